What follows belongs to an exercise in optimizing a design on an open flow for small area; a production flow would make more cautious choices.
At most, simulation tests tie the RTL to the original design; equivalence was not proved.
Order is by start time. A run may have started before the one above it ended, and the first run may already hold edits.
The series may have gaps, and a smaller design here may also do less where the tests do not look.
The RTL of run 5 was laid out without a check of its function.
Power is estimated from default activity; no workload was simulated.

[design/flow/config.mk]
export PLATFORM = sky130hd
export DESIGN_NAME = top
export DESIGN_NICKNAME = top
export VERILOG_FILES = /design/flow/design.v
export SDC_FILE = /design/flow/constraint.sdc
export NUM_CORES = 4
export LEC_CHECK = 0
export CAP_MARGIN = 20
export CORE_MARGIN = 2
export CORE_UTILIZATION = 40
export PLACE_DENSITY = 0.6
export SLEW_MARGIN = 20
[design/flow/constraint.sdc]
create_clock -name core_clock -period 10.0 [get_ports {clk}]
set_input_delay 2.0000 -clock core_clock [delete_from_list [all_inputs] [get_ports {clk}]]
set_output_delay 2.0000 -clock core_clock [all_outputs]
set_load 0.01 [all_outputs]
[design/flow/run.sh]
#!/bin/bash
# synth_recipe.tcl (not shown) runs the flow's synth.tcl, then flattens the netlist and writes it again
# the make line also repeats each setting of config.mk as NAME=value (left out here)
make -C /OpenROAD-flow-scripts/flow DESIGN_CONFIG=/design/flow/config.mk WORK_HOME=/design/flow/orfs CLKGATE_MAP_FILE= SYNTH_SCRIPT=/design/flow/synth_recipe.tcl finish
[design/flow/design.v]
module signal_generator #(parameter DELAY = 2,
						  parameter TIMER_SIZE = 63
						  )(input  clk,
							input  rst,
							output reg out);
   reg [TIMER_SIZE:0] counter;
   always @(posedge clk) begin
	  if (rst) begin
		 counter <= 0;
		 out <= 0;
	  end else begin
		 if (counter == DELAY - 1) begin
			out <= 1;
			counter <= 0;
		 end else begin
			out <= 0;
			counter = counter + 1;
		 end
	  end
   end
endmodule
module switch(input  clk,
			  input  rst,
			  input  trigger,
			  output out);
   reg 				 out_reg;
   assign out = out_reg;
   always @(posedge clk)
	 if (rst)
	   out_reg <= 0;
	 else if (trigger)
	   out_reg <= ~out_reg;
endmodule
module interval_switch #(parameter DELAY = 2,
						 parameter TIMER_SIZE = 63
						  )(input  clk,
							input  rst,
							output out);
   wire 						   trigger;
   switch switch(clk, rst, trigger, out);
   signal_generator #(.DELAY(DELAY)) signal_generator(clk, rst, trigger);
endmodule
module edge_detector #(parameter FALL = 1,
					   parameter RISE = 1
					   )(input clk,
						 input rst,
						 input signal,
						 output reg out);
   reg 								prev_signal;
   always @(posedge clk) begin
	  if (rst) begin
		 out <= 0;
	  end else if (RISE && signal && !prev_signal) begin
		 out <= 1;
	  end else if (FALL && !signal && prev_signal) begin
		 out <= 1;
	  end else begin
		 out <= 0;
	  end
	  prev_signal <= signal;
   end
endmodule
module counter(input             clk,
			   input 			 rst,
			   input 			 increment,
			   input 			 trigger,
			   output reg [63:0] out);
   reg [63:0] 					 counter;
   always @(posedge clk) begin
	  if (rst) begin
		 out <= 0;
		 counter <= 0;
	  end else if (trigger) begin
		 out <= counter;
		 counter <= 0;
	  end else if (increment) begin
		 counter = counter + 1;
	  end
   end
endmodule
module pulse_recognizer (input     [14:0] in,
						 output reg [4:0] out);
   always @(*) begin
	  if      (in < 40)                                             out <= 9;
      else if (in > 60       && in < 72)      out <= 1;
      else if (in > 71       && in < 82)      out <= 2;
      else if (in > 81       && in < 92)      out <= 3;
      else if (in > 91       && in < 102)      out <= 4;
      else if (in > 101  && in < 114) out <= 5;
      else if (in > 113  && in < 124) out <= 6;
      else if (in > 123  && in < 135) out <= 7;
      else if (in > 134  && in < 148) out <= 8;
      else                                                                             out <= 0;
   end
endmodule
module pulse_buffer(input                          clk,
					input 						   rst,
					input 						   next,
					input [14:0] pulse,
					output 						   completed,
					output reg [63:0] 			   out);
   reg [4:0] 					   buffer [15:0];
   reg [7:0] 									   index;
   wire 										   last_index = index == 15;
   wire [4:0] 				   recognized_pulse;
   assign completed = last_index;
   integer 							 i;
   pulse_recognizer pulse_recognizer(pulse, recognized_pulse);
   always @(posedge clk) begin
	  if (rst) begin
		 for (i = 0; i < 16; i++) begin
			buffer[i] <= 0;
		 end
		 index <= 0;
		 out <= 0;
	  end else if (next) begin
		 if (index < 16)
		   buffer[index[3:0]] <= recognized_pulse;
		 index <= index + 1;
	  end else if (last_index) begin
		 for (i = 0; i < 16; i++) begin
			out[4*i+:4] <= buffer[i];
		 end
		 index <= 0;
	  end
   end
endmodule
module serial_transmitter(input       clk,
						  input 	  rst,
						  input 	  transmission_clock, 
						  input 	  send,
						  input [7:0] in_data,
						  output 	  transmission,
						  output 	  out_data);
   reg [7:0] 						  index;
   reg [7:0]						  data_buffer;
   reg 								  sending;
   wire 							  current_bit = data_buffer[index];
   wire 							  last_index = index == 7;
   assign transmission = sending;
   assign out_data = current_bit;
   always @(posedge clk) begin
	  if (rst) begin
		 index <= 0;
		 data_buffer <= 0;
		 sending <= 0;
	  end if (send) begin
		 data_buffer <= in_data;
		 sending <= 1;
		 index <= 0;
	  end else if (last_index && transmission_clock) begin
		 index <= 0;
		 sending <= 0;
	  end else if (sending && transmission_clock) begin
		 index <= index + 1;
	  end
   end
endmodule
module data_transmitter(input        clk,
						input 		 rst,
						input 		 send,
						input [63:0] data,
						output 		 busy,
						output 		 transmission,
						output 		 clock,
						output 		 out_data);
   reg [7:0] 						 data_buffer [7:0];
   reg [7:0] 						 index;
   reg 								 state;
   reg 								 new_byte;
   wire [7:0] 						 current_byte = data_buffer[index];
   wire 							 serial_transmitter_busy;
   wire 							 last_index = index == 7;
   wire 							 serial_clk;
   interval_switch #(.DELAY(10)) transmitter_out_clock_generator(clk, rst, clock);
   signal_generator #(.DELAY(10)) serial_generator(clk, rst, serial_clk);
   assign transmission = serial_transmitter_busy;
   assign busy = state == 1 || serial_transmitter_busy;
   integer 							 i;
   always @(posedge clk) begin
	 if (rst) begin
		 index <= -1;
		 new_byte <= 0;
		 state <= 0;
	 end else if (state == 0 && !busy) begin
		 if (send) begin
			state <= 1;
			for (i = 0; i < 8; i++) begin
		 	   data_buffer[i] <= data[8*i+:8];
			end	
		 end
	 end 
	 else if (state == 1) begin
		if (!new_byte && !last_index && serial_clk && !serial_transmitter_busy) begin
		   new_byte <= 1;
		   index <= index + 1;
		end else if (last_index) begin
		   state <= 0;
		   index <= -1;
		   new_byte <=0;
		end else begin
		   new_byte <= 0;
		end
	 end
   end
   serial_transmitter serial_transmitter(.clk(clk),
										 .rst(rst),
										 .transmission_clock(serial_clk),
										 .send(new_byte),
										 .in_data(current_byte),
										 .transmission(serial_transmitter_busy),
										 .out_data(out_data));   
endmodule
module top(input        clk,
		   input 		rst,  
		   input 		btn1, 
		   input 		vive_sensor,
		   output [2:0] led,
		   output 		transmission,
		   output 		clock,
		   output 		data);
   wire 				edge_detected;
   wire 				transmitter_busy;
   wire 				transmitter_clk;
   wire 				transmitter_data;
   wire 				transmission_active; 				   
   wire [63:0] 			counter_wire;
   wire 				every_us;
   signal_generator #(.DELAY(100)) every_us_generator(clk, rst, every_us);
   counter counter(clk, rst, every_us, edge_detected, counter_wire);
   wire [14:0] pulse_duration = counter_wire[14:0];
   wire 						 buffer_ready_wire;
   wire [63:0] 					 pulse_buffer_wire;
   pulse_buffer pulse_buffer(.clk(clk), .rst(rst),
							 .next(edge_detected),
							 .pulse(pulse_duration),
							 .completed(buffer_ready_wire),
							 .out(pulse_buffer_wire));
   data_transmitter data_transmitter(.clk(clk), .rst(rst),
									 .send(buffer_ready_wire),
									 .data(pulse_buffer_wire),
   									 .busy(transmitter_busy),
   									 .transmission(transmission_active),
   									 .out_data(transmitter_data),
   									 .clock(transmitter_clk));
   assign clock        = transmitter_clk;
   assign data         = transmitter_data;
   assign transmission = transmission_active; 				   
   wire 				every_second_switch;
   interval_switch #(.DELAY(1000000)) every_second_switch_generator(clk, rst, every_second_switch);
   edge_detector edge_detector(clk, rst, vive_sensor, edge_detected);
   assign led[0] = transmitter_busy;  
   assign led[1] = every_second_switch;  
   assign led[2] = rst;   
 endmodule
==> insert_results.sql, run 1 <==
INSERT INTO impl_metrics (metric_group, metric, value, unit) VALUES
('status', 'run_status', 'complete, no violations', ''),
('synthesis', 'synth_edf_count', '136', ''),
('critical_path', 'path_cells', 'buf_4 -> clkdlybuf4s50_1', ''),
('cts', 'cts_inserted_buffers', '55', ''),
('synthesis', 'post_synth_xor_area_fraction', '0.05620', ''),
('grt', 'grt_use_total', '0.1678', ''),
('drt', 'wire_per_inst', '15.46', 'µm'),
('synthesis', 'synth-warning-count', '11', ''),
('final_layout', 'final_common_cell', 'sky130_fd_sc_hd__dfxtp_1', ''),
('cts', 'worstSkewPairLatency', '0.61', 'ns'),
('synthesis', 'synth_top_family_by_area', 'simple AND/OR/NAND/NOR gates', ''),
('floorplan', 'core-area', '56280', 'µm²'),
('grt', 'grt_pass1_vias', '16879', ''),
('synthesis', 'synthFlopType', 'sky130_fd_sc_hd__dfxtp_1', ''),
('drt', 'route.detailed.vias_per_inst', '5.541', ''),
('critical_path', 'cp_top_family', 'buffers and inverters', ''),
('final_layout', 'filler_cells_inserted', '5346', ''),
('cts', 'cts_h_tree_depth', '2', ''),
('timing', 'timing.setup.tns', '0', 'ns'),
('drt', 'final_antenna_net_count', '0', ''),
('cts', 'tritoncts', 'done', ''),
('drt', 'drtIter0Drc', '1083', ''),
('drt', 'drtPass1Iterations', '5', ''),
('synthesis', 'synth_cells', '2477', ''),
('critical_path', 'cp_num_buf_inv', '2', ''),
('drt', 'drc', '0', ''),
('grt', 'grt_antenna_before_repair', '0', ''),
('critical_path', 'r2r_setup_slack', '6.81', 'ns'),
('final_layout', 'final_cell_mix', 'sky130_fd_sc_hd__dfxtp_1, sky130_fd_sc_hd__nor2_1, sky130_fd_sc_hd__nand2_1', ''),
('placed_design', 'cell_area_after_placement', '23470', 'µm²'),
('drt', 'num_vias', '18004', ''),
('hold_path', 'hold_path.class', 'flop to flop', ''),
('synthesis', 'synth_nets', '2499', ''),
('synthesis', 'yosys.cell_types.count', '71', ''),
('timing', 'worst_pin_slew', '1.008', 'ns'),
('critical_path', 'worstPathRequired', '8.00', 'ns'),
('run', 'maxCapViolations', '0', ''),
('power', 'leakage', '7.970', 'nW'),
('timing', 'slew_viols_final', '0', ''),
('timing', 'period_utilization_post_route', '0.5086', ''),
('critical_path', 'setup.worst_path.end', 'led[2]', ''),
('power', 'worst_ir_drop_vdd', '0.0001331', 'V'),
('timing', 'report.final.hold_viol_count', '0', ''),
('final_layout', 'area.growth.synth_to_final', '11.30', '%'),
('placed_design', 'hpwl_after_detailed_placement', '32.61', 'mm'),
('timing', 'tightest_slew_margin_relative_to_the_limit', '0.3218', ''),
('cts', 'path_clk_slew', '0.06', 'ns'),
('critical_path', 'timing.setup.critical_path_class', 'input pin to primary output', ''),
('synthesis', 'syn_area_per_cell', '9.186', 'µm²'),
('timing', 'holdWs', '0.4219', 'ns'),
('floorplan', 'start_util', '0.4043', ''),
('floorplan', 'boundaryPins', '10', ''),
('floorplan', 'fp.dieH', '242.5', 'µm'),
('cts', 'hold_buffer_count_at_cts', '0', ''),
('final_layout', 'antenna_cells_inserted', '0', ''),
('critical_path', 'timing.critical_path.from_type', 'input pin', ''),
('synthesis', 'synthAdderAreaFrac', '0.009898', ''),
('synthesis', 'synthSimpleGateAreaFrac', '0.2703', ''),
('critical_path', 'crit-reg2reg-launch', 'data_transmitter.serial_generator.counter[3]', ''),
('grt', 'grt_overflow', '0', ''),
('timing', 'setup_repair_after_global_routing_missed_its_margin', 'no', ''),
('timing', 'clock-skew-final', '0.02178', 'ns'),
('cts', 'post_cts_repair_timing_setup_buffer_count', '0', ''),
('final_layout', 'layout.core_utilization', '0.4500', ''),
('grt', 'grt_first_pass_wirelength', '84.08', 'mm'),
('floorplan', 'die_width', '242.5', 'µm'),
('synthesis', 'synth.ff_latch_count', '521', ''),
('synthesis', 'synth-async-reset-ratio', '0', ''),
('critical_path', 'regToRegEndpoint', 'data_transmitter.serial_generator.counter[57]', ''),
('placed_design', 'gpl.final_weighted_congestion', '0.8154', ''),
('power', 'power_density', '168.9', 'nW/µm²');
-- synthesized netlist by cell type, types with 4 or more instances --
master,n,share of area
sky130_fd_sc_hd__dfxtp_1,385,0.34
sky130_fd_sc_hd__nor2_1,287,0.047
sky130_fd_sc_hd__nand2_1,272,0.045
sky130_fd_sc_hd__a21oi_1,212,0.047
sky130_fd_sc_hd__edfxtp_1,136,0.18
sky130_fd_sc_hd__nand3_1,123,0.027
sky130_fd_sc_hd__nand4_1,117,0.032
sky130_fd_sc_hd__nor4_1,101,0.028
sky130_fd_sc_hd__clkbuf_1,97,0.016
sky130_fd_sc_hd__o21ai_0,88,0.019
sky130_fd_sc_hd__or3_1,83,0.023
sky130_fd_sc_hd__xor2_1,77,0.030
sky130_fd_sc_hd__xnor2_1,69,0.027
sky130_fd_sc_hd__or4_1,58,0.019
sky130_fd_sc_hd__o31ai_1,49,0.016
sky130_fd_sc_hd__inv_1,48,0.0079
sky130_fd_sc_hd__nor3_1,39,0.0086
sky130_fd_sc_hd__and3_1,29,0.0080
sky130_fd_sc_hd__and4_1,22,0.0085
sky130_fd_sc_hd__ha_1,18,0.0099
sky130_fd_sc_hd__mux2i_1,17,0.0075
sky130_fd_sc_hd__and2_1,16,0.0044
sky130_fd_sc_hd__a221o_1,14,0.0062
sky130_fd_sc_hd__or2_2,14,0.0038
sky130_fd_sc_hd__mux2_2,9,0.0045
sky130_fd_sc_hd__a222oi_1,8,0.0035
sky130_fd_sc_hd__buf_1,6,0.00099
sky130_fd_sc_hd__nand3b_1,6,0.0020
sky130_fd_sc_hd__nor2b_1,6,0.0016
sky130_fd_sc_hd__o41ai_1,5,0.0019
sky130_fd_sc_hd__a31o_2,4,0.0015
sky130_fd_sc_hd__nor4b_1,4,0.0015
-- per-layer routing --
layer	up-vias	wire length, µm	track usage
met5	-	0	0
met4	0	908	0.04375
met3	74	2175	0.02880
met2	308	23550	0.2799
met1	8609	23610	0.2251
li1	9013	-	-
-- how the worst min path moves through the flow --
stage,startpoint,to,slack [ns],cells past startpoint
after floorplan,pulse_buffer.out[0],data_transmitter.data_buffer[0][0],0.41,0
after global placement,pulse_buffer.out[7],data_transmitter.data_buffer[0][7],0.41,0
after detailed placement,pulse_buffer.out[27],data_transmitter.data_buffer[3][3],0.41,0
after CTS,pulse_buffer.out[3],data_transmitter.data_buffer[0][3],0.43,0
after global routing,pulse_buffer.out[45],data_transmitter.data_buffer[5][5],0.44,0
final,pulse_buffer.out[3],data_transmitter.data_buffer[0][3],0.42,0
-- where the power goes --
| part | internal (mW) | switching [mW] |
|---|---|---|
| combinational | 0.0161 | 0.0483 |
| clock | 1.18 | 0.850 |
| sequential | 2.17 | 0.00931 |
| total | 3.37 | 0.908 |
-- area by class of cell --
cell class | count | area, µm² | share of cell area
clock buffer | 83 | 1664 | 0.06571
tap | 756 | 945.9 | 0.03735
sequential | 521 | 11790 | 0.4656
clock inverter | 20 | 178.9 | 0.007065
timing repair buffer | 24 | 201.4 | 0.007954
inverter | 50 | 187.7 | 0.007411
multi-input combinational | 1795 | 10360 | 0.4089
-- cell families after synthesis --
family                     after synthesis
and+or+nand+nor                       1203
adders and majority gates               18
AOI/OAI and AO/OA                      400
muxes                                   28
buffers and inverters                  161
DFF                                    521
xor gates and xnor gates               146
-- metrics by stage --
stage               setup WS, ns  cells
floorplan                  2.665   2477
detailed placement         4.899   3145
finish                     4.914   3249
CTS                        4.895   3248
global route               4.842   3249
global placement           4.895   3145
==> run 2: changes to the inputs <==
==> design/flow/design.v (replaced) <==
module top(input        clk,
           input        rst,
           input        btn1,
           input        vive_sensor,
           output [2:0] led,
           output       transmission,
           output       clock,
           output       data);
   reg [3:0]  c10;
   reg        tick;
   reg        clk_out;
   reg [3:0]  c100;
   reg [13:0] cs;
   reg        blink;
   wire c10_end = c10 == 4'd9;
   wire us_tick = tick & (c100 == 4'd9);
   wire s_tick  = us_tick & (cs == 14'd9999);
   always @(posedge clk) begin
      if (rst) begin
         c10 <= 0; tick <= 0; clk_out <= 0; c100 <= 0; cs <= 0; blink <= 0;
      end else begin
         c10  <= c10_end ? 4'd0 : c10 + 4'd1;
         tick <= c10_end;
         if (tick) begin
            clk_out <= ~clk_out;
            c100    <= (c100 == 4'd9) ? 4'd0 : c100 + 4'd1;
         end
         if (us_tick) cs <= (cs == 14'd9999) ? 14'd0 : cs + 14'd1;
         if (s_tick) blink <= ~blink;
      end
   end
   reg prev_sensor, edge_r;
   always @(posedge clk) begin
      prev_sensor <= vive_sensor;
      edge_r      <= !rst && (vive_sensor ^ prev_sensor);
   end
   reg [14:0] cnt;
   reg [3:0]  cls;
   function [3:0] classify(input [14:0] d);
      if      (d < 40)             classify = 4'd9;
      else if (d > 60  && d < 72)  classify = 4'd1;
      else if (d > 71  && d < 82)  classify = 4'd2;
      else if (d > 81  && d < 92)  classify = 4'd3;
      else if (d > 91  && d < 102) classify = 4'd4;
      else if (d > 101 && d < 114) classify = 4'd5;
      else if (d > 113 && d < 124) classify = 4'd6;
      else if (d > 123 && d < 135) classify = 4'd7;
      else if (d > 134 && d < 148) classify = 4'd8;
      else                         classify = 4'd0;
   endfunction
   always @(posedge clk) begin
      if (rst) begin
         cnt <= 0; cls <= 4'd9;
      end else if (edge_r) begin
         cls <= classify(cnt);
         cnt <= 0;
      end else if (us_tick) begin
         cnt <= cnt + 15'd1;
      end
   end
   reg [7:0]  index;
   reg [63:0] pbuf;
   reg [63:0] frame;
   reg        frame_zero;
   wire       complete = index == 8'd15;
   always @(posedge clk) begin
      if (rst) begin
         index <= 0; pbuf[63:60] <= 0; frame_zero <= 1;
      end else if (edge_r) begin
         if (index[7:4] == 0) pbuf[index[3:0]*4 +: 4] <= cls;
         index <= index + 8'd1;
      end else if (complete) begin
         frame <= pbuf; frame_zero <= 0; index <= 0;
      end
   end
   reg        state;      
   reg        nb;         
   reg [2:0]  p;          
   reg        sending;
   reg [2:0]  sidx;
   reg [63:0] txbuf;
   reg        tx_zero;
   reg        hold;
   wire dbit = state && p == 3'd7 ? hold : (txbuf[{p, sidx}] & !tx_zero);
   always @(posedge clk) begin
      if (rst) begin
         state <= 0; nb <= 0; p <= 3'd7; sending <= 0; sidx <= 0; tx_zero <= 1;
      end else begin
         nb <= state & tick & !sending;
         if (!state && !sending && complete) begin
            state   <= 1;
            txbuf   <= frame;
            tx_zero <= frame_zero;
            hold    <= dbit;
         end
         if (nb) begin
            p       <= p + 3'd1;
            sending <= 1;
            if (p == 3'd6) state <= 0;
         end else if (tick && sending) begin
            sidx    <= sidx + 3'd1;
            sending <= sidx != 3'd7;
         end
      end
   end
   assign data         = dbit;
   assign transmission = sending;
   assign clock        = clk_out;
   assign led[0]       = state | sending;
   assign led[1]       = blink;
   assign led[2]       = rst;
endmodule
==> run 2 against run 1 <==
Critical path type is now flop to primary output. Synthesized cell count fell by 70%. Critical path depth rose by 6. Largest cell class unchanged. Clock-buffer cell count fell by 53. Power fell by 49%. Sequential share of layout area rose by 14 points. Maximum frequency fell by 1.5%. Clock power fell by 52%. Critical endpoint is now data. Synthesized area fell by 54%. Still clean.
==> insert_results.sql, run 2 <==
INSERT INTO impl_metrics (metric_group, metric, value, unit) VALUES
('status', 'run_status', 'complete, no violations', ''),
('timing', 'slew_viols_final', '0', ''),
('hold_path', 'worstHoldPathCells', '0', ''),
('synthesis', 'synth_nets', '763', ''),
('cts', 'hold_buffer_count_at_cts', '0', ''),
('power', 'totalPowerFinal', '2.171', 'mW'),
('synthesis', 'yosys.cell_types.count', '55', ''),
('critical_path', 'timing.setup.critical_path_class', 'flop to primary output', ''),
('critical_path', 'cp_num_buf_inv', '2', ''),
('placed_design', 'numPlacedInstances', '1060', ''),
('timing', 'period_utilization_post_route', '0.5165', ''),
('power', 'worst_ir_drop_vdd', '0.0001250', 'V'),
('cts', 'clock_tree.buffer_depth', '3', ''),
('grt', 'grt_first_pass_wirelength', '29.18', 'mm'),
('hold_path', 'hold_path.class', 'flop to flop', ''),
('critical_path', 'worstPathRequired', '8.00', 'ns'),
('critical_path', 'path_cells', 'buf_4 -> mux4_2 -> nor2b_1 -> a211oi_1 -> a21oi_1 -> a21oi_1 -> o21ai_1 -> clkdlybuf4s50_1', ''),
('critical_path', 'setup.worst_path.end_class', 'primary output', ''),
('final_layout', 'drive_gt1_frac', '0.1630', ''),
('timing', 'max_clock_freq', '0.1936', 'GHz'),
('synthesis', 'synthAdderAreaFrac', '0.01563', ''),
('grt', 'largest_net_degree_at_the_start_of_global_routing', '65', ''),
('floorplan', 'boundaryPins', '10', ''),
('timing', 'fin_crit', '5.165', 'ns'),
('power', 'share_seq_of_total_power', '0.535', ''),
('synthesis', 'syn_area_per_cell', '13.95', 'µm²'),
('cts', 'cts-resized-gates', '0', ''),
('run', 'maxCapViolations', '0', ''),
('drt', 'drtIter0Drc', '396', ''),
('timing', 'timing.setup.tns', '0', 'ns'),
('drt', 'wl', '18.11', 'mm'),
('cts', 'cts_root_buffer', 'sky130_fd_sc_hd__clkbuf_16', ''),
('synthesis', 'post-synth-top-count-cell', 'sky130_fd_sc_hd__edfxtp_1', ''),
('timing', 'setup_repair_after_global_routing_missed_its_margin', 'no', ''),
('placed_design', 'hpwl_after_detailed_placement', '10.84', 'mm'),
('timing', 'clock-skew-final', '0.01224', 'ns'),
('final_layout', 'final_common_cell', 'sky130_fd_sc_hd__edfxtp_1', ''),
('cts', 'path_clk_slew', '0.06', 'ns'),
('final_layout', 'filler_cells_inserted', '2288', ''),
('critical_path', 'r2r_setup_slack', '7.30', 'ns'),
('synthesis', 'synth.area.mux_share', '0.09799', ''),
('synthesis', 'syn_area', '10410', 'µm²'),
('cts', 'tritoncts', 'done', ''),
('floorplan', 'start_util', '0.4039', ''),
('synthesis', 'most_used_standard_cells_in_the_synthesized_netlist', 'sky130_fd_sc_hd__edfxtp_1, sky130_fd_sc_hd__nor2_1, sky130_fd_sc_hd__dfxtp_1', ''),
('synthesis', 'synthFlopType', 'sky130_fd_sc_hd__edfxtp_1', ''),
('critical_path', 'crit_path_frequent_cell', 'sky130_fd_sc_hd__a21oi_1', ''),
('critical_path', 'delay_of_the_slowest_cell_on_the_worst_path', '0.54', 'ns'),
('drt', 'drtPass1Iterations', '4', ''),
('drt', 'drc', '0', ''),
('placed_design', 'gpl.final_weighted_congestion', '0.7518', ''),
('cts', 'cts.sink_count', '258', ''),
('timing', 'setup_slack', '4.835', 'ns'),
('drt', 'final_antenna_net_count', '0', ''),
('cts', 'cts_inserted_buffers', '26', ''),
('critical_path', 'cp_top_family', 'buffers and inverters', ''),
('final_layout', 'post-route-cell-area', '11670', 'µm²'),
('power', 'power_report.internal_total', '1.738', 'mW'),
('placed_design', 'placement.io_buffers', '8', ''),
('synthesis', 'synth-async-reset-ratio', '0', ''),
('final_layout', 'antenna_cells_inserted', '0', ''),
('critical_path', 'regToRegEndpoint', 'frame[10]', ''),
('synthesis', 'synth-warning-count', '1', ''),
('final_layout', 'layout.core_utilization', '0.4531', ''),
('floorplan', 'fp-row-count', '59', ''),
('power', 'net_sw_power', '0.4335', 'mW'),
('power', 'switching_share', '0.1997', ''),
('cts', 'cts_h_tree_depth', '1', ''),
('final_layout', 'layout_top_registers', 'frame x64, pbuf x64, txbuf x64', ''),
('hold_path', 'min_to', 'txbuf[5]', ''),
('drt', 'num_vias', '5717', ''),
('grt', 'grt_antenna_before_repair', '0', ''),
('grt', 'grt_use_total', '0.1359', ''),
('placed_design', 'place_worst_setup_slack', '4.994', 'ns'),
('synthesis', 'synth-seq-area-share', '0.6781', ''),
('timing', 'holdWs', '0.4166', 'ns'),
('power', 'power_density', '186.0', 'nW/µm²'),
('critical_path', 'critical_path_peak_fanout', '19', ''),
('final_layout', 'area.growth.synth_to_final', '12.17', '%'),
('placed_design', 'cell_area_after_placement', '10820', 'µm²'),
('synthesis', 'synth_edf_count', '189', ''),
('synthesis', 'synth_cells', '746', ''),
('cts', 'post_cts_repair_timing_setup_buffer_count', '0', ''),
('power', 'leakage', '3.868', 'nW'),
('power', 'p_comb_frac', '0.018', ''),
('floorplan', 'core-area', '25760', 'µm²'),
('critical_path', 'reg2reg_depth', '4', ''),
('timing', 'setup_viol', '0', ''),
('grt', 'grt_pass1_vias', '5407', ''),
('final_layout', 'fin_nets', '770', ''),
('synthesis', 'synth_top_family_by_area', 'simple AND/OR/NAND/NOR gates', ''),
('critical_path', 'timing.critical_path.slowest_stage_cell', 'sky130_fd_sc_hd__mux4_2', ''),
('grt', 'grt_overflow', '0', ''),
('timing', 'report.final.hold_viol_count', '0', ''),
('final_layout', 'final_cell_mix', 'sky130_fd_sc_hd__edfxtp_1, sky130_fd_sc_hd__nor2_1, sky130_fd_sc_hd__dfxtp_1', ''),
('synthesis', 'synth.ff_latch_count', '258', ''),
('critical_path', 'timing.critical_path.from_type', 'flop', ''),
('synthesis', 'synthTopCellsByArea', 'sky130_fd_sc_hd__edfxtp_1, sky130_fd_sc_hd__dfxtp_1, sky130_fd_sc_hd__mux2_2', ''),
('timing', 'tightest_slew_margin_relative_to_the_limit', '0.3938', ''),
('floorplan', 'die_width', '165.3', 'µm'),
('cts', 'worstSkewPairLatency', '0.52', 'ns'),
('drt', 'route.detailed.vias_per_inst', '5.160', ''),
('timing', 'worst_pin_slew', '0.9080', 'ns'),
('synthesis', 'synthSimpleGateAreaFrac', '0.1112', ''),
('synthesis', 'compound_gate_portion_of_the_synthesized_area', '0.04617', ''),
('synthesis', 'synth_largest_type_area_fraction', '0.5454', ''),
('synthesis', 'yosysTopAreaCell', 'sky130_fd_sc_hd__edfxtp_1', ''),
('floorplan', 'fp.dieArea', '27320', 'µm²'),
('critical_path', 'crit_arrival', '3.16', 'ns'),
('floorplan', 'fp.dieH', '165.3', 'µm'),
('drt', 'wire_per_inst', '16.34', 'µm'),
('power', 'share_clk_of_total_power', '0.447', ''),
('final_layout', 'finalNonFillerCells', '1108', ''),
('critical_path', 'crit-reg2reg-launch', 'index[4]', ''),
('hold_path', 'holdCritStartpoint', 'frame[5]', ''),
('synthesis', 'post_synth_xor_area_fraction', '0.03114', '');
run 2: layer usage:
metal  vias up  GRT usage  routed length [µm]
met4         0    0.03997                 403
met1      2820     0.1853                8361
met5         -          0                   0
met2        92     0.2259                8577
met3        26    0.02098                 763
li1       2779          -                   -
run 2: worst max path at each step:
stage	cells after the start	startpoint	slack, ns	to
3_5_place_dp	2	rst	4.99	led[2]
5_1_grt	8	sidx[0]	4.63	data
2_1_floorplan	2	rst	2.77	hold
6_report	8	sidx[0]	4.84	data
4_1_cts	8	sidx[0]	4.78	data
3_3_place_gp	2	rst	5.00	led[2]
run 2: kinds of logic after synthesis:
logic type | after synthesis
flip-flops | 258
adder cells (fa/ha/maj) | 13
buffers and inverters | 49
XOR/XNOR | 37
multiplexers | 78
AO/OA/AOI/OAI | 78
AND/OR/NAND/NOR | 233
run 2: power by group through the flow:
stage               clock, mW  combinational [mW]  sequential [mW]
detailed placement          0              0.0394             1.18
global placement            0              0.0382             1.18
finish                  0.971              0.0387             1.16
floorplan                   0              0.0311             1.18
global route             1.04              0.0445             1.16
CTS                     0.998              0.0395             1.16
run 2: worst reg2reg max path, delay by kind of cell, from the launching register on:
family / cells / cell delay, ns
AND/OR/NAND/NOR: 3 / 1.26
flip-flops: 1 / 0.33
buffers and inverters: 1 / 0.66
run 2: area by class of cell:
type,count,area [µm²],area share
Clock buffer,30,686.9,0.05885
Clock inverter,18,170.2,0.01458
Inverter,13,48.80,0.004181
Multi-Input combinational cell,439,3158,0.2706
Sequential cell,258,7057,0.6046
Tap cell,335,419.2,0.03591
Timing Repair Buffer,15,132.6,0.01136
==> run 3: changes to the inputs <==
--- a/design/flow/design.v
+++ b/design/flow/design.v
@@ -59,19 +59,45 @@
       end
    end
+   function [6:0] pack(input [3:0] a, input [3:0] b);
+      pack = {b[2], (b[3] & !a[3]) ? a[2] : b[1], b[0],
+              !a[3] & (b[3] | a[2]), a[3] ? b[3] : a[1], a[0]};
+      pack[6] = a[3] | b[3];
+   endfunction
+   function [7:0] unpack(input [6:0] c);
+      reg bsmall;
+      begin
+         bsmall = !c[6] | (!c[2] & !c[1]);
+         unpack = {c[6] & (c[2] | c[1]), c[5] & bsmall, c[4] & bsmall, c[3],
+                   c[6] & !c[2], c[2] & (!c[6] | c[4]), c[1] & (!c[6] | c[2]), c[0]};
+      end
+   endfunction
    reg [7:0]  index;
-   reg [63:0] pbuf;
-   reg [63:0] frame;
+   reg [3:0]  even_slot;
+   reg [48:0] pairs;      
+   reg [3:0]  slot15;
+   reg [55:0] frame;      
    reg        frame_zero;
    wire       complete = index == 8'd15;
    always @(posedge clk) begin
       if (rst) begin
-         index <= 0; pbuf[63:60] <= 0; frame_zero <= 1;
+         index <= 0; frame_zero <= 1;
       end else if (edge_r) begin
-         if (index[7:4] == 0) pbuf[index[3:0]*4 +: 4] <= cls;
          index <= index + 8'd1;
       end else if (complete) begin
-         frame <= pbuf; frame_zero <= 0; index <= 0;
+         frame <= {pack(even_slot, slot15), pairs}; frame_zero <= 0; index <= 0;
       end
    end
+   always @(posedge clk)
+     if (edge_r && index[7:4] == 0 && !index[0]) even_slot <= cls;
+   always @(posedge clk)
+     if (rst) slot15 <= 0;
+     else if (edge_r && index == 8'd15) slot15 <= cls;
+   genvar gi;
+   generate
+      for (gi = 0; gi < 7; gi = gi + 1) begin : pair
+         always @(posedge clk)
+           if (edge_r && index == 2*gi+1) pairs[gi*7 +: 7] <= pack(even_slot, cls);
+      end
+   endgenerate
    reg        state;      
    reg        nb;         
@@ -79,8 +105,9 @@
    reg        sending;
    reg [2:0]  sidx;
-   reg [63:0] txbuf;
+   reg [55:0] txbuf;
    reg        tx_zero;
    reg        hold;
-   wire dbit = state && p == 3'd7 ? hold : (txbuf[{p, sidx}] & !tx_zero);
+   wire [7:0] cur_byte = unpack(txbuf[p*7 +: 7]);
+   wire dbit = state && p == 3'd7 ? hold : (cur_byte[sidx] & !tx_zero);
    always @(posedge clk) begin
       if (rst) begin
==> run 3 against run 2 <==
Still clean on timing, DRC and antenna. Final cell count fell by 13%. Routed wire length shrank 16%. Hold slack worse by 0.0094 ns. Clock-buffer cell count is 2 higher. Cell area shrank 13%. Clock skew is 0.013 ns higher. Highest routed layer unchanged.
==> insert_results.sql, run 3 <==
INSERT INTO impl_metrics (metric_group, metric, value, unit) VALUES
('timing', 'period_utilization_post_route', '0.5509', ''),
('critical_path', 'timing.critical_path.slowest_stage_cell', 'sky130_fd_sc_hd__clkdlybuf4s50_1', ''),
('critical_path', 'cp_top_family', 'buffers and inverters', ''),
('critical_path', 'timing.setup.critical_path_class', 'input pin to primary output', ''),
('critical_path', 'crit_path_frequent_cell', 'sky130_fd_sc_hd__clkdlybuf4s50_1', ''),
('floorplan', 'boundaryPins', '10', ''),
('final_layout', 'final_common_cell', 'sky130_fd_sc_hd__edfxtp_1', ''),
('power', 'power_report.internal_total', '1.494', 'mW'),
('cts', 'cts_root_buffer', 'sky130_fd_sc_hd__clkbuf_16', ''),
('power', 'leakage', '3.348', 'nW'),
('grt', 'grt_overflow', '0', ''),
('cts', 'clock_tree.buffer_depth', '3', ''),
('synthesis', 'synth_largest_type_area_fraction', '0.5511', ''),
('floorplan', 'fp.dieArea', '23830', 'µm²'),
('hold_path', 'holdCritStartpoint', 'frame[39]', ''),
('synthesis', 'yosysTopAreaCell', 'sky130_fd_sc_hd__edfxtp_1', ''),
('final_layout', 'area.growth.synth_to_final', '11.66', '%'),
('power', 'power_density', '182.8', 'nW/µm²'),
('timing', 'tightest_slew_margin_relative_to_the_limit', '0.3783', ''),
('power', 'p_comb_frac', '0.010', ''),
('power', 'totalPowerFinal', '1.846', 'mW'),
('floorplan', 'die_width', '154.4', 'µm'),
('drt', 'wire_per_inst', '15.83', 'µm'),
('grt', 'grt_antenna_before_repair', '0', ''),
('timing', 'slew_viols_final', '0', ''),
('synthesis', 'yosys.cell_types.count', '61', ''),
('floorplan', 'core-area', '22430', 'µm²'),
('timing', 'timing.setup.tns', '0', 'ns'),
('synthesis', 'synthTopCellsByArea', 'sky130_fd_sc_hd__edfxtp_1, sky130_fd_sc_hd__dfxtp_1, sky130_fd_sc_hd__nor2_1', ''),
('final_layout', 'filler_cells_inserted', '1972', ''),
('critical_path', 'worstPathRequired', '8.00', 'ns'),
('drt', 'route.detailed.vias_per_inst', '5.174', ''),
('grt', 'grt_first_pass_wirelength', '25.27', 'mm'),
('run', 'maxCapViolations', '0', ''),
('placed_design', 'placement.io_buffers', '8', ''),
('synthesis', 'synth-async-reset-ratio', '0', ''),
('cts', 'cts_h_tree_depth', '1', ''),
('timing', 'setup_viol', '0', ''),
('critical_path', 'crit_arrival', '3.51', 'ns'),
('cts', 'worstSkewPairLatency', '0.51', 'ns'),
('final_layout', 'layout_top_registers', 'frame x56, txbuf x56, pairs x49', ''),
('synthesis', 'syn_area', '9045', 'µm²'),
('grt', 'grt_pass1_vias', '5008', ''),
('power', 'switching_share', '0.1907', ''),
('cts', 'tritoncts', 'done', ''),
('final_layout', 'drive_gt1_frac', '0.1024', ''),
('critical_path', 'setup.worst_path.end_class', 'primary output', ''),
('power', 'share_seq_of_total_power', '0.563', ''),
('power', 'worst_ir_drop_vdd', '0.0001054', 'V'),
('critical_path', 'reg2reg_depth', '4', ''),
('power', 'share_clk_of_total_power', '0.426', ''),
('final_layout', 'final_cell_mix', 'sky130_fd_sc_hd__edfxtp_1, sky130_fd_sc_hd__nor2_1, sky130_fd_sc_hd__dfxtp_1', ''),
('final_layout', 'antenna_cells_inserted', '0', ''),
('cts', 'cts_inserted_buffers', '23', ''),
('cts', 'post_cts_repair_timing_setup_buffer_count', '0', ''),
('drt', 'drc', '0', ''),
('floorplan', 'fp-row-count', '55', ''),
('timing', 'clock-skew-final', '0.02519', 'ns'),
('drt', 'num_vias', '4962', ''),
('placed_design', 'numPlacedInstances', '917', ''),
('timing', 'worst_pin_slew', '0.9291', 'ns'),
('drt', 'final_antenna_net_count', '0', ''),
('cts', 'path_clk_slew', '0.06', 'ns'),
('grt', 'grt_use_total', '0.1318', ''),
('placed_design', 'gpl.final_weighted_congestion', '0.8510', ''),
('timing', 'report.final.hold_viol_count', '0', ''),
('critical_path', 'cp_num_buf_inv', '3', ''),
('critical_path', 'regToRegEndpoint', 'txbuf[29]', ''),
('cts', 'cts-resized-gates', '0', ''),
('synthesis', 'synth_cells', '646', ''),
('critical_path', 'delay_of_the_slowest_cell_on_the_worst_path', '0.63', 'ns'),
('grt', 'largest_net_degree_at_the_start_of_global_routing', '58', ''),
('critical_path', 'crit-reg2reg-launch', 'index[4]', ''),
('synthesis', 'post-synth-top-count-cell', 'sky130_fd_sc_hd__edfxtp_1', ''),
('timing', 'fin_crit', '5.509', 'ns'),
('critical_path', 'r2r_setup_slack', '7.23', 'ns'),
('critical_path', 'timing.critical_path.from_type', 'input pin', ''),
('hold_path', 'min_to', 'txbuf[39]', ''),
('final_layout', 'finalNonFillerCells', '959', ''),
('final_layout', 'seq_area', '6366', 'µm²'),
('drt', 'wl', '15.18', 'mm'),
('synthesis', 'most_used_standard_cells_in_the_synthesized_netlist', 'sky130_fd_sc_hd__edfxtp_1, sky130_fd_sc_hd__nor2_1, sky130_fd_sc_hd__dfxtp_1', ''),
('synthesis', 'synth.ff_latch_count', '235', ''),
('synthesis', 'syn_area_per_cell', '14.00', 'µm²'),
('cts', 'cts.sink_count', '235', ''),
('final_layout', 'fin_nets', '673', ''),
('synthesis', 'synth_edf_count', '166', ''),
('critical_path', 'path_cells', 'clkdlybuf4s50_1 -> buf_4 -> clkdlybuf4s50_1', ''),
('critical_path', 'critical_path_peak_fanout', '44', ''),
('synthesis', 'synthFlopType', 'sky130_fd_sc_hd__edfxtp_1', ''),
('synthesis', 'synth-seq-area-share', '0.7038', ''),
('hold_path', 'hold_path.class', 'flop to flop', ''),
('synthesis', 'synth_nets', '662', ''),
('synthesis', 'synth-warning-count', '1', ''),
('floorplan', 'fp.dieH', '154.4', 'µm'),
('final_layout', 'multiInputGateArea', '2539', 'µm²'),
('drt', 'drtPass1Iterations', '4', ''),
('placed_design', 'hpwl_after_detailed_placement', '9.820', 'mm'),
('cts', 'hold_buffer_count_at_cts', '0', ''),
('timing', 'setup_repair_after_global_routing_missed_its_margin', 'no', ''),
('status', 'run_status', 'complete, no violations', ''),
('critical_path', 'worstSetupPathDepth', '3', ''),
('timing', 'max_clock_freq', '0.1815', 'GHz'),
('power', 'net_sw_power', '0.3521', 'mW'),
('floorplan', 'start_util', '0.4032', ''),
('drt', 'drtIter0Drc', '324', ''),
('hold_path', 'worstHoldPathCells', '0', '');
[run 3: kinds of logic after synthesis]
group	after synthesis	synth area share
DFF	235	0.7038
and+or+nand+nor	224	0.1227
AOI/OAI and AO/OA	71	0.05229
xor gates and xnor gates	36	0.03486
buffers and inverters	35	0.01743
muxes	33	0.05229
adders and majority gates	12	0.01660
[run 3: worst max-delay path by stage]
stage          start     end  slack [ns]
3_5_place_dp     rst  led[2]        4.48
4_1_cts          rst  led[2]        4.48
2_1_floorplan    rst    hold        3.35
5_1_grt          rst  led[2]        4.42
3_3_place_gp     rst  led[2]        4.50
6_report         rst  led[2]        4.49
[run 3: power groups by stage]
stage	sequential, mW	clock, mW	combinational (mW)
global placement	1.06	0	0.0184
finish	1.04	0.787	0.0191
floorplan	1.06	0	0.0145
detailed placement	1.06	0	0.0196
CTS	1.04	0.809	0.0196
global route	1.04	0.854	0.0218
[run 3: per-layer routing]
layer	vias up	share of wire	GRT usage
met5	-	0	0
met4	0	0.019	0.04233
met3	22	0.040	0.02073
met2	77	0.51	0.2323
met1	2461	0.43	0.1675
li1	2402	-	-
[run 3: area by class of cell]
class,instances,share of cell area
flip-flops and latches,235,0.6303
multi-input cells,376,0.2514
clock buffers,32,0.06033
well taps,285,0.03531
repair buffers,14,0.01239
clock inverters,10,0.007681
inverters,7,0.002602
[run 3: worst reg2reg max path, stage by stage, from the launching register on]
cell and delay [ns]:
sky130_fd_sc_hd__dfxtp_1 0.34, sky130_fd_sc_hd__nor4_1 0.54, sky130_fd_sc_hd__nand4_1 0.56, sky130_fd_sc_hd__nor3_2 0.30
sky130_fd_sc_hd__buf_4 0.61
[run 3: stage by stage]
| stage | cell area [µm²] | hold slack, ns | setup WS [ns] | utilization |
|---|---|---|---|---|
| final | 10100 | 0.4072 | 4.491 | 0.4502 |
| after global routing | 10100 | 0.4235 | 4.423 | 0.4502 |
| after CTS | 10100 | 0.4053 | 4.484 | 0.4502 |
| after detailed placement | 9413 | 0.4045 | 4.484 | 0.4196 |
| after global placement | 9413 | 0.4018 | 4.495 | 0.4196 |
| after floorplan | 9045 | 0.4003 | 3.353 | - |
==> run 4: changes to the inputs <==
--- a/design/flow/config.mk
+++ b/design/flow/config.mk
@@ -9,4 +9,5 @@
 export CORE_MARGIN = 2
 export CORE_UTILIZATION = 40
+export CTS_BUF_LIST = sky130_fd_sc_hd__clkbuf_4
 export PLACE_DENSITY = 0.6
 export SLEW_MARGIN = 20
==> run 4 against run 3 <==
Still clean on timing, DRC and antenna. Clock skew rose by 0.023 ns. Global-route usage rose by 0.41 points. First-iteration DRC count fell by 3.4%. Power fell by 2.2%. Clock power fell by 5.2%. Sequential power barely moved. Maximum frequency rose by 0.13%. Via count rose by 4.5%. Non-clock buffer count did not move. Sequential share of layout area fell by 0.17 points. Largest power group unchanged.
==> insert_results.sql, run 4 <==
INSERT INTO impl_metrics (metric_group, metric, value, unit) VALUES
('synthesis', 'synthSimpleGateAreaFrac', '0.1227', ''),
('cts', 'cts_h_tree_depth', '2', ''),
('synthesis', 'synth-async-reset-ratio', '0', ''),
('critical_path', 'path_cells', 'clkdlybuf4s50_1 -> buf_4 -> clkdlybuf4s50_1', ''),
('power', 'worst_ir_drop_vdd', '0.00006620', 'V'),
('synthesis', 'syn_area', '9045', 'µm²'),
('timing', 'max_clock_freq', '0.1817', 'GHz'),
('timing', 'timing.setup.tns', '0', 'ns'),
('floorplan', 'core-area', '22430', 'µm²'),
('grt', 'grt_use_total', '0.1359', ''),
('drt', 'drtPass1Iterations', '4', ''),
('floorplan', 'boundaryPins', '10', ''),
('power', 'switching_share', '0.2043', ''),
('drt', 'wire_per_inst', '15.27', 'µm'),
('cts', 'cts.sink_count', '235', ''),
('drt', 'num_vias', '5185', ''),
('power', 'leakage', '3.444', 'nW'),
('floorplan', 'die_width', '154.4', 'µm'),
('drt', 'wl', '15.56', 'mm'),
('drt', 'drc', '0', ''),
('cts', 'hold_buffer_count_at_cts', '0', ''),
('cts', 'clock_tree.buffer_depth', '3', ''),
('synthesis', 'most_used_standard_cells_in_the_synthesized_netlist', 'sky130_fd_sc_hd__edfxtp_1, sky130_fd_sc_hd__nor2_1, sky130_fd_sc_hd__dfxtp_1', ''),
('synthesis', 'synth.ff_latch_count', '235', ''),
('synthesis', 'synthFlopType', 'sky130_fd_sc_hd__edfxtp_1', ''),
('power', 'power_density', '178.3', 'nW/µm²'),
('final_layout', 'final_cell_mix', 'sky130_fd_sc_hd__edfxtp_1, sky130_fd_sc_hd__clkbuf_4, sky130_fd_sc_hd__nor2_1', ''),
('drt', 'route.detailed.vias_per_inst', '5.088', ''),
('power', 'net_sw_power', '0.3689', 'mW'),
('drt', 'drtIter0Drc', '313', ''),
('final_layout', 'layout_top_registers', 'frame x56, txbuf x56, pairs x49', ''),
('placed_design', 'cell_area_after_placement', '9413', 'µm²'),
('critical_path', 'delay_of_the_slowest_cell_on_the_worst_path', '0.63', 'ns'),
('synthesis', 'synth-seq-area-share', '0.7038', ''),
('synthesis', 'post-synth-top-count-cell', 'sky130_fd_sc_hd__edfxtp_1', ''),
('cts', 'cts_root_buffer', 'sky130_fd_sc_hd__clkbuf_4', ''),
('cts', 'path_clk_slew', '0.06', 'ns'),
('status', 'run_status', 'complete, no violations', ''),
('final_layout', 'area.growth.synth_to_final', '11.97', '%'),
('synthesis', 'synth_top_family_by_area', 'simple AND/OR/NAND/NOR gates', ''),
('drt', 'final_antenna_net_count', '0', ''),
('critical_path', 'timing.critical_path.slowest_stage_cell', 'sky130_fd_sc_hd__clkdlybuf4s50_1', ''),
('cts', 'cts_inserted_buffers', '59', ''),
('placed_design', 'place_worst_setup_slack', '4.484', 'ns'),
('final_layout', 'drive_gt1_frac', '0.1760', ''),
('critical_path', 'timing.setup.critical_path_class', 'input pin to primary output', ''),
('synthesis', 'synth_edf_count', '166', ''),
('grt', 'grt_pass1_vias', '5352', ''),
('run', 'maxCapViolations', '0', ''),
('placed_design', 'hpwl_after_detailed_placement', '9.820', 'mm'),
('synthesis', 'yosys.cell_types.count', '61', ''),
('critical_path', 'timing.critical_path.from_type', 'input pin', ''),
('timing', 'setup_viol', '0', ''),
('floorplan', 'start_util', '0.4032', ''),
('cts', 'tritoncts', 'done', ''),
('power', 'power_report.internal_total', '1.436', 'mW'),
('final_layout', 'fin_nets', '709', ''),
('grt', 'grt_antenna_before_repair', '1', ''),
('placed_design', 'gpl.final_weighted_congestion', '0.8510', ''),
('critical_path', 'crit_path_frequent_cell', 'sky130_fd_sc_hd__clkdlybuf4s50_1', ''),
('critical_path', 'setup.worst_path.end_class', 'primary output', ''),
('synthesis', 'synth_cells', '646', ''),
('final_layout', 'final_common_cell', 'sky130_fd_sc_hd__edfxtp_1', ''),
('synthesis', 'synth-warning-count', '1', ''),
('critical_path', 'worstPathRequired', '8.00', 'ns'),
('power', 'share_seq_of_total_power', '0.576', ''),
('grt', 'grt_overflow', '0', ''),
('synthesis', 'syn_area_per_cell', '14.00', 'µm²'),
('critical_path', 'crit_arrival', '3.50', 'ns'),
('timing', 'period_utilization_post_route', '0.5502', ''),
('synthesis', 'synth_nets', '662', ''),
('floorplan', 'fp-row-count', '55', ''),
('synthesis', 'synth.area.mux_share', '0.05229', ''),
('synthesis', 'post_synth_xor_area_fraction', '0.03486', ''),
('power', 'p_comb_frac', '0.011', ''),
('synthesis', 'synthAdderAreaFrac', '0.01660', ''),
('synthesis', 'yosysTopAreaCell', 'sky130_fd_sc_hd__edfxtp_1', ''),
('cts', 'cts-resized-gates', '0', ''),
('timing', 'holdWs', '0.3962', 'ns'),
('power', 'totalPowerFinal', '1.805', 'mW'),
('timing', 'setup_repair_after_global_routing_missed_its_margin', 'no', ''),
('critical_path', 'critical_path_peak_fanout', '44', ''),
('final_layout', 'post-route-cell-area', '10130', 'µm²'),
('cts', 'worstSkewPairLatency', '0.66', 'ns'),
('floorplan', 'fp.dieH', '154.4', 'µm'),
('synthesis', 'synth_largest_type_area_fraction', '0.5511', ''),
('timing', 'slew_viols_final', '0', ''),
('cts', 'post_cts_repair_timing_setup_buffer_count', '0', ''),
('timing', 'report.final.hold_viol_count', '0', ''),
('grt', 'largest_net_degree_at_the_start_of_global_routing', '58', ''),
('power', 'share_clk_of_total_power', '0.413', ''),
('timing', 'setup_slack', '4.498', 'ns'),
('placed_design', 'placement.io_buffers', '8', ''),
('floorplan', 'fp.dieArea', '23830', 'µm²'),
('grt', 'grt_first_pass_wirelength', '25.83', 'mm'),
('timing', 'fin_crit', '5.502', 'ns'),
('synthesis', 'compound_gate_portion_of_the_synthesized_area', '0.05229', ''),
('hold_path', 'hold_path.class', 'flop to flop', ''),
('timing', 'worst_pin_slew', '0.9752', 'ns'),
('synthesis', 'synthTopCellsByArea', 'sky130_fd_sc_hd__edfxtp_1, sky130_fd_sc_hd__dfxtp_1, sky130_fd_sc_hd__nor2_1', ''),
('timing', 'clock-skew-final', '0.04783', 'ns'),
('timing', 'tightest_slew_margin_relative_to_the_limit', '0.3475', '');
## run 4: worst paths after layout
| kind | startpoint | end | slack, ns | cells after the start |
|---|---|---|---|---|
| worst min-delay path | pairs[18] | frame[18] | 0.40 | 0 |
| worst min register to register | pairs[18] | frame[18] | 0.40 | 0 |
| worst max-delay path | rst | led[2] | 4.50 | 3 |
| worst max register to register | index[4] | txbuf[2] | 7.20 | 4 |
## run 4: metrics by stage
step,util,instances
after floorplan,-,646
after global placement,0.4196,917
after detailed placement,0.4196,917
after CTS,0.4513,1018
after global routing,0.4514,1019
final,0.4514,1019
## run 4: final cells by class
| cell class | instances | area [µm²] |
|---|---|---|
| antenna | 1 | 2.502 |
| tap | 285 | 356.6 |
| inverter | 7 | 26.28 |
| fill | 1994 | 12310 |
| multi-input combinational | 376 | 2539 |
| timing repair buffer | 14 | 125.1 |
| sequential | 235 | 6366 |
| clock inverter | 14 | 58.81 |
| clock buffer | 87 | 653.1 |
## run 4: logic make-up (layout without fill, tap and decap cells)
| logic type | count (synthesis) | in the layout |
|---|---|---|
| flip-flops | 235 | 235 |
| AND/OR/NAND/NOR | 224 | 224 |
| AO/OA/AOI/OAI | 71 | 71 |
| XOR/XNOR | 36 | 36 |
| buffers and inverters | 35 | 122 |
| multiplexers | 33 | 33 |
| adder cells (fa/ha/maj) | 12 | 12 |
| other | 0 | 1 |
## run 4: power groups by stage
stage | sequential [mW] | combinational, mW | clock (mW)
after floorplan | 1.06 | 0.0145 | 0
after global placement | 1.06 | 0.0184 | 0
after detailed placement | 1.06 | 0.0196 | 0
after CTS | 1.04 | 0.0197 | 0.773
after global routing | 1.04 | 0.0218 | 0.824
final | 1.04 | 0.0193 | 0.746
## run 4: worst max-delay path: cells and delay by family
family	cells	cell delay [ns]
buf+inv	3	1.49
## run 4: routing by layer
layer | routed length, µm | vias to the layer above | global-route usage
li1 | - | 2512 | -
met1 | 6561 | 2523 | 0.1609
met2 | 7827 | 119 | 0.2343
met3 | 839 | 31 | 0.03586
met4 | 333 | 0 | 0.05996
met5 | 0 | - | 0
==> run 5: changes to the inputs <==
--- a/design/flow/design.v
+++ b/design/flow/design.v
@@ -11,12 +11,14 @@
    reg        clk_out;
    reg [3:0]  c100;
-   reg [13:0] cs;
+   reg [13:0] cs;      
    reg        blink;
    wire c10_end = c10 == 4'd9;
    wire us_tick = tick & (c100 == 4'd9);
-   wire s_tick  = us_tick & (cs == 14'd9999);
+   localparam [13:0] CS_SEED = 14'd15416, CS_LAST = 14'd256;
+   wire cs_last = cs == CS_LAST;
+   wire s_tick  = us_tick & cs_last;
    always @(posedge clk) begin
       if (rst) begin
-         c10 <= 0; tick <= 0; clk_out <= 0; c100 <= 0; cs <= 0; blink <= 0;
+         c10 <= 0; tick <= 0; clk_out <= 0; c100 <= 0; cs <= CS_SEED; blink <= 0;
       end else begin
          c10  <= c10_end ? 4'd0 : c10 + 4'd1;
@@ -26,5 +28,5 @@
             c100    <= (c100 == 4'd9) ? 4'd0 : c100 + 4'd1;
          end
-         if (us_tick) cs <= (cs == 14'd9999) ? 14'd0 : cs + 14'd1;
+         if (us_tick) cs <= cs_last ? CS_SEED : {cs[12:0], cs[13] ^ cs[12]};
          if (s_tick) blink <= ~blink;
       end
@@ -89,15 +91,11 @@
    end
    always @(posedge clk)
-     if (edge_r && index[7:4] == 0 && !index[0]) even_slot <= cls;
+     if (edge_r) even_slot <= cls;
    always @(posedge clk)
      if (rst) slot15 <= 0;
      else if (edge_r && index == 8'd15) slot15 <= cls;
-   genvar gi;
-   generate
-      for (gi = 0; gi < 7; gi = gi + 1) begin : pair
-         always @(posedge clk)
-           if (edge_r && index == 2*gi+1) pairs[gi*7 +: 7] <= pack(even_slot, cls);
-      end
-   endgenerate
+   always @(posedge clk)
+     if (edge_r && index[7:4] == 0 && index[0] && index[3:1] != 3'd7)
+       pairs <= {pack(even_slot, cls), pairs[48:7]};
    reg        state;      
    reg        nb;         
--- a/design/flow/config.mk
+++ b/design/flow/config.mk
@@ -9,5 +9,7 @@
 export CORE_MARGIN = 2
 export CORE_UTILIZATION = 40
-export CTS_BUF_LIST = sky130_fd_sc_hd__clkbuf_4
+export CTS_BUF_LIST = sky130_fd_sc_hd__clkbuf_8
+export CTS_CLUSTER_DIAMETER = 60
+export CTS_CLUSTER_SIZE = 20
 export PLACE_DENSITY = 0.6
 export SLEW_MARGIN = 20
==> run 5 against run 4 <==
Still clean. Sequential power about the same. Final cell count decreased by 9.7%. Critical path depth increased by 3. Power decreased by 14%. Sequential share of layout area increased by 3.8 points. Maximum frequency decreased by 1.8%. Critical endpoint is now data. Largest cell class unchanged.
==> insert_results.sql, run 5 <==
INSERT INTO impl_metrics (metric_group, metric, value, unit) VALUES
('status', 'run_status', 'complete, no violations', ''),
('synthesis', 'most_used_standard_cells_in_the_synthesized_netlist', 'sky130_fd_sc_hd__edfxtp_1, sky130_fd_sc_hd__dfxtp_1, sky130_fd_sc_hd__nor2_1', ''),
('synthesis', 'synth-async-reset-ratio', '0', ''),
('synthesis', 'synth_cells', '624', ''),
('hold_path', 'worstHoldPathCells', '0', ''),
('grt', 'grt_use_total', '0.1236', ''),
('grt', 'grt_overflow', '0', ''),
('floorplan', 'start_util', '0.4065', ''),
('timing', 'holdWs', '0.4162', 'ns'),
('power', 'share_clk_of_total_power', '0.314', ''),
('hold_path', 'holdCritStartpoint', 'frame[54]', ''),
('synthesis', 'synthTopCellsByArea', 'sky130_fd_sc_hd__edfxtp_1, sky130_fd_sc_hd__dfxtp_1, sky130_fd_sc_hd__nor2_1', ''),
('floorplan', 'boundaryPins', '10', ''),
('hold_path', 'min_to', 'txbuf[54]', ''),
('cts', 'cts_h_tree_depth', '1', ''),
('synthesis', 'synthSimpleGateAreaFrac', '0.1134', ''),
('grt', 'grt_pass1_vias', '4751', ''),
('critical_path', 'r2r_setup_slack', '7.25', 'ns'),
('drt', 'wl', '14.45', 'mm'),
('critical_path', 'timing.setup.critical_path_class', 'flop to primary output', ''),
('final_layout', 'fin_nets', '644', ''),
('placed_design', 'gpl.final_weighted_congestion', '0.8034', ''),
('synthesis', 'post-synth-top-count-cell', 'sky130_fd_sc_hd__edfxtp_1', ''),
('grt', 'grt_first_pass_wirelength', '23.85', 'mm'),
('power', 'worst_ir_drop_vdd', '0.00007311', 'V'),
('cts', 'cts.sink_count', '235', ''),
('timing', 'setup_slack', '4.394', 'ns'),
('cts', 'cts-resized-gates', '0', ''),
('synthesis', 'synth-warning-count', '1', ''),
('floorplan', 'fp-row-count', '54', ''),
('cts', 'path_clk_slew', '0.12', 'ns'),
('cts', 'hold_buffer_count_at_cts', '0', ''),
('cts', 'worstSkewPairLatency', '0.53', 'ns'),
('synthesis', 'synth.ff_latch_count', '235', ''),
('grt', 'grt_antenna_before_repair', '0', ''),
('drt', 'drc', '0', ''),
('synthesis', 'synth.area.mux_share', '0.04457', ''),
('placed_design', 'numPlacedInstances', '890', ''),
('synthesis', 'compound_gate_portion_of_the_synthesized_area', '0.06107', ''),
('power', 'switching_share', '0.2102', ''),
('final_layout', 'layout_top_registers', 'frame x56, txbuf x56, pairs x49', ''),
('critical_path', 'timing.critical_path.from_type', 'flop', ''),
('synthesis', 'syn_area', '8871', 'µm²'),
('power', 'power_report.internal_total', '1.225', 'mW'),
('final_layout', 'antenna_cells_inserted', '0', ''),
('critical_path', 'setup.worst_path.end_class', 'primary output', ''),
('power', 'p_comb_frac', '0.012', ''),
('synthesis', 'synthFlopType', 'sky130_fd_sc_hd__edfxtp_1', ''),
('synthesis', 'synth-seq-area-share', '0.7176', ''),
('synthesis', 'syn_area_per_cell', '14.22', 'µm²'),
('power', 'totalPowerFinal', '1.550', 'mW'),
('synthesis', 'synth_nets', '639', ''),
('final_layout', 'multiInputGateArea', '2331', 'µm²'),
('critical_path', 'crit-reg2reg-launch', 'p[0]', ''),
('synthesis', 'synthAdderAreaFrac', '0.01551', ''),
('floorplan', 'core-area', '21820', 'µm²'),
('synthesis', 'synth_largest_type_area_fraction', '0.5619', ''),
('power', 'power_density', '162.3', 'nW/µm²'),
('final_layout', 'final_common_cell', 'sky130_fd_sc_hd__edfxtp_1', ''),
('cts', 'cts_root_buffer', 'sky130_fd_sc_hd__clkbuf_8', ''),
('critical_path', 'worstPathRequired', '8.00', 'ns'),
('timing', 'tightest_slew_margin_relative_to_the_limit', '0.4666', ''),
('critical_path', 'regToRegEndpoint', 'hold', ''),
('timing', 'setup_viol', '0', ''),
('final_layout', 'layout.core_utilization', '0.4376', ''),
('drt', 'num_vias', '4722', ''),
('drt', 'drtIter0Drc', '299', ''),
('final_layout', 'filler_cells_inserted', '1944', ''),
('run', 'maxCapViolations', '0', ''),
('placed_design', 'place_worst_setup_slack', '4.872', 'ns'),
('cts', 'tritoncts', 'done', ''),
('synthesis', 'post_synth_xor_area_fraction', '0.02666', ''),
('cts', 'post_cts_repair_timing_setup_buffer_count', '0', ''),
('grt', 'largest_net_degree_at_the_start_of_global_routing', '58', ''),
('timing', 'max_clock_freq', '0.1784', 'GHz'),
('timing', 'report.final.hold_viol_count', '0', ''),
('floorplan', 'fp.dieArea', '23380', 'µm²'),
('critical_path', 'critical_path_peak_fanout', '14', ''),
('final_layout', 'drive_gt1_frac', '0.08281', ''),
('drt', 'drtPass1Iterations', '4', ''),
('drt', 'wire_per_inst', '15.71', 'µm'),
('cts', 'cts_inserted_buffers', '17', ''),
('synthesis', 'synth_edf_count', '166', ''),
('final_layout', 'post-route-cell-area', '9550', 'µm²'),
('synthesis', 'yosysTopAreaCell', 'sky130_fd_sc_hd__edfxtp_1', ''),
('cts', 'clock_tree.buffer_depth', '3', ''),
('final_layout', 'area.growth.synth_to_final', '7.659', '%'),
('timing', 'worst_pin_slew', '0.7997', 'ns'),
('placed_design', 'hpwl_after_detailed_placement', '8.949', 'mm'),
('critical_path', 'reg2reg_depth', '6', ''),
('timing', 'period_utilization_post_route', '0.5606', ''),
('timing', 'clock-skew-final', '0.03567', 'ns'),
('power', 'share_seq_of_total_power', '0.674', ''),
('placed_design', 'cell_area_after_placement', '9218', 'µm²'),
('timing', 'timing.setup.tns', '0', 'ns'),
('placed_design', 'placement.io_buffers', '8', ''),
('timing', 'setup_repair_after_global_routing_missed_its_margin', 'no', ''),
('synthesis', 'synth_top_family_by_area', 'simple AND/OR/NAND/NOR gates', ''),
('timing', 'fin_crit', '5.606', 'ns'),
('power', 'net_sw_power', '0.3259', 'mW'),
('floorplan', 'fp.dieH', '152.9', 'µm'),
('power', 'leakage', '3.299', 'nW'),
('floorplan', 'die_width', '152.9', 'µm'),
('drt', 'final_antenna_net_count', '0', ''),
('drt', 'route.detailed.vias_per_inst', '5.133', ''),
('final_layout', 'seq_area', '6366', 'µm²'),
('timing', 'slew_viols_final', '0', ''),
('final_layout', 'final_cell_mix', 'sky130_fd_sc_hd__edfxtp_1, sky130_fd_sc_hd__dfxtp_1, sky130_fd_sc_hd__nor2_1', ''),
('hold_path', 'hold_path.class', 'flop to flop', ''),
('critical_path', 'crit_arrival', '3.61', 'ns'),
('synthesis', 'yosys.cell_types.count', '60', ''),
('final_layout', 'finalNonFillerCells', '920', '');
## run 5: worst max path at each step
stage / start / end / cells after the start
final: p[0] / data / 6
after detailed placement: p[0] / data / 6
after floorplan: rst / hold / 3
after global routing: p[0] / data / 6
after global placement: p[0] / data / 7
after CTS: p[0] / data / 7
## run 5: kinds of logic (layout without fill, tap and decap cells)
kind of cell	count (synthesis)	after routing
and+or+nand+nor	202	202
AOI/OAI and AO/OA	79	79
buffers and inverters	41	57
adders and majority gates	11	11
xor gates and xnor gates	27	27
DFF	235	235
muxes	29	29
## run 5: critical path: stages (launching register included)
cell and delay, ns:
sky130_fd_sc_hd__dfxtp_1 0.85, sky130_fd_sc_hd__mux4_1 0.64, sky130_fd_sc_hd__mux2_2 0.34, sky130_fd_sc_hd__a211oi_1 0.22, sky130_fd_sc_hd__a311oi_1 0.09, sky130_fd_sc_hd__nor4_2 0.33
sky130_fd_sc_hd__clkdlybuf4s50_1 0.60
## run 5: layout make-up
class,count,share of cell area
Sequential cell,235,0.6666
Multi-Input combinational cell,348,0.2441
Tap cell,280,0.03668
Clock buffer,18,0.02594
Timing Repair Buffer,13,0.01231
Clock inverter,12,0.008909
Inverter,14,0.005502
## run 5: power by group through the flow
stage	Combinational (mW)	Clock [mW]	Sequential, mW
global placement	0.0177	0	1.07
floorplan	0.0141	0	1.06
CTS	0.0188	0.508	1.05
global route	0.0212	0.546	1.05
finish	0.0182	0.487	1.05
detailed placement	0.0187	0	1.07
## run 5: layer usage
| metal | vias up | global-route usage | share of wire |
|---|---|---|---|
| li1 | 2306 | - | - |
| met1 | 2331 | 0.1659 | 0.46 |
| met2 | 65 | 0.2084 | 0.49 |
| met3 | 20 | 0.02523 | 0.035 |
| met4 | 0 | 0.02866 | 0.020 |
| met5 | - | 0 | 0 |
==> run 6: changes to the inputs <==
--- a/design/flow/design.v
+++ b/design/flow/design.v
@@ -8,24 +8,18 @@
            output       data);
    reg [3:0]  c10;
-   reg        tick;
-   reg        clk_out;
    reg [3:0]  c100;
-   reg [13:0] cs;      
+   reg [13:0] cs;
    reg        blink;
-   wire c10_end = c10 == 4'd9;
+   localparam [13:0] CS_SEED = 14'd15416, CS_LAST = 14'd256;
+   wire tick    = &c10;
    wire us_tick = tick & (c100 == 4'd9);
-   localparam [13:0] CS_SEED = 14'd15416, CS_LAST = 14'd256;
    wire cs_last = cs == CS_LAST;
    wire s_tick  = us_tick & cs_last;
    always @(posedge clk) begin
       if (rst) begin
-         c10 <= 0; tick <= 0; clk_out <= 0; c100 <= 0; cs <= CS_SEED; blink <= 0;
+         c10 <= 4'd5; c100 <= 0; cs <= CS_SEED; blink <= 0;
       end else begin
-         c10  <= c10_end ? 4'd0 : c10 + 4'd1;
-         tick <= c10_end;
-         if (tick) begin
-            clk_out <= ~clk_out;
-            c100    <= (c100 == 4'd9) ? 4'd0 : c100 + 4'd1;
-         end
+         c10 <= tick ? 4'd6 : c10 + 4'd1;
+         if (tick) c100 <= (c100 == 4'd9) ? 4'd0 : c100 + 4'd1;
          if (us_tick) cs <= cs_last ? CS_SEED : {cs[12:0], cs[13] ^ cs[12]};
          if (s_tick) blink <= ~blink;
@@ -131,5 +125,5 @@
    assign data         = dbit;
    assign transmission = sending;
-   assign clock        = clk_out;
+   assign clock        = c100[0];
    assign led[0]       = state | sending;
    assign led[1]       = blink;
==> run 6 against run 5 <==
Still clean. Sequential cell count decreased by 2. Via count decreased by 2.5%. Clock-buffer cell count grew 1. First-iteration DRC count rose by 11%. Power up 1.3%. Final cell count decreased by 0.87%. Highest routed layer unchanged.
==> insert_results.sql, run 6 <==
INSERT INTO impl_metrics (metric_group, metric, value, unit) VALUES
('final_layout', 'final_cell_mix', 'sky130_fd_sc_hd__edfxtp_1, sky130_fd_sc_hd__dfxtp_1, sky130_fd_sc_hd__nor2_1, sky130_fd_sc_hd__nand2_1, sky130_fd_sc_hd__nand3_1', ''),
('timing', 'clock-skew-final', '0.03279', 'ns'),
('drt', 'drtPass1Iterations', '4', ''),
('timing', 'worst_pin_slew', '0.8596', 'ns'),
('power', 'power_density', '165.0', 'nW/µm²'),
('drt', 'wire_per_inst', '15.33', 'µm'),
('synthesis', 'synth-warning-count', '1', ''),
('critical_path', 'crit_arrival', '3.64', 'ns'),
('floorplan', 'core-area', '21760', 'µm²'),
('final_layout', 'post-route-cell-area', '9518', 'µm²'),
('grt', 'largest_net_degree_at_the_start_of_global_routing', '58', ''),
('final_layout', 'filler_cells_inserted', '1954', ''),
('critical_path', 'worstPathRequired', '8.00', 'ns'),
('synthesis', 'synth-async-reset-ratio', '0', ''),
('synthesis', 'yosys.cell_types.count', '65', ''),
('cts', 'cts_root_buffer', 'sky130_fd_sc_hd__clkbuf_8', ''),
('timing', 'setup_viol', '0', ''),
('synthesis', 'yosysTopAreaCell', 'sky130_fd_sc_hd__edfxtp_1', ''),
('synthesis', 'synth_edf_count', '166', ''),
('floorplan', 'fp-row-count', '54', ''),
('synthesis', 'synth-seq-area-share', '0.7170', ''),
('synthesis', 'post-synth-top-count-cell', 'sky130_fd_sc_hd__edfxtp_1', ''),
('synthesis', 'synth_nets', '628', ''),
('cts', 'worstSkewPairLatency', '0.53', 'ns'),
('grt', 'grt_antenna_before_repair', '0', ''),
('timing', 'setup_repair_after_global_routing_missed_its_margin', 'no', ''),
('final_layout', 'antenna_cells_inserted', '0', ''),
('floorplan', 'die_width', '152.5', 'µm'),
('grt', 'grt_first_pass_wirelength', '23.20', 'mm'),
('synthesis', 'syn_area_per_cell', '14.37', 'µm²'),
('timing', 'slew_viols_final', '0', ''),
('placed_design', 'hpwl_after_detailed_placement', '8.682', 'mm'),
('final_layout', 'final_common_cell', 'sky130_fd_sc_hd__edfxtp_1', ''),
('final_layout', 'layout_top_registers', 'frame x56, txbuf x56, pairs x49', ''),
('drt', 'num_vias', '4606', ''),
('synthesis', 'synth.ff_latch_count', '233', ''),
('cts', 'post_cts_repair_timing_setup_buffer_count', '0', ''),
('drt', 'wl', '13.98', 'mm'),
('cts', 'hold_buffer_count_at_cts', '0', ''),
('grt', 'grt_pass1_vias', '4651', ''),
('final_layout', 'area.growth.synth_to_final', '7.870', '%'),
('timing', 'timing.setup.tns', '0', 'ns'),
('synthesis', 'most_used_standard_cells_in_the_synthesized_netlist', 'sky130_fd_sc_hd__edfxtp_1, sky130_fd_sc_hd__dfxtp_1, sky130_fd_sc_hd__nor2_1', ''),
('timing', 'tightest_slew_margin_relative_to_the_limit', '0.4261', ''),
('run', 'maxCapViolations', '0', ''),
('grt', 'grt_use_total', '0.1197', ''),
('cts', 'path_clk_slew', '0.12', 'ns'),
('timing', 'report.final.hold_viol_count', '0', ''),
('hold_path', 'hold_path.class', 'flop to flop', ''),
('critical_path', 'timing.critical_path.from_type', 'flop', ''),
('cts', 'clock_tree.buffer_depth', '3', ''),
('critical_path', 'setup.worst_path.end_class', 'primary output', ''),
('drt', 'drc', '0', ''),
('drt', 'final_antenna_net_count', '0', ''),
('grt', 'grt_overflow', '0', ''),
('final_layout', 'drive_gt1_frac', '0.1108', ''),
('cts', 'tritoncts', 'done', ''),
('drt', 'route.detailed.vias_per_inst', '5.050', ''),
('synthesis', 'synthTopCellsByArea', 'sky130_fd_sc_hd__edfxtp_1, sky130_fd_sc_hd__dfxtp_1, sky130_fd_sc_hd__mux4_2', ''),
('floorplan', 'fp.dieH', '152.5', 'µm'),
('status', 'run_status', 'complete, no violations', ''),
('synthesis', 'synth_cells', '614', ''),
('synthesis', 'synth_largest_type_area_fraction', '0.5649', ''),
('critical_path', 'timing.setup.critical_path_class', 'flop to primary output', ''),
('timing', 'max_clock_freq', '0.1774', 'GHz'),
('floorplan', 'fp.dieArea', '23260', 'µm²'),
('critical_path', 'critical_path_peak_fanout', '11', ''),
('cts', 'cts-resized-gates', '0', ''),
('cts', 'cts_inserted_buffers', '18', ''),
('placed_design', 'placement.io_buffers', '8', ''),
('drt', 'drtIter0Drc', '333', ''),
('placed_design', 'gpl.final_weighted_congestion', '0.8395', ''),
('timing', 'period_utilization_post_route', '0.5636', ''),
('cts', 'cts.sink_count', '233', ''),
('power', 'totalPowerFinal', '1.570', 'mW'),
('final_layout', 'fin_nets', '634', ''),
('timing', 'holdWs', '0.4106', 'ns'),
('timing', 'fin_crit', '5.636', 'ns'),
('synthesis', 'synthFlopType', 'sky130_fd_sc_hd__edfxtp_1', ''),
('floorplan', 'boundaryPins', '10', ''),
('power', 'worst_ir_drop_vdd', '0.00009988', 'V'),
('synthesis', 'syn_area', '8823', 'µm²'),
('power', 'leakage', '3.168', 'nW'),
('floorplan', 'start_util', '0.4056', ''),
('placed_design', 'cell_area_after_placement', '9159', 'µm²'),
('cts', 'cts_h_tree_depth', '1', '');
[run 6: cell count changes after synthesis, sizes merged, moves of 4 or more]
cell | previous run | this run
nand2 | 44 | 60
mux2i | 18 | 12
mux4 | 6 | 14
nor2b | 11 | 6
a211oi | 6 | 2
o21ai | 9 | 17
inv | 14 | 10
o22a | 4 | 0
nand3b | 5 | 1
xor2 | 14 | 10
and3 | 11 | 6
a22o | 6 | 1
[run 6: cells by family after synthesis]
| family | synth area share |
|---|---|
| flops | 0.7170 |
| simple gates | 0.1126 |
| compound gates | 0.05573 |
| buf+inv | 0.02212 |
| mux | 0.05459 |
| xor+xnor | 0.02382 |
| fa+ha+maj | 0.01418 |
[run 6: cell type report]
class,instances,area [µm²],area share
clock inverter,13,97.59,0.01025
tap,280,350.3,0.03681
timing repair buffer,14,125.1,0.01315
sequential,233,6326,0.6647
clock buffer,19,261.5,0.02747
multi-input combinational,342,2316,0.2433
inverter,11,41.29,0.004338
[run 6: worst paths after layout]
kind | slack (ns) | end | cells after the start | startpoint
worst max register to register | 7.27 | hold | 7 | p[0]
worst min register to register | 0.41 | txbuf[52] | 0 | frame[52]
worst min-delay path | 0.41 | txbuf[52] | 0 | frame[52]
worst max-delay path | 4.36 | data | 7 | p[0]
[run 6: stage by stage]
stage | worst slack [ns] | utilization | cells
after CTS | 4.275 | 0.4375 | 912
after global routing | 4.123 | 0.4375 | 912
after floorplan | 3.332 | - | 614
after detailed placement | 4.876 | 0.4210 | 880
after global placement | 4.924 | 0.4210 | 880
final | 4.364 | 0.4375 | 912
[run 6: power by group]
group | internal, mW | switching, mW | total (mW)
Clock | 0.193 | 0.317 | 0.509
Sequential | 1.03 | 0.00771 | 1.04
Combinational | 0.00778 | 0.0138 | 0.0215
[run 6: critical path: stages (launching register included)]
cell	delay (ns)
sky130_fd_sc_hd__dfxtp_1	0.79
sky130_fd_sc_hd__buf_4	0.34
sky130_fd_sc_hd__mux4_2	0.55
sky130_fd_sc_hd__mux2i_1	0.23
sky130_fd_sc_hd__a21oi_1	0.13
sky130_fd_sc_hd__o21bai_1	0.20
sky130_fd_sc_hd__a211oi_2	0.28
sky130_fd_sc_hd__clkdlybuf4s50_1	0.60
[run 6: metal layers]
layer	up-vias	part of all wire	global-route usage
met5	-	0	0
met4	0	0.020	0.02646
met3	20	0.036	0.02418
li1	2272	-	-
met1	2241	0.46	0.1564
met2	73	0.48	0.2079
==> run 7: changes to the inputs <==
==> design/flow/flow/run.sh (new file) <==
#!/bin/bash
set -e
cp standard.sh standard_copy.sh.txt
export CTS_ARGS="-sink_clustering_enable -repair_clock_nets -sink_clustering_size 20 -sink_clustering_max_diameter 60 -buf_list sky130_fd_sc_hd__clkbuf_8 -dont_use_dummy_load"
export BUFFER_PORTS_ARGS="-buffer_cell sky130_fd_sc_hd__buf_1"
bash standard.sh > standard.log 2>&1
==> design/flow/standard.sh (new file) <==
#!/bin/bash
# synth_recipe.tcl (not shown) runs the flow's synth.tcl, then flattens the netlist and writes it again
# the make line also repeats each setting of config.mk as NAME=value (left out here)
make -C /OpenROAD-flow-scripts/flow DESIGN_CONFIG=/design/flow/config.mk WORK_HOME=/design/flow/orfs CLKGATE_MAP_FILE= SYNTH_SCRIPT=/design/flow/synth_recipe.tcl "${@:-finish}"
removed: design/flow/run.sh
==> run 7 against run 6 <==
Largest power group unchanged. Synthesized cell count unchanged. Die area unchanged. Largest cell class unchanged. Sequential cell count unchanged. First-iteration DRC count down 16%. Power fell by 5.9%. Clock-buffer cell count decreased by 2. Still clean. Critical path depth unchanged. Sequential share of layout area grew 1.2 points. Critical path type unchanged. Non-clock buffer count unchanged. Hold slack got worse by 0.047 ns.
==> insert_results.sql, run 7 <==
INSERT INTO impl_metrics (metric_group, metric, value, unit) VALUES
('power', 'power_density', '158.2', 'nW/µm²'),
('drt', 'drtIter0Drc', '281', ''),
('power', 'power_report.internal_total', '1.192', 'mW'),
('grt', 'grt_overflow', '0', ''),
('synthesis', 'synthTopCellsByArea', 'sky130_fd_sc_hd__edfxtp_1, sky130_fd_sc_hd__dfxtp_1, sky130_fd_sc_hd__mux4_2', ''),
('floorplan', 'fp.dieH', '152.5', 'µm'),
('run', 'maxCapViolations', '0', ''),
('critical_path', 'timing.critical_path.slowest_stage_cell', 'sky130_fd_sc_hd__mux4_2', ''),
('cts', 'clock_tree.buffer_depth', '3', ''),
('grt', 'grt_pass1_vias', '4660', ''),
('timing', 'period_utilization_post_route', '0.4980', ''),
('drt', 'wire_per_inst', '15.57', 'µm'),
('status', 'run_status', 'complete, no violations', ''),
('placed_design', 'cell_area_after_placement', '9110', 'µm²'),
('synthesis', 'synthFlopType', 'sky130_fd_sc_hd__edfxtp_1', ''),
('final_layout', 'final_common_cell', 'sky130_fd_sc_hd__edfxtp_1', ''),
('synthesis', 'synth-async-reset-ratio', '0', ''),
('critical_path', 'worstPathRequired', '8.00', 'ns'),
('synthesis', 'synth.ff_latch_count', '233', ''),
('floorplan', 'start_util', '0.4056', ''),
('timing', 'clock-skew-final', '0.06799', 'ns'),
('placed_design', 'hpwl_after_detailed_placement', '8.648', 'mm'),
('timing', 'slew_viols_final', '0', ''),
('critical_path', 'setup.worst_path.end_class', 'primary output', ''),
('cts', 'cts_root_buffer', 'sky130_fd_sc_hd__clkbuf_8', ''),
('synthesis', 'syn_area', '8823', 'µm²'),
('grt', 'largest_net_degree_at_the_start_of_global_routing', '58', ''),
('drt', 'wl', '13.97', 'mm'),
('synthesis', 'yosysTopAreaCell', 'sky130_fd_sc_hd__edfxtp_1', ''),
('critical_path', 'path_cells', 'buf_4 -> mux4_2 -> mux2i_1 -> nor2b_1 -> a221oi_2 -> a211oi_2 -> buf_1', ''),
('synthesis', 'synth-warning-count', '1', ''),
('synthesis', 'post-synth-top-count-cell', 'sky130_fd_sc_hd__edfxtp_1', ''),
('drt', 'num_vias', '4593', ''),
('cts', 'cts_h_tree_depth', '1', ''),
('cts', 'cts-resized-gates', '0', ''),
('timing', 'report.final.hold_viol_count', '0', ''),
('critical_path', 'timing.setup.critical_path_class', 'flop to primary output', ''),
('placed_design', 'gpl.final_weighted_congestion', '0.8125', ''),
('grt', 'grt_first_pass_wirelength', '23.43', 'mm'),
('timing', 'setup_viol', '0', ''),
('drt', 'final_antenna_net_count', '0', ''),
('timing', 'setup_repair_after_global_routing_missed_its_margin', 'no', ''),
('timing', 'worst_pin_slew', '0.8552', 'ns'),
('drt', 'drtPass1Iterations', '4', ''),
('synthesis', 'most_used_standard_cells_in_the_synthesized_netlist', 'sky130_fd_sc_hd__edfxtp_1, sky130_fd_sc_hd__dfxtp_1, sky130_fd_sc_hd__nor2_1', ''),
('critical_path', 'crit_arrival', '2.98', 'ns'),
('final_layout', 'area.growth.synth_to_final', '5.899', '%'),
('power', 'switching_share', '0.1936', ''),
('power', 'net_sw_power', '0.2861', 'mW'),
('synthesis', 'synth_largest_type_area_fraction', '0.5649', ''),
('timing', 'tightest_slew_margin_relative_to_the_limit', '0.4291', ''),
('grt', 'grt_use_total', '0.1215', ''),
('power', 'worst_ir_drop_vdd', '0.00006960', 'V'),
('floorplan', 'core-area', '21760', 'µm²'),
('floorplan', 'die_width', '152.5', 'µm'),
('drt', 'drc', '0', ''),
('cts', 'post_cts_repair_timing_setup_buffer_count', '0', ''),
('final_layout', 'antenna_cells_inserted', '0', ''),
('drt', 'route.detailed.vias_per_inst', '5.120', ''),
('synthesis', 'synth-seq-area-share', '0.7170', ''),
('final_layout', 'final_cell_mix', 'sky130_fd_sc_hd__edfxtp_1, sky130_fd_sc_hd__dfxtp_1, sky130_fd_sc_hd__nor2_1, sky130_fd_sc_hd__nand2_1, sky130_fd_sc_hd__nand3_1', ''),
('cts', 'cts_inserted_buffers', '17', ''),
('critical_path', 'delay_of_the_slowest_cell_on_the_worst_path', '0.58', 'ns'),
('cts', 'path_clk_slew', '0.11', 'ns'),
('synthesis', 'synth_nets', '628', ''),
('cts', 'cts.sink_count', '233', ''),
('final_layout', 'drive_gt1_frac', '0.09887', ''),
('floorplan', 'fp-row-count', '54', ''),
('cts', 'tritoncts', 'done', ''),
('timing', 'fin_crit', '4.980', 'ns'),
('synthesis', 'synth_cells', '614', ''),
('placed_design', 'placement.io_buffers', '8', ''),
('synthesis', 'yosys.cell_types.count', '65', ''),
('final_layout', 'fin_nets', '633', ''),
('cts', 'hold_buffer_count_at_cts', '0', ''),
('critical_path', 'critical_path_peak_fanout', '15', ''),
('final_layout', 'post-route-cell-area', '9344', 'µm²'),
('final_layout', 'layout_top_registers', 'frame x56, txbuf x56, pairs x49', ''),
('power', 'share_clk_of_total_power', '0.283', ''),
('timing', 'max_clock_freq', '0.2008', 'GHz'),
('floorplan', 'boundaryPins', '10', ''),
('grt', 'grt_antenna_before_repair', '0', ''),
('hold_path', 'hold_path.class', 'flop to flop', ''),
('synthesis', 'syn_area_per_cell', '14.37', 'µm²'),
('critical_path', 'timing.critical_path.from_type', 'flop', ''),
('timing', 'timing.setup.tns', '0', 'ns'),
('power', 'p_comb_frac', '0.014', ''),
('synthesis', 'synth_edf_count', '166', ''),
('final_layout', 'filler_cells_inserted', '1989', ''),
('cts', 'worstSkewPairLatency', '0.51', 'ns'),
('power', 'share_seq_of_total_power', '0.703', ''),
('power', 'leakage', '3.079', 'nW'),
('floorplan', 'fp.dieArea', '23260', 'µm²'),
('critical_path', 'r2r_setup_slack', '7.51', 'ns');
run 7: cell counts after synthesis:
Identical to the previous run, type by type.
run 7: per-stage QoR:
| stage | instances | power, mW | hold WS [ns] | util | setup WS, ns |
|---|---|---|---|---|---|
| after CTS | 897 | 1.503 | 0.3645 | 0.4295 | 4.940 |
| after detailed placement | 880 | 1.083 | 0.4045 | 0.4187 | 5.542 |
| after floorplan | 614 | 1.075 | 0.4003 | - | 3.332 |
| after global placement | 880 | 1.081 | 0.4003 | 0.4187 | 5.580 |
| after global routing | 897 | 1.544 | 0.3728 | 0.4295 | 4.794 |
| final | 897 | 1.478 | 0.3632 | 0.4295 | 5.020 |
run 7: final timing paths:
| check | from | to | depth (start not counted) |
|---|---|---|---|
| setup / recovery | p[0] | data | 7 |
| hold / removal | frame[27] | txbuf[27] | 0 |
| setup reg to reg | p[0] | hold | 7 |
| hold reg to reg | frame[27] | txbuf[27] | 0 |
run 7: worst max-delay path, delay by kind of cell (launching register included):
family	cells	cell delay [ns]
AO/OA/AOI/OAI	2	0.38
buffers and inverters	2	0.54
flip-flops	1	0.38
multiplexers	2	0.89
AND/OR/NAND/NOR	1	0.28
run 7: logic make-up after synthesis:
group / count (synthesis) / share of synthesized area
fa+ha+maj: 10 / 0.01418
compound gates: 72 / 0.05573
mux: 29 / 0.05459
flops: 233 / 0.7170
buf+inv: 39 / 0.02212
xor+xnor: 24 / 0.02382
simple gates: 207 / 0.1126
run 7: cell type report:
| type | count | area (µm²) | area share |
|---|---|---|---|
| sequential | 233 | 6326 | 0.6770 |
| timing repair buffer | 14 | 76.32 | 0.008168 |
| tap | 280 | 350.3 | 0.03749 |
| inverter | 11 | 41.29 | 0.004419 |
| multi-input combinational | 342 | 2316 | 0.2479 |
| clock buffer | 17 | 234.0 | 0.02504 |
run 7: layer usage:
layer | share of wire | up-vias | GRT usage
met1 | 0.45 | 2270 | 0.1566
met5 | 0 | - | 0
met3 | 0.032 | 21 | 0.02275
met4 | 0.022 | 0 | 0.03086
met2 | 0.49 | 52 | 0.2128
li1 | - | 2250 | -
run 7: power groups by stage:
stage	registers, mW	logic, mW	clock network, mW
after global routing	1.04	0.0238	0.480
after CTS	1.04	0.0213	0.442
final	1.04	0.0206	0.418
after global placement	1.06	0.0200	0
after floorplan	1.06	0.0173	0
after detailed placement	1.06	0.0213	0
==> run 8: changes to the inputs <==
==> design/flow/flow/run.sh (replaced) <==
#!/bin/bash
set -e
cp standard.sh standard_copy.sh.txt
export CTS_ARGS="-sink_clustering_enable -repair_clock_nets -sink_clustering_size 12 -sink_clustering_max_diameter 50 -buf_list sky130_fd_sc_hd__clkbuf_4 -dont_use_dummy_load"
export BUFFER_PORTS_ARGS="-buffer_cell sky130_fd_sc_hd__buf_1"
bash standard.sh > standard.log 2>&1
--- a/design/flow/config.mk
+++ b/design/flow/config.mk
@@ -9,7 +9,7 @@
 export CORE_MARGIN = 2
 export CORE_UTILIZATION = 40
-export CTS_BUF_LIST = sky130_fd_sc_hd__clkbuf_8
-export CTS_CLUSTER_DIAMETER = 60
-export CTS_CLUSTER_SIZE = 20
+export CTS_BUF_LIST = sky130_fd_sc_hd__clkbuf_4
+export CTS_CLUSTER_DIAMETER = 50
+export CTS_CLUSTER_SIZE = 12
 export PLACE_DENSITY = 0.6
 export SLEW_MARGIN = 20
==> run 8 against run 7 <==
Maximum frequency shrank 2.5%. First-iteration DRC count shrank 8.9%. Clock-buffer cell count grew 8. Synthesized area is the same. Clock skew shrank 0.022 ns. Critical path type unchanged. Critical endpoint unchanged. Global-route usage grew 0.17 points.
==> insert_results.sql, run 8 <==
INSERT INTO impl_metrics (metric_group, metric, value, unit) VALUES
('timing', 'setup_repair_after_global_routing_missed_its_margin', 'no', ''),
('floorplan', 'start_util', '0.4056', ''),
('drt', 'final_antenna_net_count', '0', ''),
('hold_path', 'worstHoldPathCells', '0', ''),
('synthesis', 'synth_edf_count', '166', ''),
('critical_path', 'crit_arrival', '3.11', 'ns'),
('grt', 'grt_first_pass_wirelength', '23.76', 'mm'),
('synthesis', 'synthTopCellsByArea', 'sky130_fd_sc_hd__edfxtp_1, sky130_fd_sc_hd__dfxtp_1, sky130_fd_sc_hd__mux4_2', ''),
('timing', 'max_clock_freq', '0.1957', 'GHz'),
('grt', 'grt_antenna_before_repair', '0', ''),
('timing', 'holdWs', '0.3940', 'ns'),
('synthesis', 'most_used_standard_cells_in_the_synthesized_netlist', 'sky130_fd_sc_hd__edfxtp_1, sky130_fd_sc_hd__dfxtp_1, sky130_fd_sc_hd__nor2_1', ''),
('power', 'worst_ir_drop_vdd', '0.00007511', 'V'),
('timing', 'setup_slack', '4.891', 'ns'),
('cts', 'cts.sink_count', '233', ''),
('critical_path', 'timing.critical_path.from_type', 'flop', ''),
('critical_path', 'worstPathRequired', '8.00', 'ns'),
('final_layout', 'post-route-cell-area', '9298', 'µm²'),
('power', 'share_clk_of_total_power', '0.267', ''),
('synthesis', 'yosysTopAreaCell', 'sky130_fd_sc_hd__edfxtp_1', ''),
('synthesis', 'synth-seq-area-share', '0.7170', ''),
('placed_design', 'placement.io_buffers', '8', ''),
('critical_path', 'critical_path_peak_fanout', '15', ''),
('timing', 'setup_viol', '0', ''),
('synthesis', 'synth_largest_type_area_fraction', '0.5649', ''),
('critical_path', 'timing.setup.critical_path_class', 'flop to primary output', ''),
('placed_design', 'gpl.final_weighted_congestion', '0.8125', ''),
('synthesis', 'synth-async-reset-ratio', '0', ''),
('synthesis', 'synthFlopType', 'sky130_fd_sc_hd__edfxtp_1', ''),
('floorplan', 'fp.dieArea', '23260', 'µm²'),
('synthesis', 'synth-warning-count', '1', ''),
('floorplan', 'die_width', '152.5', 'µm'),
('synthesis', 'synth_cells', '614', ''),
('timing', 'clock-skew-final', '0.04620', 'ns'),
('cts', 'cts_inserted_buffers', '25', ''),
('final_layout', 'drive_gt1_frac', '0.1104', ''),
('floorplan', 'fp.dieH', '152.5', 'µm'),
('timing', 'tightest_slew_margin_relative_to_the_limit', '0.4294', ''),
('final_layout', 'layout.core_utilization', '0.4274', ''),
('timing', 'timing.setup.tns', '0', 'ns'),
('placed_design', 'cell_area_after_placement', '9110', 'µm²'),
('cts', 'worstSkewPairLatency', '0.65', 'ns'),
('timing', 'worst_pin_slew', '0.8547', 'ns'),
('placed_design', 'numPlacedInstances', '880', ''),
('floorplan', 'boundaryPins', '10', ''),
('cts', 'cts_root_buffer', 'sky130_fd_sc_hd__clkbuf_4', ''),
('synthesis', 'syn_area_per_cell', '14.37', 'µm²'),
('grt', 'grt_overflow', '0', ''),
('drt', 'route.detailed.vias_per_inst', '5.122', ''),
('final_layout', 'finalNonFillerCells', '905', ''),
('drt', 'wl', '14.15', 'mm'),
('drt', 'wire_per_inst', '15.64', 'µm'),
('run', 'maxCapViolations', '0', ''),
('cts', 'path_clk_slew', '0.11', 'ns'),
('cts', 'tritoncts', 'done', ''),
('grt', 'largest_net_degree_at_the_start_of_global_routing', '58', ''),
('synthesis', 'synth.ff_latch_count', '233', ''),
('synthesis', 'post-synth-top-count-cell', 'sky130_fd_sc_hd__edfxtp_1', ''),
('final_layout', 'layout_top_registers', 'frame x56, txbuf x56, pairs x49', ''),
('cts', 'cts-resized-gates', '0', ''),
('power', 'switching_share', '0.2025', ''),
('hold_path', 'hold_path.class', 'flop to flop', ''),
('cts', 'clock_tree.buffer_depth', '3', ''),
('drt', 'num_vias', '4635', ''),
('final_layout', 'area.growth.synth_to_final', '5.374', '%'),
('synthesis', 'syn_area', '8823', 'µm²'),
('timing', 'slew_viols_final', '0', ''),
('power', 'net_sw_power', '0.2929', 'mW'),
('final_layout', 'final_cell_mix', 'sky130_fd_sc_hd__edfxtp_1, sky130_fd_sc_hd__dfxtp_1, sky130_fd_sc_hd__nor2_1, sky130_fd_sc_hd__nand2_1, sky130_fd_sc_hd__nand3_1', ''),
('power', 'leakage', '3.071', 'nW'),
('critical_path', 'setup.worst_path.end_class', 'primary output', ''),
('floorplan', 'fp-row-count', '54', ''),
('final_layout', 'fin_nets', '641', ''),
('final_layout', 'final_common_cell', 'sky130_fd_sc_hd__edfxtp_1', ''),
('grt', 'grt_pass1_vias', '4724', ''),
('power', 'power_report.internal_total', '1.154', 'mW'),
('floorplan', 'core-area', '21760', 'µm²'),
('timing', 'period_utilization_post_route', '0.5109', ''),
('placed_design', 'place_worst_setup_slack', '5.542', 'ns'),
('critical_path', 'reg2reg_depth', '7', ''),
('power', 'power_density', '155.6', 'nW/µm²'),
('final_layout', 'filler_cells_inserted', '2000', ''),
('synthesis', 'yosys.cell_types.count', '65', ''),
('final_layout', 'antenna_cells_inserted', '0', ''),
('cts', 'post_cts_repair_timing_setup_buffer_count', '0', ''),
('grt', 'grt_use_total', '0.1232', ''),
('power', 'share_seq_of_total_power', '0.718', ''),
('cts', 'cts_h_tree_depth', '1', ''),
('placed_design', 'hpwl_after_detailed_placement', '8.648', 'mm'),
('drt', 'drtIter0Drc', '256', ''),
('drt', 'drc', '0', ''),
('status', 'run_status', 'complete, no violations', ''),
('timing', 'fin_crit', '5.109', 'ns'),
('timing', 'report.final.hold_viol_count', '0', ''),
('power', 'totalPowerFinal', '1.446', 'mW'),
('power', 'p_comb_frac', '0.014', ''),
('drt', 'drtPass1Iterations', '4', ''),
('synthesis', 'synth_nets', '628', ''),
('cts', 'hold_buffer_count_at_cts', '0', '');
[run 8: cell counts after synthesis]
No cell type changed its count.
[run 8: final cells by class]
cell class                 count  area, µm²  share of cell area
timing repair buffer          14      76.32            0.008209
multi-input combinational    342       2316              0.2491
inverter                      11      41.29            0.004441
clock buffer                  25      187.7             0.02019
tap                          280      350.3             0.03768
sequential                   233       6326              0.6804
[run 8: final timing paths]
kind	startpoint	endpoint	slack, ns
worst max register to register	p[0]	hold	7.53
worst min-delay path	pairs[6]	frame[6]	0.39
worst min register to register	pairs[6]	frame[6]	0.39
worst max-delay path	p[0]	data	4.89
[run 8: logic make-up after synthesis]
| logic type | Yosys count | synth area share |
|---|---|---|
| xor gates and xnor gates | 24 | 0.02382 |
| adders and majority gates | 10 | 0.01418 |
| buffers and inverters | 39 | 0.02212 |
| AOI/OAI and AO/OA | 72 | 0.05573 |
| muxes | 29 | 0.05459 |
| DFF | 233 | 0.7170 |
| and+or+nand+nor | 207 | 0.1126 |
[run 8: worst max-delay path, stage by stage, from the launching register on]
cell,delay [ns]
sky130_fd_sc_hd__dfxtp_1,0.38
sky130_fd_sc_hd__buf_4,0.34
sky130_fd_sc_hd__mux4_2,0.58
sky130_fd_sc_hd__mux2i_1,0.32
sky130_fd_sc_hd__nor2b_1,0.28
sky130_fd_sc_hd__a221oi_2,0.10
sky130_fd_sc_hd__a211oi_2,0.28
sky130_fd_sc_hd__buf_1,0.20
[run 8: metal layers]
metal | track usage | wire length, µm | vias to the layer above
met5 | 0 | 0 | -
met4 | 0.03175 | 347 | 0
met3 | 0.02617 | 515 | 33
met2 | 0.2126 | 6820 | 57
met1 | 0.1595 | 6469 | 2270
li1 | - | - | 2275
[run 8: power groups by stage]
| stage | clock, mW | combinational [mW] | sequential [mW] |
|---|---|---|---|
| after floorplan | 0 | 0.0173 | 1.06 |
| after global placement | 0 | 0.0200 | 1.06 |
| after detailed placement | 0 | 0.0213 | 1.06 |
| after CTS | 0.410 | 0.0213 | 1.04 |
| after global routing | 0.451 | 0.0238 | 1.04 |
| final | 0.387 | 0.0206 | 1.04 |

-- re-timing with driven ports --
The results above use ideal ports. As a check the final layouts listed here were re-extracted and re-timed, cells and wires unchanged. Step 1 assumes that a clkbuf_16 drives the clock port and a buf_2 every other input. Step 2 moves the port delays by t, midway between the first and last clock arrival at a register: inputs arrive t later, outputs are due t later. That takes back most of the time a late clock gives input paths. Slacks: no drivers / after step 1 / after step 2; pairs: no drivers / after step 1.
run | t (ns) | setup WS [ns] | worst register clock-pin slew, ns | worst data-port slew with drivers (ns) | pins driven straight from the clock port
run 1 | 0.665 | 4.914 / 4.892 / 4.892 | 0.07 / 0.07 | 0.03 | 1
run 2 | 0.564 | 4.835 / 4.789 / 4.975 | 0.07 / 0.07 | 0.03 | 1
run 3 | 0.536 | 4.491 / 4.466 / 4.466 | 0.06 / 0.06 | 0.03 | 1
run 4 | 0.680 | 4.498 / 4.474 / 4.474 | 0.07 / 0.07 | 0.03 | 1
run 5 | 0.545 | 4.394 / 4.357 / 4.902 | 0.12 / 0.12 | 0.03 | 1
run 6 | 0.546 | 4.364 / 4.328 / 4.874 | 0.12 / 0.12 | 0.03 | 1
run 7 | 0.512 | 5.020 / 4.982 / 5.494 | 0.11 / 0.11 | 0.03 | 1
run 8 | 0.661 | 4.891 / 4.856 / 5.518 | 0.12 / 0.12 | 0.03 | 1
After both steps every run listed still meets setup and hold. The setup slack of run 3, which loses most, moves by -0.025 ns with the drivers and by -0.025 ns with both steps.
